This is an optimization exercise on Yosys and OpenROAD, whose aim is small area, not a production implementation. Where RTL was checked, it was by simulation tests only, not by an equivalence proof against the original. Runs are listed by start time; runs that overlapped did not see each other's results, and the first one shown may already differ from the original design. Not every run is shown, and edits may drop behaviour that the tests do not exercise. Only the layout flow was run in run 2; the RTL was not checked for function there. In runs 6 to 14 the design's own scripts or RTL, not TritonCTS, make the clock network. The flow treats the clock pin as an ideal source. Dropping or thinning the clock tree relies on that and would not hold on a real chip. Power is estimated from default activity; no workload was simulated.

[flow/run.sh]
#!/bin/bash
# synth_recipe.tcl (not shown) runs the flow's synth.tcl, then flattens the netlist and writes it again
# the make line also repeats each setting of config.mk as NAME=value (left out here)
make -C /OpenROAD-flow-scripts/flow DESIGN_CONFIG=/design/flow/config.mk WORK_HOME=/design/flow/orfs CLKGATE_MAP_FILE= SYNTH_SCRIPT=/design/flow/synth_recipe.tcl finish
[flow/config.mk]
export PLATFORM = sky130hd
export DESIGN_NAME = frequence_divider
export DESIGN_NICKNAME = frequence_divider
export VERILOG_FILES = /design/flow/design.v
export SDC_FILE = /design/flow/constraint.sdc
export NUM_CORES = 4
export LEC_CHECK = 0
export CAP_MARGIN = 20
export CORE_MARGIN = 2
export CORE_UTILIZATION = 40
export CTS_BUF_LIST = sky130_fd_sc_hd__clkbuf_8
export SLEW_MARGIN = 20
[flow/constraint.sdc]
create_clock -name core_clock -period 20.0 [get_ports {iClk}]
set_input_delay 4.0000 -clock core_clock [delete_from_list [all_inputs] [get_ports {iClk}]]
set_output_delay 4.0000 -clock core_clock [all_outputs]
set_load 0.01 [all_outputs]
[flow/design.v]
module frequence_divider(input iClk, input rst, output reg oClk);
	integer count;
	parameter RATE =  50000000 ;
	always @(posedge iClk)
		begin 
			if(rst)
				begin
					count = 0;
					oClk = 0;
				end
			else
				begin
					if(count < RATE/2)
						oClk = 1;
					else
						oClk = 0;
					count = (count + 1) % RATE;
				end
		end 
endmodule 
==> implementation parameters, run 1 <==
Parameter                              Value

Synth
  Post-Synth Simple-Gate Area ... between 30% and 40%
  Fraction of registers with async set or reset after synthesis ... 0%
  Average size of a mapped cell ... 7.128 um^2
  Cell area after technology mapping ... ~8500 um^2
  Xor and xnor fraction of the mapped netlist area ... around 16%
  Combinational family with the most area after synthesis ... compound AO/OA/AOI/OAI gates
  Share of the synthesized area in the top cell type ... between 10% and 20%
  Number of enable flip-flop cells after synthesis ... 0
  Biggest area consumer among synthesized cells ... xnor2_1
  Share of synthesized cell area in full adder, half adder and majority cells ... 0.4123%
  Synthesis-stage register bit count ... 33
  Yosys warning total ... 1
  Proportion of synthesized chip area in sequential cells ... approximately 8%
  Main synth FF type ... dfxtp_1
  Fraction of the mapped netlist area in compound gates ... 35.49%
  Synth Instances ... around 1.2k
  Distinct cell type count of the synthesized netlist ... around 120
  Post-synthesis mux area share ... 2.356%
  Top cells by area in the synthesized netlist ... xnor2_1 (11%), dfxtp_1 (7.8%), nor2_1 (5.4%)
  Post-synthesis net count ... between 1k and 1.5k

Timing
  Final setup violation count ... 0
  Final count of hold timing violations ... 0
  Max-slew violation count ... 0
  Final period demand of the worst path ... about 13 ns
  Setup repair after global routing missed its margin ... false
  Fmax ... roughly 77 MHz
  Final TNS setup ... 0 ns
  Part of the cycle the worst path needs ... about two thirds
  Final worst clock skew ... slightly below 0.007 ns
  Slew at the pin closest to its max-slew limit ... between 0.9 and 1 ns
  Relative max-transition margin ... approximately a third

Finish
  Final design area excluding fillers ... between 8000 and 9000 um^2
  Antenna cells ... 0
  Filler cells ... about 2.3k
  Post-layout nets ... between 1k and 1.5k
  Area overhead of the layout relative to synthesis ... 2.813%
  Layout cell share with drive strength beyond 1 ... under 10%

Detailed routing
  Number of nets still failing antenna checks after routing ... 0
  Vias ... between 9k and 10k
  Avg WL per Cell ... ~21 um
  Total length of routed wires ... around 29000 um
  DR DRC count ... 0
  Via count normalized by instance count ... between 6 and 7
  First-pass DRT Iterations ... 5
  Number of DRC markers in iteration 0 ... around 1.0k

Worst setup path
  WP data required ... 20.21 ns
  Library cell contributing the largest single delay on the critical path ... o21ai_1
  Critical path arrival ... roughly 13 ns
  Crit-path most repeated cell ... a31oi_1
  Critical path endpoint category ... flop
  Flop2flop setup slack ... between 6 and 7 ns
  Critical Path Max Stage Delay ... ~0.84 ns
  Worst Path Max Fanout ... 16
  Critical Setup Path Class ... reg -> reg
  Type of element launching the critical path ... flop

Clocking
  Clock insertion delay at the later pin of the skew report ... about 0.28 ns
  Setup bufs post-CTS ... 0
  H-tree levels ... 2
  Clock slew at the register clock pins of the worst setup and hold paths ... 0.07 ns
  Hold-fix buffers, CTS ... 0
  Maximum buffer depth of the clock tree ... 2
  Root buffer cell ... clkbuf_8
  Post-CTS sizing ... 0
  Total CTS buffers ... 5
  Clock tree from TritonCTS ... built
  Sink Count ... 33

Global route
  Wire length of the first global-routing pass ... around 47000 um
  Vias in the first global route ... 8699
  Total overflow reported by the global router ... 0
  Aggregate global-route resource usage ... 25.60%
  Initial antenna violation count ... 0
  Largest net degree at the start of global routing ... 50

Floorplan
  Number of top-level pins ... 3
  Chip width ... around 150 um
  # rows ... between 50 and 60
  Starting density of the core ... between 40% and 50%
  DIE HEIGHT ... about 150 um
  Die Area ... about 22000 um^2
  Core area ... around 21000 um^2

Pwr
  VDD IR max ... 0.00002529 V
  Power per standard cell area ... 18.81 nW/um^2
  Leak ... between 2 and 3 nW

Place
  Post-placement cell area ... about 8600 um^2
  Final RePlAce weighted congestion ... just under 1
  IO Port Bufs ... 2
  DPL Wire Length ... between 20000 and 25000 um

Run status
  Status ... no timing/DRC/antenna violations

Worst hold path
  Class of the most critical hold timing path ... reg -> reg

Run
  Max-capacitance violation count ... 0
registers in the layout (all words and copies together) (netlist names):
signal and cells:
count 32, oClk 1
area by class of cell:
cell class	instances	area (um^2)	area share, %
Clock buffer	6	82.58	0.9453
Sequential cell	33	660.6	7.562
Timing Repair Buffer	9	72.57	0.8307
Tap cell	275	344.1	3.939
Clock inverter	1	3.754	0.04297
Multi-Input combinational cell	1091	7516	86.04
Inverter	15	56.30	0.6445
through the flow:
step	util (%)	power, mW	worst slack, ns	std cells	hold slack (ns)
3_5_place_dp	41.24	0.1141	6.996	1422	0.5558
4_1_cts	41.65	0.1647	6.912	1429	0.5715
3_3_place_gp	41.24	0.1141	7.280	1422	0.5398
2_1_floorplan	-	0.1055	9.769	1192	0.4986
6_report	41.69	0.1643	6.943	1430	0.5694
5_1_grt	41.69	0.1723	6.012	1430	0.6401
cell families (layout without fill, tap and decap cells):
group / Yosys count / in the layout
XOR/XNOR: 154 / 154
AO/OA/AOI/OAI: 393 / 393
adder cells (fa/ha/maj): 3 / 3
flip-flops: 33 / 33
AND/OR/NAND/NOR: 522 / 522
buffers and inverters: 68 / 31
multiplexers: 19 / 19
layout by cell type, fill, tap and decap left out, types with 11 or more instances in the layout:
master and count:
xor2_1 47, or3_1 11, o211ai_1 15, nor3_1 53, o21ai_1 16, dfxtp_1 33, and4_1 15, o21a_1 12
a21o_1 12, nor4_1 15, a211oi_1 20, or2_2 14, nand3_1 51, mux2i_1 11, and2_1 24, a21oi_1 70
o31ai_1 14, nand4_1 24, and3_1 23, nand2_1 99, nor2_1 122, a211o_1 11, o21ai_0 49, xnor2_1 101
inv_1 16, a31oi_1 29
routing by layer:
| metal | vias up | global-route usage [%] | share of wire (%) |
|---|---|---|---|
| met5 | - | 0 | 0 |
| met4 | 0 | 7.972 | 3.2 |
| met3 | 71 | 1.982 | 6.3 |
| met2 | 417 | 42.27 | 45 |
| met1 | 4500 | 35.45 | 45 |
| li1 | 4506 | - | - |
critical path, delay by kind of cell, from the launching register on:
kind            cells  cell delay (ns)
buf+inv             1             0.28
simple gates       13             5.11
xor+xnor            3             1.32
flops               1             0.50
compound gates     17             5.37
fa+ha+maj           1             0.38
report_power, final:
group          internal [mW]  total, mW  switching, mW
clock                 0.0268     0.0502         0.0235
combinational         0.0148     0.0433         0.0284
sequential            0.0672     0.0708        0.00368
path summary, 6_finish.rpt:
kind                            cells past startpoint         to  startpoint
worst max-delay path                               35  count[23]    count[0]
worst min-delay path                                1   count[0]    count[0]
worst max register to register                     35  count[23]    count[0]
worst min register to register                      1   count[0]    count[0]
cells in the mapped netlist, types with 6 or more instances:
cell type and count:
nor3_2 7, a31oi_1 29, or4_1 8, mux2i_1 11, nand4_1 24, a311oi_1 6
or3_1 11, o31ai_1 14, buf_2 12, o22ai_1 10, nor4_1 15, buf_4 7
a211oi_1 20, nor3_1 53, o21a_1 12, o211ai_1 15, and2_1 24, a41oi_1 10
a21oi_1 70, o21ai_1 16, and3_1 23, nand2_1 99, a211o_1 11, a21o_1 12
or2_2 14, xnor2_1 102, o2111ai_1 6, clkbuf_1 25, o211a_1 9, mux2_2 6
xor2_1 48, nand2b_1 8, dfxtp_1 33, and4_1 15, o21ai_0 49, nand3_1 51
inv_1 15, nor2_1 122
==> inputs of run 2 (changes only) <==
==> flow/design.v (replaced) <==
module frequence_divider(input iClk, input rst, output reg oClk);
	localparam [24:0] T = 25'h170b9c5;
	reg  [24:0] s;
	wire [24:0] d;
	wire rstn, x, tcn, oclk_x;
	fd_inv   u_rstn (.a(rst), .y(rstn));
	fd_nor2  u_d1 (.a(rst), .b(s[0]), .y(d[1]));
	fd_nand2 u_d2 (.a(rstn), .b(s[1]), .y(d[2]));
	fd_nor2  u_d3 (.a(rst), .b(s[2]), .y(d[3]));
	fd_nor2  u_d4 (.a(rst), .b(s[3]), .y(d[4]));
	fd_nor2  u_d5 (.a(rst), .b(s[4]), .y(d[5]));
	fd_nand2 u_d6 (.a(rstn), .b(s[5]), .y(d[6]));
	fd_nand2 u_d7 (.a(rstn), .b(s[6]), .y(d[7]));
	fd_nand2 u_d8 (.a(rstn), .b(s[7]), .y(d[8]));
	fd_nor2  u_d9 (.a(rst), .b(s[8]), .y(d[9]));
	fd_nor2  u_d10 (.a(rst), .b(s[9]), .y(d[10]));
	fd_nand2 u_d11 (.a(rstn), .b(s[10]), .y(d[11]));
	fd_nand2 u_d12 (.a(rstn), .b(s[11]), .y(d[12]));
	fd_nand2 u_d13 (.a(rstn), .b(s[12]), .y(d[13]));
	fd_nor2  u_d14 (.a(rst), .b(s[13]), .y(d[14]));
	fd_nand2 u_d15 (.a(rstn), .b(s[14]), .y(d[15]));
	fd_nor2  u_d16 (.a(rst), .b(s[15]), .y(d[16]));
	fd_nor2  u_d17 (.a(rst), .b(s[16]), .y(d[17]));
	fd_nor2  u_d18 (.a(rst), .b(s[17]), .y(d[18]));
	fd_nor2  u_d19 (.a(rst), .b(s[18]), .y(d[19]));
	fd_nand2 u_d20 (.a(rstn), .b(s[19]), .y(d[20]));
	fd_nand2 u_d21 (.a(rstn), .b(s[20]), .y(d[21]));
	fd_nand2 u_d22 (.a(rstn), .b(s[21]), .y(d[22]));
	fd_nor2  u_d23 (.a(rst), .b(s[22]), .y(d[23]));
	fd_nand2 u_d24 (.a(rstn), .b(s[23]), .y(d[24]));
	fd_xnor2 u_fb (.a(s[24]), .b(s[6]), .y(x));
	fd_nand3 u_d0 (.a(rstn), .b(tcn), .c(x), .y(d[0]));
	wire [5:0] m;
	fd_nand4 u_m0 (.a(s[0]), .b(d[2]), .c(s[2]), .d(d[4]), .y(m[0]));
	fd_nand4 u_m1 (.a(d[5]), .b(d[6]), .c(s[6]), .d(s[7]), .y(m[1]));
	fd_nand4 u_m2 (.a(s[8]), .b(d[11]), .c(s[11]), .d(s[12]), .y(m[2]));
	fd_nand4 u_m3 (.a(s[13]), .b(d[15]), .c(d[17]), .d(d[18]), .y(m[3]));
	fd_nand4 u_m4 (.a(d[20]), .b(s[20]), .c(s[21]), .d(s[22]), .y(m[4]));
	fd_nand2 u_m5 (.a(d[24]), .b(s[24]), .y(m[5]));
	wire g0, g1;
	fd_nor4  u_g0 (.a(m[0]), .b(m[1]), .c(m[2]), .d(m[3]), .y(g0));
	fd_nor2  u_g1 (.a(m[4]), .b(m[5]), .y(g1));
	fd_nand2 u_tc (.a(g0), .b(g1), .y(tcn));
	wire oclk_d;
	fd_xor2  u_ox (.a(oClk), .b(tcn), .y(oclk_x));
	fd_nor2  u_od (.a(rst), .b(oclk_x), .y(oclk_d));
	always @(posedge iClk) begin
		s    <= d;
		oClk <= oclk_d;
	end
endmodule
module fd_inv(input a, output y);
	assign y = ~a;
endmodule
module fd_nand2(input a, b, output y);
	assign y = ~(a & b);
endmodule
module fd_nor2(input a, b, output y);
	assign y = ~(a | b);
endmodule
module fd_nand3(input a, b, c, output y);
	assign y = ~(a & b & c);
endmodule
module fd_nor3(input a, b, c, output y);
	assign y = ~(a | b | c);
endmodule
module fd_nand4(input a, b, c, d, output y);
	assign y = ~(a & b & c & d);
endmodule
module fd_nor4(input a, b, c, d, output y);
	assign y = ~(a | b | c | d);
endmodule
module fd_xor2(input a, b, output y);
	assign y = a ^ b;
endmodule
module fd_xnor2(input a, b, output y);
	assign y = ~(a ^ b);
endmodule
--- a/flow/config.mk
+++ b/flow/config.mk
@@ -10,3 +10,4 @@
 export CORE_UTILIZATION = 40
 export CTS_BUF_LIST = sky130_fd_sc_hd__clkbuf_8
 export SLEW_MARGIN = 20
+export SYNTH_HIERARCHICAL = 1
==> run 2 against run 1 <==
  * Still clean on timing, DRC and antenna
  * Clock-buffer cell count is 3 lower
  * Worst setup slack better by 7.2 ns
  * Clock power is 46% lower
  * Critical path depth is 27 lower
  * Hold slack worse by 0.19 ns
  * Final cell count is 94% lower
  * Utilization is 4.4 points higher
  * First-iteration DRC count is 99% lower
  * Die area is 91% lower
  * Critical path type is now in -> reg
  * Largest power group unchanged
==> implementation parameters, run 2 <==
Parameter                              Value

Finish
  Area overhead of the layout relative to synthesis ... 11.87%
  Post-layout utilization of the core ... between 40% and 50%
  Most frequent standard cell in the layout excluding fill and tap cells ... dfxtp_1
  Number of flip-flops in the largest register ... 25
  Antenna cells ... 0
  Final design area excluding fillers ... approximately 780 um^2
  Most frequent cells in the layout ... dfxtp_1 (26), nor2_1 (14), nand2_1 (14), nand4_1 (5), clkbuf_8 (3)
  Post-layout nets ... between 70 and 80
  Layout cell share with drive strength beyond 1 ... approximately 5.8%

Clocking
  Maximum buffer depth of the clock tree ... 2
  Sink Count ... 26
  Total CTS buffers ... 3
  Hold-fix buffers, CTS ... 0
  Setup bufs post-CTS ... 0
  Post-CTS sizing ... 0
  H-tree levels ... 1
  Clock slew at the register clock pins of the worst setup and hold paths ... around 0.080 ns
  Clock insertion delay at the later pin of the skew report ... around 0.26 ns
  Clock tree from TritonCTS ... built
  Root buffer cell ... clkbuf_8

Worst setup path
  Worst Path Max Fanout ... 14
  Library cell contributing the largest single delay on the critical path ... clkdlybuf4s50_1
  Critical Path Max Stage Delay ... between 0.7 and 0.8 ns
  Critical path arrival ... approximately 6 ns
  Type of element launching the critical path ... input port
  Critical path endpoint category ... flop
  WP data required ... slightly above 20 ns
  CP Cell Sequence ... clkdlybuf4s50_1, inv_1, nand2_1, nand4_1, nor4_2, nand2_1, xor2_1, nor2_1
  Critical Setup Path Class ... in -> reg
  Crit-path most repeated cell ... nand2_1

Worst hold path
  Class of the most critical hold timing path ... reg -> reg

Synth
  Synth Instances ... 64
  Fraction of registers with async set or reset after synthesis ... 0%
  Distinct cell type count of the synthesized netlist ... 9
  Share of the synthesized area in the top cell type ... between 70% and 80%
  Synthesis-stage register bit count ... 26
  Biggest area consumer among synthesized cells ... dfxtp_1
  Cell area after technology mapping ... around 700 um^2
  Main synth FF type ... dfxtp_1
  Post-synthesis net count ... 66
  Proportion of synthesized chip area in sequential cells ... between 70% and 80%
  Yosys warning total ... 7
  Number of enable flip-flop cells after synthesis ... 0
  Count leader, synth ... dfxtp_1
  Average size of a mapped cell ... 10.87 um^2
  Top cells by area in the synthesized netlist ... dfxtp_1 (75%), nand2_1 (7.6%), nor2_1 (7.6%)
  Commonest cells in the netlist ... dfxtp_1 (26), nand2_1 (14), nor2_1 (14), nand4_1 (5)

Detailed routing
  Vias ... around 390
  First-pass DRT Iterations ... 2
  DR DRC count ... 0
  Routed length on met3 ... roughly 42 um
  Uppermost signal routing layer after detailed routing ... met4
  Number of DRC markers in iteration 0 ... 7
  Number of nets still failing antenna checks after routing ... 0
  Via count normalized by instance count ... between 4 and 5
  Metal1 wirelength ... 540 um
  Wire length on met2 ... 344 um
  Total length of routed wires ... ~940 um
  Avg WL per Cell ... ~11 um

Timing
  Final period demand of the worst path ... ~5.8 ns
  Slew at the pin closest to its max-slew limit ... between 0.4 and 0.5 ns
  Fmax ... between 150 and 200 MHz
  Part of the cycle the worst path needs ... 29.06%
  Setup repair after global routing missed its margin ... false
  Final TNS setup ... 0 ns
  Final worst clock skew ... between 0.003 and 0.004 ns
  Relative max-transition margin ... approximately 68%
  Final setup violation count ... 0
  Final count of hold timing violations ... 0
  Max-slew violation count ... 0

Place
  Final RePlAce weighted congestion ... roughly 0.70
  DPL Wire Length ... roughly 650 um
  Post-placement cell area ... ~740 um^2
  IO Port Bufs ... 2

Floorplan
  Core area ... between 1500 and 2000 um^2
  DIE HEIGHT ... around 46 um
  Chip width ... around 46 um
  Starting density of the core ... 41.19%
  Number of top-level pins ... 3
  Die Area ... ~2100 um^2
  # rows ... 15

Run
  Max-capacitance violation count ... 0

Pwr
  VDD IR max ... 0.00007283 V
  Power per standard cell area ... roughly 110 nW/um^2
  Leak ... between 0.3 and 0.4 nW

Global route
  Wire length of the first global-routing pass ... 1449 um
  Initial antenna violation count ... 0
  Largest net degree at the start of global routing ... 15
  Aggregate global-route resource usage ... 10.82%
  Vias in the first global route ... between 300 and 400
  Total overflow reported by the global router ... 0

Run status
  Status ... no timing/DRC/antenna violations
[run 2: cell types whose count changed in the layout (fill, tap and decap cells not counted), sizes merged, moves of 33 or more]
| cell | delta |
|---|---|
| o21ai | -70 |
| xor2 | -49 |
| nor2 | -108 |
| a31oi | -33 |
| nor3 | -60 |
| nand2 | -88 |
| a21oi | -75 |
| nand3 | -51 |
| xnor2 | -103 |
[run 2: per-module statistics from Yosys, one instance, submodules excluded]
module	area [um^2]	cells	flip-flops and latches	copies in the design
frequence_divider	520.5	26	26	1
fd_xnor2	8.758	1	0	1
fd_xor2	8.758	1	0	1
fd_nor4	12.51	1	0	1
fd_nand2	3.754	1	0	14
fd_nand4	6.256	1	0	5
fd_nand3	5.005	1	0	1
fd_inv	3.754	1	0	1
fd_nor2	3.754	1	0	14
[run 2: worst paths after layout]
kind | start | end | slack, ns | cells past startpoint
max | rst | oClk | 14.19 | 8
min | s[21] | s[22] | 0.38 | 1
max reg2reg | s[4] | oClk | 18.70 | 6
min reg2reg | s[21] | s[22] | 0.38 | 1
[run 2: power breakdown]
part           switching [mW]  leakage (nW)  internal (mW)  total [mW]
clock                  0.0138        0.0216         0.0134      0.0273
sequential            0.00110         0.216         0.0545      0.0556
combinational         0.00200        0.0873        0.00119     0.00319
total                  0.0169         0.325         0.0692      0.0861
[run 2: final cells by class]
type | count | area (um^2)
clock buffer | 3 | 41.29
tap | 17 | 21.27
multi-input combinational | 37 | 171.4
sequential | 26 | 520.5
timing repair buffer | 2 | 20.02
inverter | 1 | 3.754
fill | 159 | 910.9
[run 2: worst max-delay path, delay by kind of cell]
family | cells | cell delay (ns)
buffers and inverters | 2 | 1.08
AND/OR/NAND/NOR | 5 | 0.70
XOR/XNOR | 1 | 0.16
[run 2: stage by stage]
step,worst slack [ns],power [mW],hold WS (ns),instances
2_1_floorplan,15.03,0.05872,0.3578,64
3_3_place_gp,13.87,0.06008,0.3587,83
3_5_place_dp,13.86,0.06014,0.3653,83
4_1_cts,14.14,0.08737,0.3832,86
5_1_grt,13.98,0.08965,0.3911,86
6_report,14.19,0.08610,0.3814,86
[run 2: logic make-up (layout without fill, tap and decap cells)]
group,count (synthesis),in the layout,share of synthesized area [%]
AND/OR/NAND/NOR,35,35,22.12
flip-flops,26,26,74.82
XOR/XNOR,2,2,2.518
buffers and inverters,1,6,0.5391
[run 2: layer usage]
layer | vias up | GRT usage, %
met5 | - | 0
met4 | 0 | 5.143
met3 | 2 | 7.143
met2 | 4 | 11.55
met1 | 162 | 15.88
li1 | 217 | -
==> inputs of run 3 (changes only) <==
--- a/flow/design.v
+++ b/flow/design.v
@@ -35,12 +35,13 @@
 	fd_nand4 u_m1 (.a(d[5]), .b(d[6]), .c(s[6]), .d(s[7]), .y(m[1]));
 	fd_nand4 u_m2 (.a(s[8]), .b(d[11]), .c(s[11]), .d(s[12]), .y(m[2]));
 	fd_nand4 u_m3 (.a(s[13]), .b(d[15]), .c(d[17]), .d(d[18]), .y(m[3]));
-	fd_nand4 u_m4 (.a(d[20]), .b(s[20]), .c(s[21]), .d(s[22]), .y(m[4]));
-	fd_nand2 u_m5 (.a(d[24]), .b(s[24]), .y(m[5]));
-	wire g0, g1;
-	fd_nor4  u_g0 (.a(m[0]), .b(m[1]), .c(m[2]), .d(m[3]), .y(g0));
-	fd_nor2  u_g1 (.a(m[4]), .b(m[5]), .y(g1));
-	fd_nand2 u_tc (.a(g0), .b(g1), .y(tcn));
+	fd_nand3 u_m4 (.a(d[20]), .b(s[20]), .c(s[21]), .y(m[4]));
+	fd_nand3 u_m5 (.a(s[22]), .b(d[24]), .c(s[24]), .y(m[5]));
+	wire g0, g1, g2;
+	fd_nor2  u_g0 (.a(m[0]), .b(m[1]), .y(g0));
+	fd_nor2  u_g1 (.a(m[2]), .b(m[3]), .y(g1));
+	fd_nor2  u_g2 (.a(m[4]), .b(m[5]), .y(g2));
+	fd_nand3 u_tc (.a(g0), .b(g1), .c(g2), .y(tcn));
 	wire oclk_d;
 	fd_xor2  u_ox (.a(oClk), .b(tcn), .y(oclk_x));
 	fd_nor2  u_od (.a(rst), .b(oclk_x), .y(oclk_d));
==> flow/flow/run.sh (new file) <==
#!/bin/bash
# Standard layout, with the port buffers made of buf_1 cells.
export BUFFER_PORTS_ARGS="-buffer_cell sky130_fd_sc_hd__buf_1"
bash standard.sh > standard.log 2>&1
==> flow/standard.sh (new file) <==
#!/bin/bash
# synth_recipe.tcl (not shown) runs the flow's synth.tcl, then flattens the netlist and writes it again
# the make line also repeats each setting of config.mk as NAME=value (left out here)
make -C /OpenROAD-flow-scripts/flow DESIGN_CONFIG=/design/flow/config.mk WORK_HOME=/design/flow/orfs CLKGATE_MAP_FILE= SYNTH_SCRIPT=/design/flow/synth_recipe.tcl "${@:-finish}"
removed: flow/run.sh
==> run 3 against run 2 <==
  * Still clean on timing, DRC and antenna
  * Power about the same
  * Critical path depth stayed put
  * Hold slack better by 0.0017 ns
  * Sequential share of layout area is 1.4 points higher
  * Wire length rose by 3.9%
  * Cell area fell by 2.1%
  * Largest cell class unchanged
  * Clock-buffer cell count unchanged
==> implementation parameters, run 3 <==
Parameter                              Value

Detailed routing
  Number of nets still failing antenna checks after routing ... 0
  Total length of routed wires ... 976 um
  DR DRC count ... 0
  Vias ... about 420
  Via count normalized by instance count ... 4.793
  First-pass DRT Iterations ... 4
  Number of DRC markers in iteration 0 ... 8
  Avg WL per Cell ... about 11 um

Timing
  Fmax ... 186.2 MHz
  Final worst clock skew ... ~0.0022 ns
  Max-slew violation count ... 0
  Part of the cycle the worst path needs ... ~27%
  Final count of hold timing violations ... 0
  Final setup margin ... approximately 15 ns
  Final period demand of the worst path ... about 5.4 ns
  Final setup violation count ... 0
  Slew at the pin closest to its max-slew limit ... around 0.56 ns
  Setup repair after global routing missed its margin ... false
  Relative max-transition margin ... ~63%
  Final TNS setup ... 0 ns

Synth
  Post-synthesis net count ... 67
  Main synth FF type ... dfxtp_1
  Top cells by area in the synthesized netlist ... dfxtp_1 (75%), nor2_1 (8.7%), nand2_1 (6.5%)
  Biggest area consumer among synthesized cells ... dfxtp_1
  Fraction of registers with async set or reset after synthesis ... 0%
  Cell area after technology mapping ... slightly below 700 um^2
  Yosys warning total ... 7
  Synthesis-stage register bit count ... 26
  Distinct cell type count of the synthesized netlist ... 8
  Share of the synthesized area in the top cell type ... between 70% and 80%
  Post-synthesis mux area share ... 0%
  Post-Synth Simple-Gate Area ... between 20% and 30%
  Xor and xnor fraction of the mapped netlist area ... 2.532%
  Number of enable flip-flop cells after synthesis ... 0
  Proportion of synthesized chip area in sequential cells ... between 70% and 80%
  Count leader, synth ... dfxtp_1
  Synth Instances ... 65
  Fraction of the mapped netlist area in compound gates ... 0%
  Combinational family with the most area after synthesis ... simple AND/OR/NAND/NOR gates
  Commonest cells in the netlist ... dfxtp_1 (26), nor2_1 (16), nand2_1 (12), nand3_1 (4), nand4_1 (4)
  Average size of a mapped cell ... ~11 um^2
  Share of synthesized cell area in full adder, half adder and majority cells ... 0%

Floorplan
  Core area ... roughly 1700 um^2
  Number of top-level pins ... 3
  # rows ... 15
  Starting density of the core ... between 40% and 50%
  DIE HEIGHT ... approximately 46 um
  Chip width ... roughly 46 um
  Die Area ... 2078 um^2

Pwr
  Leak ... ~0.32 nW
  Gate power share ... 3.5%
  Clock power share ... about a third
  Internal portion of total power ... roughly 0.069 mW
  Net Sw Frac ... 19.83%
  Power per standard cell area ... 113.1 nW/um^2
  VDD IR max ... between 0.00006 and 0.00007 V
  Switching power summed over all nets ... between 0.015 and 0.02 mW
  Sequential group share of total power ... 64.6%

Run status
  Status ... no timing/DRC/antenna violations

Clocking
  Root buffer cell ... clkbuf_8
  Total CTS buffers ... 3
  Post-CTS sizing ... 0
  Setup bufs post-CTS ... 0
  Clock slew at the register clock pins of the worst setup and hold paths ... ~0.08 ns
  H-tree levels ... 1
  Hold-fix buffers, CTS ... 0
  Clock tree from TritonCTS ... built
  Clock insertion delay at the later pin of the skew report ... 0.26 ns
  Sink Count ... 26
  Maximum buffer depth of the clock tree ... 2

Global route
  Aggregate global-route resource usage ... around an eighth
  Wire length of the first global-routing pass ... between 1500 and 2000 um
  Vias in the first global route ... 339
  Total overflow reported by the global router ... 0
  Initial antenna violation count ... 0
  Largest net degree at the start of global routing ... 15

Finish
  Number of flip-flops in the largest register ... 25
  Most frequent cells in the layout ... dfxtp_1 (26), nor2_1 (16), nand2_1 (12), nand3_1 (4), nand4_1 (4)
  Most frequent standard cell in the layout excluding fill and tap cells ... dfxtp_1
  Final design area excluding fillers ... 762.0 um^2
  Antenna cells ... 0
  Layout cell share with drive strength beyond 1 ... 4.286%
  Post-layout nets ... 74
  Area overhead of the layout relative to synthesis ... 10.13%
  Filler cells ... 154

Worst setup path
  WP data required ... between 20 and 25 ns
  Worst Path Max Fanout ... 14
  Crit-path most repeated cell ... nor2_1
  Critical Path Max Stage Delay ... about 0.42 ns
  Critical path arrival ... around 5.5 ns
  Critical path endpoint category ... flop
  CP Cell Sequence ... buf_1, inv_1, nand2_1, nand4_1, nor2_1, nand3_1, xor2_1, nor2_1
  Type of element launching the critical path ... input port
  Library cell contributing the largest single delay on the critical path ... buf_1
  Critical Setup Path Class ... in -> reg

Worst hold path
  Class of the most critical hold timing path ... reg -> reg

Place
  DPL Wire Length ... roughly 610 um
  Worst slack at placement ... approximately 14 ns
  IO Port Bufs ... 2
  Final RePlAce weighted congestion ... approximately 0.62
  Post-placement cell area ... 720.7 um^2

Run
  Max-capacitance violation count ... 0
==> run 3: cell count changes after synthesis <==
cell     change
nand4_1      -1
nor4_2       -1
nor2_1       +2
nand2_1      -2
nand3_1      +3
==> run 3: power groups by stage <==
| stage | Combinational [mW] | Clock [mW] | Sequential (mW) |
|---|---|---|---|
| floorplan | 0.00212 | 0 | 0.0566 |
| global placement | 0.00298 | 0 | 0.0568 |
| detailed placement | 0.00306 | 0 | 0.0568 |
| CTS | 0.00308 | 0.0288 | 0.0556 |
| global route | 0.00362 | 0.0302 | 0.0558 |
| finish | 0.00304 | 0.0275 | 0.0556 |
==> run 3: layer usage <==
metal / GRT usage, % / up-vias / wire [um] / share of wire [%]
li1: - / 221 / - / -
met1: 16.33 / 185 / 507 / 52
met2: 12.68 / 9 / 393 / 40
met3: 7.143 / 2 / 54 / 5.5
met4: 8.824 / 0 / 21 / 2.2
met5: 0 / - / 0 / 0
==> run 3: worst max-delay path: cells and delay by family <==
kind | cells | cell delay, ns
XOR/XNOR | 1 | 0.18
buffers and inverters | 2 | 0.76
AND/OR/NAND/NOR | 5 | 0.55
==> run 3: kinds of logic after synthesis <==
| group | Yosys count |
|---|---|
| simple gates | 36 |
| xor+xnor | 2 |
| buf+inv | 1 |
| flops | 26 |
==> run 3: layout make-up <==
cell class	instances	area, um^2	share of cell area, %
clock buffer	3	41.29	5.419
multi-input combinational	38	167.7	22.00
sequential	26	520.5	68.31
tap	17	21.27	2.791
timing repair buffer	2	7.507	0.9852
inverter	1	3.754	0.4926
==> run 3: per-stage QoR <==
| step | util [%] | hold slack [ns] | power, mW | cells |
|---|---|---|---|---|
| final | 45.62 | 0.3831 | 0.08617 | 87 |
| after CTS | 45.62 | 0.3831 | 0.08751 | 87 |
| after detailed placement | 43.15 | 0.3659 | 0.05987 | 84 |
| after global routing | 45.62 | 0.3898 | 0.08960 | 87 |
| after global placement | 43.15 | 0.3615 | 0.05980 | 84 |
| after floorplan | - | 0.3578 | 0.05870 | 65 |
==> run 3: per-module statistics from Yosys (local to each module, per instance), a selection <==
| module | flops+latches | cells | times used |
|---|---|---|---|
| frequence_divider | 26 | 26 | 1 |
| fd_xor2 | 0 | 1 | 1 |
| fd_xnor2 | 0 | 1 | 1 |
| fd_nand4 | 0 | 1 | 4 |
| fd_nor2 | 0 | 1 | 16 |
| fd_inv | 0 | 1 | 1 |
| fd_nand2 | 0 | 1 | 12 |
==> run 3: worst paths after layout <==
path / start / endpoint / slack (ns) / cells after the start
min: s[11] / s[12] / 0.38 / 1
max reg2reg: s[17] / oClk / 18.81 / 6
max: rst / oClk / 14.63 / 8
min reg2reg: s[11] / s[12] / 0.38 / 1
==> inputs of run 4 (changes only) <==
==> flow/flow/run.sh (replaced) <==
#!/bin/bash
# The standard layout with two changes:
#  - the port buffers are buf_1 cells (BUFFER_PORTS_ARGS);
#  - the clock tree is a single clock buffer placed at the centre of the
#    registers (flow/one_clkbuf.tcl, sourced before CTS).
# Each tool's output goes to standard.log in this folder.
set -euo pipefail
export BUFFER_PORTS_ARGS="-buffer_cell sky130_fd_sc_hd__buf_1"
export PRE_CTS_TCL="$PWD/flow/one_clkbuf.tcl"
export ONE_CLKBUF_CELL="${ONE_CLKBUF_CELL:-sky130_fd_sc_hd__clkbuf_8}"
bash standard.sh > standard.log 2>&1
==> flow/flow/one_clkbuf.tcl (new file) <==
# Sourced by ORFS's cts.tcl before it builds the clock tree. It replaces
# clock_tree_synthesis with a tree of one clock buffer: the clock port drives
# the buffer, the buffer drives every register's clock pin. The buffer sits at
# the centre of the registers; cts.tcl's detailed placement legalises it.
rename clock_tree_synthesis orfs_clock_tree_synthesis
proc clock_tree_synthesis { args } {
  set block [ord::get_db_block]
  set db [ord::get_db]
  set master [$db findMaster $::env(ONE_CLKBUF_CELL)]
  set clk_port [get_ports [get_property [lindex [all_clocks] 0] sources]]
  set clk_net [$block findNet [get_name $clk_port]]
  set sinks [$clk_net getITerms]
  set sx 0
  set sy 0
  foreach it $sinks {
    set bb [[$it getInst] getBBox]
    set sx [expr { $sx + ([$bb xMin] + [$bb xMax]) / 2 }]
    set sy [expr { $sy + ([$bb yMin] + [$bb yMax]) / 2 }]
  }
  set n [llength $sinks]
  set inst [odb::dbInst_create $block $master clkbuf_0_iClk]
  set net [odb::dbNet_create $block clknet_0_iClk]
  $net setSigType CLOCK
  foreach it $sinks {
    $it disconnect
    $it connect $net
  }
  [$inst findITerm A] connect $clk_net
  [$inst findITerm X] connect $net
  $inst setLocation [expr { $sx / $n }] [expr { $sy / $n }]
  $inst setPlacementStatus PLACED
  global_connect
  puts "one_clkbuf: [$master getName] drives $n clock pins"
  set_propagated_clock [all_clocks]
}
==> run 4 against run 3 <==
  * Synthesized cell count is the same
  * Synthesized area stayed put
  * The run now fails in clock tree synthesis
==> implementation parameters, run 4 <==
Parameter                              Value

Run status
  Status ... did not finish
  Step where the flow halted ... clock tree synthesis
  First error line in the log ... [ERROR STA-0333] object '_c2c61133227f0000_p_Pin' is not a port.

Place
  Worst slack at placement ... 14.34 ns
  Final RePlAce weighted congestion ... between 0.6 and 0.7
  DPL Wire Length ... about 610 um
  # placed instances ... between 80 and 90
  IO Port Bufs ... 2

Synth
  Post-synthesis mux area share ... 0%
  Synthesis-stage register bit count ... 26
  Post-Synth Simple-Gate Area ... a little over a fifth
  Post-synthesis net count ... 67
  Commonest cells in the netlist ... dfxtp_1 (26), nor2_1 (16), nand2_1 (12), nand3_1 (4), nand4_1 (4)
  Fraction of the mapped netlist area in compound gates ... 0%
  Biggest area consumer among synthesized cells ... dfxtp_1
  Top cells by area in the synthesized netlist ... dfxtp_1 (75%), nor2_1 (8.7%), nand2_1 (6.5%)
  Share of synthesized cell area in full adder, half adder and majority cells ... 0%
  Average size of a mapped cell ... roughly 11 um^2
  Count leader, synth ... dfxtp_1
  Main synth FF type ... dfxtp_1
  Proportion of synthesized chip area in sequential cells ... 75.23%
  Share of the synthesized area in the top cell type ... 75.23%
  Synth Instances ... between 60 and 70
  Cell area after technology mapping ... approximately 700 um^2
  Combinational family with the most area after synthesis ... simple AND/OR/NAND/NOR gates
  Yosys warning total ... 7
  Number of enable flip-flop cells after synthesis ... 0
  Xor and xnor fraction of the mapped netlist area ... about 2.5%
  Fraction of registers with async set or reset after synthesis ... 0%
  Distinct cell type count of the synthesized netlist ... 8

Floorplan
  # rows ... 15
  Number of top-level pins ... 3
  Starting density of the core ... between 40% and 50%
  DIE HEIGHT ... roughly 46 um
  Chip width ... about 46 um
==> run 4: cell counts after synthesis <==
No cell type changed its count.
==> run 4: worst max-delay path by stage <==
stage	from	endpoint	depth (start not counted)
3_5_place_dp	rst	oClk	8
3_3_place_gp	rst	oClk	8
2_1_floorplan	rst	oClk	7
==> run 4: cell families after synthesis <==
logic type	count (synthesis)
buf+inv	1
simple gates	36
flops	26
xor+xnor	2
==> run 4: per-stage QoR <==
stage               hold slack [ns]  instance area, um^2
floorplan                    0.3578                691.9
global placement             0.3615                720.7
detailed placement           0.3659                720.7
==> run 4: modules after synthesis, one instance, submodules excluded <==
module	times used	cells
fd_inv	1	1
fd_nand2	12	1
fd_nand3	4	1
fd_nand4	4	1
fd_nor2	16	1
fd_xnor2	1	1
fd_xor2	1	1
frequence_divider	1	26
==> run 4: power groups by stage <==
stage | clock [mW] | sequential [mW] | combinational [mW]
after detailed placement | 0 | 0.0568 | 0.00306
after global placement | 0 | 0.0568 | 0.00298
after floorplan | 0 | 0.0566 | 0.00212
==> inputs of run 5 (changes only) <==
--- a/flow/flow/one_clkbuf.tcl
+++ b/flow/flow/one_clkbuf.tcl
@@ -7,8 +7,8 @@
   set block [ord::get_db_block]
   set db [ord::get_db]
   set master [$db findMaster $::env(ONE_CLKBUF_CELL)]
-  set clk_port [get_ports [get_property [lindex [all_clocks] 0] sources]]
-  set clk_net [$block findNet [get_name $clk_port]]
+  set clk_src [lindex [get_property [lindex [all_clocks] 0] sources] 0]
+  set clk_net [$block findNet [get_full_name $clk_src]]
   set sinks [$clk_net getITerms]
   set sx 0
   set sy 0
--- a/flow/config.mk
+++ b/flow/config.mk
@@ -7,7 +7,8 @@
 export LEC_CHECK = 0
 export CAP_MARGIN = 20
 export CORE_MARGIN = 2
-export CORE_UTILIZATION = 40
+export CORE_UTILIZATION = 85
 export CTS_BUF_LIST = sky130_fd_sc_hd__clkbuf_8
+export PLACE_DENSITY = 0.95
 export SLEW_MARGIN = 20
 export SYNTH_HIERARCHICAL = 1
==> run 5 against run 4 <==
  * The run fails in power grid generation
  * Synthesized cell count is the same
  * Synthesized area stayed put
==> implementation parameters, run 5 <==
Parameter                              Value

Synth
  Post-Synth Simple-Gate Area ... between 20% and 30%
  Commonest cells in the netlist ... dfxtp_1 (26), nor2_1 (16), nand2_1 (12), nand3_1 (4), nand4_1 (4)
  Yosys warning total ... 7
  Distinct cell type count of the synthesized netlist ... 8
  Fraction of the mapped netlist area in compound gates ... 0%
  Synth Instances ... between 60 and 70
  Top cells by area in the synthesized netlist ... dfxtp_1 (75%), nor2_1 (8.7%), nand2_1 (6.5%)
  Post-synthesis net count ... 67
  Main synth FF type ... dfxtp_1
  Post-synthesis mux area share ... 0%
  Number of enable flip-flop cells after synthesis ... 0
  Synthesis-stage register bit count ... 26
  Share of synthesized cell area in full adder, half adder and majority cells ... 0%
  Proportion of synthesized chip area in sequential cells ... 75.23%
  Fraction of registers with async set or reset after synthesis ... 0%
  Biggest area consumer among synthesized cells ... dfxtp_1
  Cell area after technology mapping ... 691.9 um^2
  Count leader, synth ... dfxtp_1
  Average size of a mapped cell ... roughly 11 um^2
  Combinational family with the most area after synthesis ... simple AND/OR/NAND/NOR gates
  Xor and xnor fraction of the mapped netlist area ... between 2 and 3%
  Share of the synthesized area in the top cell type ... around 75%

Floorplan
  Chip width ... around 33 um
  # rows ... 10
  Starting density of the core ... between 90% and 100%
  DIE HEIGHT ... approximately 33 um

Run status
  Status ... did not finish
  Step where the flow halted ... power grid generation
  First error line in the log ... [ERROR PDN-0185] Insufficient width (28.06 um) to add straps on layer met4 in grid "grid" with total strap width 15.2 um and offset 13.6 um.
[run 5: cell counts after synthesis]
Identical to the previous run, type by type.
[run 5: cell families after synthesis]
| family | after synthesis |
|---|---|
| XOR/XNOR | 2 |
| buffers and inverters | 1 |
| flip-flops | 26 |
| AND/OR/NAND/NOR | 36 |
[run 5: per-module statistics from Yosys, one instance, submodules excluded]
module | copies in the design | cells inside | flops+latches | area (um^2)
fd_nand3 | 4 | 1 | 0 | 5.005
fd_inv | 1 | 1 | 0 | 3.754
fd_nor2 | 16 | 1 | 0 | 3.754
fd_xnor2 | 1 | 1 | 0 | 8.758
fd_nand2 | 12 | 1 | 0 | 3.754
fd_nand4 | 4 | 1 | 0 | 6.256
fd_xor2 | 1 | 1 | 0 | 8.758
frequence_divider | 1 | 26 | 26 | 520.5
==> inputs of run 6 (changes only) <==
==> flow/flow/run.sh (replaced) <==
#!/bin/bash
# The standard layout with two changes:
#  - the port buffers are buf_1 cells (BUFFER_PORTS_ARGS);
#  - the clock tree is a one-level tree of clock buffers, each at the centre of its
#    the registers it drives (flow/one_clkbuf.tcl, sourced before CTS).
# Each tool's output goes to standard.log in this folder.
set -euo pipefail
export BUFFER_PORTS_ARGS="-buffer_cell sky130_fd_sc_hd__buf_1"
export PRE_CTS_TCL="$PWD/flow/one_clkbuf.tcl"
export CLKBUF_GROUPS="${CLKBUF_GROUPS:-sky130_fd_sc_hd__clkbuf_2 5 sky130_fd_sc_hd__clkbuf_8 21}"
bash standard.sh > standard.log 2>&1
==> flow/flow/one_clkbuf.tcl (replaced) <==
# Sourced by ORFS's cts.tcl before it builds the clock tree. It replaces
# clock_tree_synthesis with a one-level tree: the clock port drives a few
# clock buffers, each driving a group of register clock pins directly.
# CLKBUF_GROUPS lists "cell count" pairs; the last group takes the remaining
# registers. Registers are grouped by x position (left to right) and each
# buffer sits at the centre of its group; cts.tcl's detailed placement
# legalises the buffers.
rename clock_tree_synthesis orfs_clock_tree_synthesis
proc clock_tree_synthesis { args } {
  set block [ord::get_db_block]
  set db [ord::get_db]
  set clk_src [lindex [get_property [lindex [all_clocks] 0] sources] 0]
  set clk_net [$block findNet [get_full_name $clk_src]]
  set sinks {}
  foreach it [$clk_net getITerms] {
    set bb [[$it getInst] getBBox]
    lappend sinks [list [expr { ([$bb xMin] + [$bb xMax]) / 2 }] \
      [expr { ([$bb yMin] + [$bb yMax]) / 2 }] $it]
  }
  set sinks [lsort -integer -index 0 $sinks]
  set groups $::env(CLKBUF_GROUPS)
  set ngroups [expr { [llength $groups] / 2 }]
  set start 0
  for { set g 0 } { $g < $ngroups } { incr g } {
    set cell [lindex $groups [expr { 2 * $g }]]
    set count [lindex $groups [expr { 2 * $g + 1 }]]
    if { $g == $ngroups - 1 } {
      set members [lrange $sinks $start end]
    } else {
      set members [lrange $sinks $start [expr { $start + $count - 1 }]]
    }
    incr start [llength $members]
    set inst [odb::dbInst_create $block [$db findMaster $cell] clkbuf_${g}_iClk]
    set net [odb::dbNet_create $block clknet_${g}_iClk]
    $net setSigType CLOCK
    set sx 0
    set sy 0
    foreach m $members {
      set it [lindex $m 2]
      $it disconnect
      $it connect $net
      set sx [expr { $sx + [lindex $m 0] }]
      set sy [expr { $sy + [lindex $m 1] }]
    }
    set n [llength $members]
    [$inst findITerm A] connect $clk_net
    [$inst findITerm X] connect $net
    $inst setLocation [expr { $sx / $n }] [expr { $sy / $n }]
    $inst setPlacementStatus PLACED
    puts "one_clkbuf: $cell drives $n clock pins"
  }
  global_connect
  set_propagated_clock [all_clocks]
}
--- a/flow/config.mk
+++ b/flow/config.mk
@@ -6,9 +6,9 @@
 export NUM_CORES = 4
 export LEC_CHECK = 0
 export CAP_MARGIN = 20
-export CORE_MARGIN = 2
-export CORE_UTILIZATION = 85
+export CORE_AREA = 2 2 64 64
 export CTS_BUF_LIST = sky130_fd_sc_hd__clkbuf_8
-export PLACE_DENSITY = 0.95
+export DIE_AREA = 0 0 66 66
+export PLACE_DENSITY = 0.9
 export SLEW_MARGIN = 20
 export SYNTH_HIERARCHICAL = 1
==> run 6 against run 5 <==
  * Now clean on timing, DRC and antenna
  * Synthesized area is the same
  * Synthesized cell count is the same
==> implementation parameters, run 6 <==
Parameter                              Value

Worst hold path
  Class of the most critical hold timing path ... reg -> reg
  Hold endpoint ... s[8]
  Worst hold stages ... 1
  Hold wc startpoint ... s[7]

Worst setup path
  Register-to-Register Path Depth ... 6
  Type of element launching the critical path ... input port
  Critical path arrival ... roughly 5.5 ns
  Worst Path Max Fanout ... 14
  Worst R2R Start ... s[17]
  Reg-to-reg endpoint ... oClk
  Flop2flop setup slack ... around 19 ns
  Critical path endpoint category ... flop
  Critical Setup Path Class ... in -> reg
  WP data required ... 20.05 ns

Place
  DPL Wire Length ... 657.3 um
  Worst slack at placement ... between 10 and 15 ns
  Final RePlAce weighted congestion ... just over 0.7
  IO Port Bufs ... 2

Finish
  Post-layout nets ... 73
  Layout cell share with drive strength beyond 1 ... roughly 2.9%
  Most frequent standard cell in the layout excluding fill and tap cells ... dfxtp_1
  Area overhead of the layout relative to synthesis ... 12.48%
  Most frequent cells in the layout ... dfxtp_1 (26), nor2_1 (16), nand2_1 (12), nand3_1 (4), nand4_1 (4)
  Number of flip-flops in the largest register ... 25
  Antenna cells ... 0

Run status
  Status ... no timing/DRC/antenna violations

Global route
  Vias in the first global route ... around 400
  Total overflow reported by the global router ... 0
  Largest net degree at the start of global routing ... 22
  Initial antenna violation count ... 0
  Wire length of the first global-routing pass ... about 1600 um
  Aggregate global-route resource usage ... between 4 and 5%

Clocking
  Clock slew at the register clock pins of the worst setup and hold paths ... between 0.1 and 0.15 ns
  Hold-fix buffers, CTS ... 0
  Clock insertion delay at the later pin of the skew report ... approximately 0.17 ns
  Post-CTS sizing ... 0
  Setup bufs post-CTS ... 0

Synth
  Share of the synthesized area in the top cell type ... about three quarters
  Yosys warning total ... 7
  Post-synthesis net count ... 67
  Average size of a mapped cell ... between 10 and 15 um^2
  Distinct cell type count of the synthesized netlist ... 8
  Number of enable flip-flop cells after synthesis ... 0
  Synthesis-stage register bit count ... 26
  Top cells by area in the synthesized netlist ... dfxtp_1 (75%), nor2_1 (8.7%), nand2_1 (6.5%)
  Proportion of synthesized chip area in sequential cells ... about three quarters
  Cell area after technology mapping ... between 600 and 700 um^2
  Synth Instances ... 65
  Commonest cells in the netlist ... dfxtp_1 (26), nor2_1 (16), nand2_1 (12), nand3_1 (4), nand4_1 (4)
  Count leader, synth ... dfxtp_1
  Biggest area consumer among synthesized cells ... dfxtp_1
  Main synth FF type ... dfxtp_1
  Fraction of registers with async set or reset after synthesis ... 0%

Pwr
  Net Sw Frac ... approximately a fifth
  Sequential group share of total power ... around 73%
  Gate power share ... 3.9%
  Power per standard cell area ... between 90 and 100 nW/um^2
  Leak ... a little over 0.3 nW
  Clock power share ... between 20% and 30%
  Internal portion of total power ... between 0.06 and 0.07 mW
  VDD IR max ... just under 0.00004 V
  Switching power summed over all nets ... between 0.015 and 0.02 mW

Detailed routing
  Vias ... roughly 420
  Number of DRC markers in iteration 0 ... 17
  Total length of routed wires ... 959 um
  Via count normalized by instance count ... approximately 3.6
  Avg WL per Cell ... 8.197 um
  Number of nets still failing antenna checks after routing ... 0
  First-pass DRT Iterations ... 4
  DR DRC count ... 0

Timing
  Final count of hold timing violations ... 0
  Final worst clock skew ... between 0.05 and 0.06 ns
  Part of the cycle the worst path needs ... 27.14%
  Setup repair after global routing missed its margin ... false
  Relative max-transition margin ... between 60% and 70%
  Slew at the pin closest to its max-slew limit ... ~0.56 ns
  Final TNS setup ... 0 ns
  Fmax ... ~180 MHz
  Final setup violation count ... 0
  Final period demand of the worst path ... ~5.4 ns
  Final setup margin ... between 10 and 15 ns
  Max-slew violation count ... 0

Run
  Max-capacitance violation count ... 0

Floorplan
  Core area ... 3689 um^2
  Starting density of the core ... between 10% and 20%
  Chip width ... 66 um
  # rows ... 22
  DIE HEIGHT ... around 66 um
  Number of top-level pins ... 3
  Die Area ... approximately 4400 um^2
## run 6: cell counts after synthesis
No cell type changed its count.
## run 6: area by class of cell
class                           count  area, um^2
Buffer                              2       18.77
Tap cell                           48       60.06
Inverter                            1       3.754
Timing Repair Buffer                2       7.507
Multi-Input combinational cell     38       167.7
Sequential cell                    26       520.5
Fill cell                         410        2910
## run 6: how the worst max path moves through the flow
| stage | start | to | slack [ns] |
|---|---|---|---|
| 2_1_floorplan | rst | oClk | 15.19 |
| 3_3_place_gp | rst | oClk | 14.38 |
| 3_5_place_dp | rst | oClk | 14.36 |
| 4_1_cts | rst | oClk | 14.55 |
| 5_1_grt | rst | oClk | 14.27 |
| 6_report | rst | oClk | 14.57 |
## run 6: kinds of logic (layout without fill, tap and decap cells)
group	Yosys count	after routing	share of synthesized area, %
and+or+nand+nor	36	36	21.70
DFF	26	26	75.23
xor gates and xnor gates	2	2	2.532
buffers and inverters	1	5	0.5420
## run 6: per-module statistics from Yosys (local to each module, per instance)
module	flops+latches	times used	cell area, um^2	cells
fd_inv	0	1	3.754	1
fd_nand2	0	12	3.754	1
fd_nand3	0	4	5.005	1
fd_nand4	0	4	6.256	1
fd_nor2	0	16	3.754	1
fd_xnor2	0	1	8.758	1
fd_xor2	0	1	8.758	1
frequence_divider	26	1	520.5	26
## run 6: critical path, stage by stage
cell	delay (ns)
buf_1	0.42
inv_1	0.34
nand2_1	0.18
nand4_1	0.10
nor2_1	0.11
nand3_1	0.11
xor2_1	0.16
nor2_1	0.06
## run 6: power by group through the flow
stage / Clock (mW) / Combinational (mW) / Sequential (mW)
after floorplan: 0 / 0.00212 / 0.0566
final: 0.0181 / 0.00303 / 0.0558
after global routing: 0.0200 / 0.00361 / 0.0560
after global placement: 0 / 0.00290 / 0.0568
after detailed placement: 0 / 0.00304 / 0.0569
after CTS: 0.0183 / 0.00309 / 0.0558
## run 6: stage by stage
stage | util (%) | instances | power (mW) | hold slack [ns] | area, um^2
detailed placement | 20.59 | 115 | 0.05996 | 0.3682 | 759.5
global route | 21.10 | 117 | 0.07963 | 0.3644 | 778.2
CTS | 21.10 | 117 | 0.07713 | 0.3508 | 778.2
floorplan | - | 65 | 0.05870 | 0.3578 | 691.9
global placement | 20.59 | 115 | 0.05968 | 0.3645 | 759.5
finish | 21.10 | 117 | 0.07685 | 0.3364 | 778.2
## run 6: layer usage
| metal | part of all wire (%) | GRT usage [%] |
|---|---|---|
| met3 | 4.2 | 0.5111 |
| met1 | 48 | 6.112 |
| met5 | 0 | 0 |
| met2 | 48 | 8.207 |
| met4 | 0 | 0.5102 |
==> inputs of run 7 (changes only) <==
--- a/flow/flow/run.sh
+++ b/flow/flow/run.sh
@@ -7,5 +7,5 @@
 set -euo pipefail
 export BUFFER_PORTS_ARGS="-buffer_cell sky130_fd_sc_hd__buf_1"
 export PRE_CTS_TCL="$PWD/flow/one_clkbuf.tcl"
-export CLKBUF_GROUPS="${CLKBUF_GROUPS:-sky130_fd_sc_hd__clkbuf_2 5 sky130_fd_sc_hd__clkbuf_8 21}"
+export CLKBUF_GROUPS="${CLKBUF_GROUPS:-sky130_fd_sc_hd__clkbuf_1 3 sky130_fd_sc_hd__clkbuf_8 23}"
 bash standard.sh > standard.log 2>&1
==> run 7 against run 6 <==
  * Still clean
  * Maximum frequency increased by 0.20%
  * Register-to-register slack about the same
  * Worst setup slack improved by 0.011 ns
  * Combinational power about the same
  * Wire length decreased by 4.1%
  * Critical path type unchanged
  * Critical endpoint unchanged
==> implementation parameters, run 7 <==
Parameter                              Value

Global route
  Met3 Track Usage GR ... less than 1%
  Global Route met1 Usage ... 6.211%
  Vias in the first global route ... 386
  Aggregate global-route resource usage ... ~4.4%
  Busiest grt layer ... met2
  Largest net degree at the start of global routing ... 24
  Total overflow reported by the global router ... 0
  GR Layer Usage met2 ... 7.449%
  Initial antenna violation count ... 0
  Wire length of the first global-routing pass ... 1600 um

Finish
  Area overhead of the layout relative to synthesis ... 12.30%
  Most frequent standard cell in the layout excluding fill and tap cells ... dfxtp_1
  Layout cell share with drive strength beyond 1 ... under 10%
  Filler cells ... between 400 and 500
  Antenna cells ... 0
  Post-layout nets ... 73
  Final design area excluding fillers ... between 700 and 800 um^2
  Number of flip-flops in the largest register ... 25
  Most frequent cells in the layout ... dfxtp_1 (26), nor2_1 (16), nand2_1 (12), nand3_1 (4), nand4_1 (4)
  Post-layout utilization of the core ... a little over a fifth
  Final instance count without filler cells ... between 100 and 150

Timing
  Setup repair after global routing missed its margin ... false
  Slew at the pin closest to its max-slew limit ... approximately 0.57 ns
  Final count of hold timing violations ... 0
  Final period demand of the worst path ... about 5.4 ns
  Fmax ... 184.6 MHz
  Part of the cycle the worst path needs ... 27.08%
  Final TNS setup ... 0 ns
  Final worst clock skew ... around 0.073 ns
  Fin Hold WS ... roughly 0.31 ns
  Relative max-transition margin ... 62.33%
  Final setup margin ... between 10 and 15 ns
  Final setup violation count ... 0
  Max-slew violation count ... 0

Worst setup path
  Critical Setup Path Class ... in -> reg
  Worst Path Max Fanout ... 14
  Worst R2R Start ... s[4]
  Critical path endpoint category ... flop
  Critical Path Source ... rst
  Register-to-Register Path Depth ... 6
  WP data required ... 20.06 ns
  Type of element launching the critical path ... input port
  Flop2flop setup slack ... 18.86 ns
  Critical path arrival ... ~5.5 ns
  Worst setup path endpoint ... oClk
  Reg-to-reg endpoint ... oClk

Synth
  Distinct cell type count of the synthesized netlist ... 8
  Cell area after technology mapping ... about 690 um^2
  Share of the synthesized area in the top cell type ... approximately three quarters
  Synthesis-stage register bit count ... 26
  Proportion of synthesized chip area in sequential cells ... between 70% and 80%
  Biggest area consumer among synthesized cells ... dfxtp_1
  Post-synthesis net count ... 67
  Average size of a mapped cell ... about 11 um^2
  Count leader, synth ... dfxtp_1
  Fraction of registers with async set or reset after synthesis ... 0%
  Top cells by area in the synthesized netlist ... dfxtp_1 (75%), nor2_1 (8.7%), nand2_1 (6.5%)
  Commonest cells in the netlist ... dfxtp_1 (26), nor2_1 (16), nand2_1 (12), nand3_1 (4), nand4_1 (4)
  Number of enable flip-flop cells after synthesis ... 0
  Main synth FF type ... dfxtp_1
  Synth Instances ... 65
  Yosys warning total ... 7

Clocking
  Clock slew at the register clock pins of the worst setup and hold paths ... about 0.12 ns
  Setup bufs post-CTS ... 0
  Post-CTS sizing ... 0
  Hold-fix buffers, CTS ... 0
  Clock insertion delay at the later pin of the skew report ... about 0.17 ns

Detailed routing
  Avg WL per Cell ... a little under 8 um
  Vias ... 417
  Number of nets still failing antenna checks after routing ... 0
  First-pass DRT Iterations ... 2
  DR DRC count ... 0
  Number of DRC markers in iteration 0 ... 26
  Via count normalized by instance count ... 3.564
  Total length of routed wires ... approximately 920 um

Floorplan
  DIE HEIGHT ... around 66 um
  Core area ... between 3000 and 4000 um^2
  Chip width ... around 66 um
  Die Area ... ~4400 um^2
  Starting density of the core ... a little under a fifth
  Number of top-level pins ... 3
  # rows ... 22

Place
  Worst slack at placement ... 14.36 ns
  DPL Wire Length ... roughly 660 um
  IO Port Bufs ... 2
  Post-placement cell area ... 759.5 um^2
  Final RePlAce weighted congestion ... between 0.7 and 0.8
  # placed instances ... between 100 and 150

Run
  Max-capacitance violation count ... 0

Pwr
  Power per standard cell area ... about 98 nW/um^2
  Leak ... just over 0.3 nW
  VDD IR max ... 0.00004822 V
  Final Power ... 0.07607 mW

Run status
  Status ... no timing/DRC/antenna violations

Worst hold path
  Class of the most critical hold timing path ... reg -> reg
-- run 7: cell counts after synthesis --
Identical to the previous run, type by type.
-- run 7: worst min path at each step --
stage	start	to	cells after the start
6_report	s[7]	s[8]	1
5_1_grt	s[7]	s[8]	1
4_1_cts	s[7]	s[8]	1
3_5_place_dp	s[21]	s[22]	1
3_3_place_gp	s[12]	s[13]	1
2_1_floorplan	s[11]	s[12]	1
-- run 7: Yosys stat by module (local to each module, per instance) --
module / flip-flops and latches / area, um^2 / times used / cells inside
frequence_divider: 26 / 520.5 / 1 / 26
fd_xnor2: 0 / 8.758 / 1 / 1
fd_xor2: 0 / 8.758 / 1 / 1
fd_nand4: 0 / 6.256 / 4 / 1
fd_nand3: 0 / 5.005 / 4 / 1
fd_inv: 0 / 3.754 / 1 / 1
fd_nand2: 0 / 3.754 / 12 / 1
fd_nor2: 0 / 3.754 / 16 / 1
-- run 7: power breakdown --
part / switching [mW] / total [mW] / internal (mW)
Clock: 0.0118 / 0.0173 / 0.00558
Combinational: 0.00190 / 0.00300 / 0.00109
Sequential: 0.00115 / 0.0557 / 0.0546
-- run 7: cell type report --
type / instances / area, um^2 / share of cell area [%]
sequential: 26 / 520.5 / 66.99
multi-input combinational: 38 / 167.7 / 21.58
buffer: 2 / 17.52 / 2.254
tap: 48 / 60.06 / 7.729
inverter: 1 / 3.754 / 0.4831
timing repair buffer: 2 / 7.507 / 0.9662
-- run 7: kinds of logic after synthesis --
logic type	synth area share, %
XOR/XNOR	2.532
buffers and inverters	0.5420
flip-flops	75.23
AND/OR/NAND/NOR	21.70
-- run 7: critical path, stage by stage --
cell and delay [ns]:
buf_1 0.43, inv_1 0.34, nand2_1 0.16, nand4_1 0.09, nor2_1 0.12, nand3_1 0.11
xor2_1 0.17, nor2_1 0.06
-- run 7: layer usage --
layer / wire length, um / vias up
met2: 416 / 3
met3: 24 / 2
li1: - / 215
met4: 15 / 0
met1: 463 / 197
met5: 0 / -
==> inputs of run 8 (changes only) <==
==> flow/flow/run.sh (replaced) <==
#!/bin/bash
# The standard layout with two changes:
#  - the port buffers are buf_1 cells (BUFFER_PORTS_ARGS);
#  - the clock tree is one level of clock buffers, each at the centre of the
#    registers it drives (flow/one_clkbuf.tcl, sourced before CTS).
# Each tool's output goes to standard.log in this folder.
set -euo pipefail
export BUFFER_PORTS_ARGS="-buffer_cell sky130_fd_sc_hd__buf_1"
export PRE_CTS_TCL="$PWD/flow/one_clkbuf.tcl"
export CLKBUF_GROUPS="${CLKBUF_GROUPS:-sky130_fd_sc_hd__clkbuf_1 3 sky130_fd_sc_hd__clkbuf_8 23}"
bash standard.sh > standard.log 2>&1
==> run 8 against run 7 <==
  * Global-route usage stayed put
  * Clock skew stayed put
  * Highest routed layer unchanged
  * Worst setup slack did not move
  * First-iteration DRC count unchanged
  * Largest power group unchanged
  * Final cell count stayed put
  * Via count is the same
  * Cell area stayed put
  * Hold slack stayed put
  * Critical endpoint unchanged
==> implementation parameters, run 8 <==
Parameter                              Value

Detailed routing
  Total length of routed wires ... 920 um
  Avg WL per Cell ... roughly 7.9 um
  Vias ... between 400 and 500
  Number of DRC markers in iteration 0 ... 26
  DR DRC count ... 0
  Via count normalized by instance count ... ~3.6
  First-pass DRT Iterations ... 2
  Number of nets still failing antenna checks after routing ... 0

Global route
  Wire length of the first global-routing pass ... between 1500 and 2000 um
  Aggregate global-route resource usage ... under 10%
  Largest net degree at the start of global routing ... 24
  Total overflow reported by the global router ... 0
  Initial antenna violation count ... 0
  Vias in the first global route ... roughly 390

Timing
  Part of the cycle the worst path needs ... roughly 27%
  Final setup violation count ... 0
  Final period demand of the worst path ... 5.416 ns
  Setup repair after global routing missed its margin ... false
  Final count of hold timing violations ... 0
  Relative max-transition margin ... between 60% and 70%
  Fmax ... approximately 180 MHz
  Slew at the pin closest to its max-slew limit ... approximately 0.57 ns
  Max-slew violation count ... 0
  Final worst clock skew ... approximately 0.073 ns
  Final TNS setup ... 0 ns

Clocking
  Clock insertion delay at the later pin of the skew report ... ~0.17 ns
  Clock slew at the register clock pins of the worst setup and hold paths ... 0.12 ns
  Setup bufs post-CTS ... 0
  Hold-fix buffers, CTS ... 0
  Post-CTS sizing ... 0

Synth
  Post-Synth Simple-Gate Area ... a little over a fifth
  Cell area after technology mapping ... between 600 and 700 um^2
  Share of synthesized cell area in full adder, half adder and majority cells ... 0%
  Top cells by area in the synthesized netlist ... dfxtp_1 (75%), nor2_1 (8.7%), nand2_1 (6.5%)
  Fraction of the mapped netlist area in compound gates ... 0%
  Distinct cell type count of the synthesized netlist ... 8
  Commonest cells in the netlist ... dfxtp_1 (26), nor2_1 (16), nand2_1 (12), nand3_1 (4), nand4_1 (4)
  Average size of a mapped cell ... 10.64 um^2
  Proportion of synthesized chip area in sequential cells ... approximately three quarters
  Number of enable flip-flop cells after synthesis ... 0
  Post-synthesis net count ... 67
  Share of the synthesized area in the top cell type ... around 75%
  Combinational family with the most area after synthesis ... simple AND/OR/NAND/NOR gates
  Main synth FF type ... dfxtp_1
  Xor and xnor fraction of the mapped netlist area ... roughly 2.5%
  Biggest area consumer among synthesized cells ... dfxtp_1
  Post-synthesis mux area share ... 0%
  Synth Instances ... 65
  Fraction of registers with async set or reset after synthesis ... 0%
  Count leader, synth ... dfxtp_1
  Synthesis-stage register bit count ... 26
  Yosys warning total ... 7

Finish
  Most frequent cells in the layout ... dfxtp_1 (26), nor2_1 (16), nand2_1 (12), nand3_1 (4), nand4_1 (4)
  Antenna cells ... 0
  Area used by multi-input combinational logic ... around 170 um^2
  Most frequent standard cell in the layout excluding fill and tap cells ... dfxtp_1
  Post-layout nets ... 73
  Filler cells ... approximately 410
  Seq. cell area ... about 520 um^2
  Post-layout utilization of the core ... between 20% and 30%
  Number of flip-flops in the largest register ... 25
  Area overhead of the layout relative to synthesis ... 12.30%
  Layout cell share with drive strength beyond 1 ... around 1.4%

Worst setup path
  Type of element launching the critical path ... input port
  WP data required ... around 20 ns
  Critical Setup Path Class ... in -> reg
  Worst Path Max Fanout ... 14
  Worst R2R Start ... s[4]
  Critical path endpoint category ... flop
  Critical Path Max Stage Delay ... roughly 0.43 ns
  Library cell contributing the largest single delay on the critical path ... buf_1
  Crit path buf inv count ... 2
  CP Cell Sequence ... buf_1, inv_1, nand2_1, nand4_1, nor2_1, nand3_1, xor2_1, nor2_1
  Top cell family by delay on the critical path ... buffers and inverters
  Crit-path most repeated cell ... nor2_1
  Critical Path Source ... rst
  Critical path arrival ... ~5.5 ns

Place
  IO Port Bufs ... 2
  DPL Wire Length ... ~660 um
  Final RePlAce weighted congestion ... 0.7233

Floorplan
  Number of top-level pins ... 3
  Core area ... 3689 um^2
  DIE HEIGHT ... about 66 um
  Starting density of the core ... about a fifth
  Die Area ... roughly 4400 um^2
  # rows ... 22
  Chip width ... ~66 um

Pwr
  Power per standard cell area ... approximately 100 nW/um^2
  Leak ... around 0.31 nW
  VDD IR max ... 0.00004822 V

Worst hold path
  Class of the most critical hold timing path ... reg -> reg
  Hold wc startpoint ... s[7]

Run
  Max-capacitance violation count ... 0

Run status
  Status ... no timing/DRC/antenna violations
-- run 8: cell type report --
type	instances	share of cell area, %
inverter	1	0.4831
tap	48	7.729
buffer	2	2.254
sequential	26	66.99
timing repair buffer	2	0.9662
multi-input combinational	38	21.58
-- run 8: worst paths after layout --
path / end / slack [ns] / depth (start not counted)
hold reg to reg: s[8] / 0.31 / 1
setup reg to reg: oClk / 18.86 / 6
hold / removal: s[8] / 0.31 / 1
setup / recovery: oClk / 14.58 / 8
-- run 8: logic make-up (layout without fill, tap and decap cells) --
kind of cell           count (synthesis)  after routing
buffers and inverters                  1              5
AND/OR/NAND/NOR                       36             36
XOR/XNOR                               2              2
flip-flops                            26             26
-- run 8: metrics by stage --
| stage | instance area [um^2] | power (mW) | hold slack [ns] | setup WS (ns) | std cells |
|---|---|---|---|---|---|
| after floorplan | 691.9 | 0.05870 | 0.3578 | 15.19 | 65 |
| after global placement | 759.5 | 0.05968 | 0.3645 | 14.38 | 115 |
| after detailed placement | 759.5 | 0.05996 | 0.3682 | 14.36 | 115 |
| after CTS | 777.0 | 0.07647 | 0.3239 | 14.56 | 117 |
| after global routing | 777.0 | 0.07891 | 0.3385 | 14.28 | 117 |
| final | 777.0 | 0.07607 | 0.3107 | 14.58 | 117 |
-- run 8: worst register-to-register path, stage by stage, from the launching register on --
cell and delay (ns):
dfxtp_1 0.32, nor2_1 0.14, nand4_1 0.11, nor2_1 0.12
nand3_1 0.11, xor2_1 0.17, nor2_1 0.06
-- run 8: Yosys stat by module (local to each module, per instance) --
module	area [um^2]	flip-flops and latches
frequence_divider	520.5	26
fd_xnor2	8.758	0
fd_xor2	8.758	0
fd_nand4	6.256	0
fd_nand3	5.005	0
fd_inv	3.754	0
fd_nand2	3.754	0
fd_nor2	3.754	0
-- run 8: per-layer routing --
| metal | share of wire, % | wire length [um] | track usage (%) | up-vias |
|---|---|---|---|---|
| met5 | 0 | 0 | 0 | - |
| met4 | 1.6 | 15 | 0.5102 | 0 |
| met3 | 2.6 | 24 | 0.5111 | 2 |
| met2 | 45 | 416 | 7.449 | 3 |
| met1 | 50 | 463 | 6.211 | 197 |
| li1 | - | - | - | 215 |
-- run 8: report_power, final --
part           internal, mW  switching [mW]  leakage [nW]  total, mW
Clock               0.00558          0.0118       0.00837     0.0173
Sequential           0.0546         0.00115         0.216     0.0557
Combinational       0.00109         0.00190        0.0824    0.00300
Total                0.0613          0.0148         0.307     0.0761
==> inputs of run 9 (changes only) <==
==> flow/design.v (replaced) <==
module frequence_divider(input iClk, input rst, output reg oClk);
	localparam [24:0] T = 25'h0a367b8;
	reg  [24:0] s;
	wire [24:0] d;
	wire rstn, x, tcn, oclk_x;
	fd_inv   u_rstn (.a(rst), .y(rstn));
	fd_nor2  u_d1 (.a(rst), .b(s[0]), .y(d[1]));
	fd_nor2  u_d2 (.a(rst), .b(s[1]), .y(d[2]));
	fd_nand2 u_d3 (.a(rstn), .b(s[2]), .y(d[3]));
	fd_nand2 u_d4 (.a(rstn), .b(s[3]), .y(d[4]));
	fd_nand2 u_d5 (.a(rstn), .b(s[4]), .y(d[5]));
	fd_nor2  u_d6 (.a(rst), .b(s[5]), .y(d[6]));
	fd_nand2 u_d7 (.a(rstn), .b(s[6]), .y(d[7]));
	fd_nand2 u_d8 (.a(rstn), .b(s[7]), .y(d[8]));
	fd_nand2 u_d9 (.a(rstn), .b(s[8]), .y(d[9]));
	fd_nand2 u_d10 (.a(rstn), .b(s[9]), .y(d[10]));
	fd_nor2  u_d11 (.a(rst), .b(s[10]), .y(d[11]));
	fd_nor2  u_d12 (.a(rst), .b(s[11]), .y(d[12]));
	fd_nand2 u_d13 (.a(rstn), .b(s[12]), .y(d[13]));
	fd_nand2 u_d14 (.a(rstn), .b(s[13]), .y(d[14]));
	fd_nor2  u_d15 (.a(rst), .b(s[14]), .y(d[15]));
	fd_nand2 u_d16 (.a(rstn), .b(s[15]), .y(d[16]));
	fd_nand2 u_d17 (.a(rstn), .b(s[16]), .y(d[17]));
	fd_nor2  u_d18 (.a(rst), .b(s[17]), .y(d[18]));
	fd_nor2  u_d19 (.a(rst), .b(s[18]), .y(d[19]));
	fd_nor2  u_d20 (.a(rst), .b(s[19]), .y(d[20]));
	fd_nand2 u_d21 (.a(rstn), .b(s[20]), .y(d[21]));
	fd_nor2  u_d22 (.a(rst), .b(s[21]), .y(d[22]));
	fd_nand2 u_d23 (.a(rstn), .b(s[22]), .y(d[23]));
	assign d[24] = s[23];
	fd_xnor2 u_fb (.a(s[24]), .b(s[2]), .y(x));
	fd_a21oi u_d0 (.a1(tcn), .a2(x), .b1(rst), .y(d[0]));
	wire [5:0] m;
	fd_nand4 u_m0 (.a(d[1]), .b(d[2]), .c(d[3]), .d(s[3]), .y(m[0]));
	fd_nand4 u_m1 (.a(s[4]), .b(s[5]), .c(d[7]), .d(s[7]), .y(m[1]));
	fd_nand4 u_m2 (.a(s[8]), .b(s[9]), .c(s[10]), .d(d[12]), .y(m[2]));
	fd_nand4 u_m3 (.a(d[13]), .b(s[13]), .c(s[14]), .d(d[16]), .y(m[3]));
	fd_nand4 u_m4 (.a(s[16]), .b(s[17]), .c(d[19]), .d(d[20]), .y(m[4]));
	fd_nand3 u_m5 (.a(s[21]), .b(d[23]), .c(s[23]), .y(m[5]));
	wire g0, g1;
	fd_nor3  u_g0 (.a(m[0]), .b(m[1]), .c(m[2]), .y(g0));
	fd_nor3  u_g1 (.a(m[3]), .b(m[4]), .c(m[5]), .y(g1));
	fd_nand2 u_tc (.a(g0), .b(g1), .y(tcn));
	wire oclk_d;
	fd_xor2  u_ox (.a(oClk), .b(tcn), .y(oclk_x));
	fd_nor2  u_od (.a(rst), .b(oclk_x), .y(oclk_d));
	always @(posedge iClk) begin
		s    <= d;
		oClk <= oclk_d;
	end
endmodule
module fd_inv(input a, output y);
	assign y = ~a;
endmodule
module fd_nand2(input a, b, output y);
	assign y = ~(a & b);
endmodule
module fd_nor2(input a, b, output y);
	assign y = ~(a | b);
endmodule
module fd_nand3(input a, b, c, output y);
	assign y = ~(a & b & c);
endmodule
module fd_nor3(input a, b, c, output y);
	assign y = ~(a | b | c);
endmodule
module fd_nand4(input a, b, c, d, output y);
	assign y = ~(a & b & c & d);
endmodule
module fd_xor2(input a, b, output y);
	assign y = a ^ b;
endmodule
module fd_xnor2(input a, b, output y);
	assign y = ~(a ^ b);
endmodule
module fd_a21oi(input a1, a2, b1, output y);
	assign y = ~((a1 & a2) | b1);
endmodule
==> flow/flow/run.sh (replaced) <==
#!/bin/bash
# The standard layout with three changes:
#  - after floorplan, every combinational gate gets the smallest drive
#    strength of its function (flow/downsize.tcl);
#  - the port buffers are buf_1 cells (BUFFER_PORTS_ARGS);
#  - the clock tree is one level of clock buffers, each at the centre of the
#    registers it drives (flow/one_clkbuf.tcl, sourced before CTS).
# Each tool's output goes to standard.log in this folder.
set -euo pipefail
export BUFFER_PORTS_ARGS="-buffer_cell sky130_fd_sc_hd__buf_1"
export POST_FLOORPLAN_TCL="$PWD/flow/downsize.tcl"
export PRE_CTS_TCL="$PWD/flow/one_clkbuf.tcl"
export CLKBUF_GROUPS="${CLKBUF_GROUPS:-sky130_fd_sc_hd__clkbuf_1 3 sky130_fd_sc_hd__clkbuf_8 23}"
bash standard.sh > standard.log 2>&1
==> flow/flow/downsize.tcl (new file) <==
# Sourced by ORFS's floorplan.tcl after its own steps (POST_FLOORPLAN_TCL).
# Synthesis maps each gate module of the design on its own and its ABC script
# sizes some gates up (nor3_2, a21oi_2) to drive an unknown load. Give every
# combinational gate the smallest drive strength of its function; registers,
# buffers and the clock tree are left alone. Later repair steps still size up
# any gate that needs it.
set db [ord::get_db]
set lib_masters {}
foreach lib [$db getLibs] {
  foreach m [$lib getMasters] {
    dict set lib_masters [$m getName] $m
  }
}
set dont_use [expr { [info exists ::env(DONT_USE_CELLS)] ? $::env(DONT_USE_CELLS) : {} }]
foreach inst [[ord::get_db_block] getInsts] {
  set name [[$inst getMaster] getName]
  if { ![regexp {^(sky130_fd_sc_hd__)(a\w+|o\w+|nand\w+|nor\w+|xor\w+|xnor\w+|inv|and\w+|or\w+|mux\w+)_(\d+)$} $name -> pfx base drive] } {
    continue
  }
  if { $base eq "inv" && [string match "*clk*" [$inst getName]] } {
    continue
  }
  foreach d {0 1} {
    set cand ${pfx}${base}_$d
    if { $d >= $drive } {
      break
    }
    if { [dict exists $lib_masters $cand] && [lsearch -exact $dont_use $cand] < 0 } {
      puts "downsize: [$inst getName] $name -> $cand"
      replace_cell [$inst getName] $cand
      break
    }
  }
}
==> run 9 against run 8 <==
  * Still clean
  * Worst setup slack lost 0.061 ns
  * Cell area down 0.64%
  * Maximum frequency down 1.1%
  * Sequential power about the same
  * Largest power group unchanged
  * Highest routed layer is now met3
==> implementation parameters, run 9 <==
Parameter                              Value

Worst setup path
  Type of element launching the critical path ... input port
  Library cell contributing the largest single delay on the critical path ... buf_1
  Critical Path Max Stage Delay ... approximately 0.40 ns
  WP data required ... 20.06 ns
  Logic depth of the worst path, buffers included ... 8
  Critical Setup Path Class ... in -> reg
  Critical path endpoint category ... flop
  Critical path arrival ... approximately 5.5 ns
  Register-to-Register Path Depth ... 6
  Crit path buf inv count ... 2
  Worst Path Max Fanout ... 13
  CP Cell Sequence ... buf_1, inv_1, nand2_1, nand4_1, nor3_1, nand2_1, xor2_1, nor2_1
  Top cell family by delay on the critical path ... buffers and inverters
  Crit-path most repeated cell ... nand2_1

Pwr
  Internal portion of total power ... 0.06131 mW
  Net Sw Frac ... 19.42%
  Sequential group share of total power ... around three quarters
  Clock power share ... a little under a quarter
  Power per standard cell area ... a little under 100 nW/um^2
  VDD IR max ... 0.00006055 V
  Gate power share ... around 3.8%
  Switching power summed over all nets ... about 0.015 mW
  Leak ... 0.3018 nW
  Final Power ... 0.07609 mW

Timing
  Final count of hold timing violations ... 0
  Fmax ... between 150 and 200 MHz
  Final period demand of the worst path ... around 5.5 ns
  Slew at the pin closest to its max-slew limit ... 0.5226 ns
  Final TNS setup ... 0 ns
  Setup repair after global routing missed its margin ... false
  Final worst clock skew ... a little under 0.07 ns
  Part of the cycle the worst path needs ... 27.39%
  Final setup violation count ... 0
  Relative max-transition margin ... 65.16%
  Max-slew violation count ... 0

Clocking
  Hold-fix buffers, CTS ... 0
  Post-CTS sizing ... 0
  Clock slew at the register clock pins of the worst setup and hold paths ... 0.12 ns
  Setup bufs post-CTS ... 0
  Clock insertion delay at the later pin of the skew report ... between 0.15 and 0.2 ns

Global route
  Vias in the first global route ... ~400
  GR Layer Usage met2 ... under 10%
  Wire length of the first global-routing pass ... about 1700 um
  Busiest grt layer ... met2
  Aggregate global-route resource usage ... 4.508%
  Largest net degree at the start of global routing ... 24
  Initial antenna violation count ... 0
  Met3 Track Usage GR ... less than 1%
  Total overflow reported by the global router ... 0
  Global Route met1 Usage ... approximately 6%

Detailed routing
  Via count normalized by instance count ... about 3.5
  Number of nets still failing antenna checks after routing ... 0
  First-pass DRT Iterations ... 4
  Avg WL per Cell ... 7.983 um
  Number of DRC markers in iteration 0 ... 11
  Vias ... 407
  DR DRC count ... 0
  Total length of routed wires ... 918 um

Synth
  Average size of a mapped cell ... 11.12 um^2
  Combinational family with the most area after synthesis ... simple AND/OR/NAND/NOR gates
  Xor and xnor fraction of the mapped netlist area ... roughly 2.5%
  Number of enable flip-flop cells after synthesis ... 0
  Post-Synth Simple-Gate Area ... between 20% and 30%
  Synthesis-stage register bit count ... 26
  Share of the synthesized area in the top cell type ... 74.29%
  Proportion of synthesized chip area in sequential cells ... 74.29%
  Post-synthesis net count ... 65
  Fraction of the mapped netlist area in compound gates ... 1.250%
  Fraction of registers with async set or reset after synthesis ... 0%
  Post-synthesis mux area share ... 0%
  Distinct cell type count of the synthesized netlist ... 10
  Count leader, synth ... dfxtp_1
  Biggest area consumer among synthesized cells ... dfxtp_1
  Top cells by area in the synthesized netlist ... dfxtp_1 (74%), nand2_1 (7.5%), nor2_1 (5.9%)
  Main synth FF type ... dfxtp_1
  Cell area after technology mapping ... about 700 um^2
  Share of synthesized cell area in full adder, half adder and majority cells ... 0%
  Yosys warning total ... 7
  Synth Instances ... 63
  Commonest cells in the netlist ... dfxtp_1 (26), nand2_1 (14), nor2_1 (11), nand4_1 (5), nor3_2 (2)

Run
  Max-capacitance violation count ... 0

Worst hold path
  Worst hold stages ... 1
  Class of the most critical hold timing path ... reg -> reg

Finish
  Area overhead of the layout relative to synthesis ... 10.18%
  Post-layout nets ... just over 70
  Most frequent cells in the layout ... dfxtp_1 (26), nand2_1 (14), nor2_1 (11), nand4_1 (5)
  Most frequent standard cell in the layout excluding fill and tap cells ... dfxtp_1
  Antenna cells ... 0
  Number of flip-flops in the largest register ... 25
  Filler cells ... roughly 420
  Layout cell share with drive strength beyond 1 ... 1.493%

Floorplan
  # rows ... 22
  Core area ... 3689 um^2
  Chip width ... ~66 um
  Number of top-level pins ... 3
  DIE HEIGHT ... approximately 66 um
  Starting density of the core ... about a fifth
  Die Area ... ~4400 um^2

Place
  IO Port Bufs ... 2
  Final RePlAce weighted congestion ... approximately 0.76

Run status
  Status ... no timing/DRC/antenna violations
run 9: cell types whose count changed after synthesis, sizes merged:
cell	before	now
nand2	12	14
nor3	0	2
nand3	4	1
nand4	4	5
nor2	16	11
a21oi	0	1
run 9: stage by stage:
| step | hold slack, ns | util (%) | instance area (um^2) | setup slack, ns | instances |
|---|---|---|---|---|---|
| after global routing | 0.3778 | 20.93 | 772.0 | 14.25 | 115 |
| after detailed placement | 0.3544 | 20.45 | 754.5 | 14.31 | 113 |
| after CTS | 0.3616 | 20.93 | 772.0 | 14.50 | 115 |
| final | 0.3514 | 20.93 | 772.0 | 14.52 | 115 |
| after global placement | 0.3445 | 20.45 | 754.5 | 14.38 | 113 |
| after floorplan | 0.3314 | - | 700.7 | 15.10 | 63 |
run 9: worst reg2reg max path, delay by kind of cell, from the launching register on:
| kind | cells | cell delay, ns |
|---|---|---|
| and+or+nand+nor | 5 | 0.63 |
| xor gates and xnor gates | 1 | 0.16 |
| DFF | 1 | 0.32 |
run 9: power by group through the flow:
stage	Sequential [mW]	Combinational, mW	Clock (mW)
finish	0.0558	0.00291	0.0174
global route	0.0561	0.00345	0.0202
CTS	0.0558	0.00298	0.0179
detailed placement	0.0570	0.00293	0
global placement	0.0569	0.00279	0
floorplan	0.0567	0.00228	0
run 9: layout make-up:
class                      count  area (um^2)  share of cell area [%]
timing repair buffer           2        7.507                  0.9724
tap                           48        60.06                   7.780
inverter                       1        3.754                  0.4862
sequential                    26        520.5                   67.42
multi-input combinational     36        162.7                   21.07
buffer                         2        17.52                   2.269
run 9: worst paths after layout:
kind               from  endpoint  slack, ns
setup / recovery    rst      oClk      14.52
hold / removal    s[14]     s[15]       0.35
setup reg to reg  s[19]      oClk      18.79
hold reg to reg   s[14]     s[15]       0.35
run 9: per-layer routing:
layer	wire length, um	part of all wire, %
met1	472	51
met2	430	47
met3	15	1.6
met4	0	0
met5	0	0
run 9: kinds of logic (layout without fill, tap and decap cells):
family / Yosys count / after routing
buf+inv: 1 / 5
simple gates: 33 / 33
xor+xnor: 2 / 2
flops: 26 / 26
compound gates: 1 / 1
run 9: modules after synthesis (local to each module, per instance):
module,flip-flops and latches,times used,cells inside
fd_a21oi,0,1,1
fd_inv,0,1,1
fd_nand2,0,14,1
fd_nand3,0,1,1
fd_nand4,0,5,1
fd_nor2,0,11,1
fd_nor3,0,2,1
fd_xnor2,0,1,1
fd_xor2,0,1,1
frequence_divider,26,1,26
==> inputs of run 10 (changes only) <==
--- a/flow/flow/run.sh
+++ b/flow/flow/run.sh
@@ -10,5 +10,5 @@
 export BUFFER_PORTS_ARGS="-buffer_cell sky130_fd_sc_hd__buf_1"
 export POST_FLOORPLAN_TCL="$PWD/flow/downsize.tcl"
 export PRE_CTS_TCL="$PWD/flow/one_clkbuf.tcl"
-export CLKBUF_GROUPS="${CLKBUF_GROUPS:-sky130_fd_sc_hd__clkbuf_1 3 sky130_fd_sc_hd__clkbuf_8 23}"
+export CLKBUF_GROUPS="${CLKBUF_GROUPS:-sky130_fd_sc_hd__clkbuf_2 4 sky130_fd_sc_hd__clkbuf_8 22}"
 bash standard.sh > standard.log 2>&1
==> run 10 against run 9 <==
  * Maximum frequency decreased by 0.31%
  * Hold slack got worse by 0.033 ns
  * Wire length increased by 0.87%
  * Power increased by 0.65%
  * Combinational power about the same
  * Synthesized area unchanged
  * Still clean
  * Worst setup slack got worse by 0.017 ns
  * Flip-flop and latch count unchanged
==> implementation parameters, run 10 <==
Parameter                              Value

Finish
  Area overhead of the layout relative to synthesis ... 10.36%
  Final design area excluding fillers ... between 700 and 800 um^2
  Post-layout utilization of the core ... a little over a fifth
  Area used by multi-input combinational logic ... between 150 and 200 um^2
  Post-layout nets ... 71
  Antenna cells ... 0
  Seq. cell area ... roughly 520 um^2
  Filler cells ... 417
  Layout cell share with drive strength beyond 1 ... 2.985%
  Most frequent standard cell in the layout excluding fill and tap cells ... dfxtp_1
  Most frequent cells in the layout ... dfxtp_1 (26), nand2_1 (14), nor2_1 (11), nand4_1 (5)
  Final instance count without filler cells ... 115
  Number of flip-flops in the largest register ... 25

Timing
  Setup repair after global routing missed its margin ... false
  Final period demand of the worst path ... 5.494 ns
  Max-slew violation count ... 0
  Slew at the pin closest to its max-slew limit ... around 0.53 ns
  Final setup violation count ... 0
  Final TNS setup ... 0 ns
  Final count of hold timing violations ... 0
  Final worst clock skew ... between 0.06 and 0.07 ns
  Fmax ... ~180 MHz
  Relative max-transition margin ... ~65%
  Part of the cycle the worst path needs ... between 20% and 30%

Worst setup path
  Worst Path Max Fanout ... 13
  Critical Setup Path Class ... in -> reg
  Type of element launching the critical path ... input port
  Critical path endpoint category ... flop
  Critical path arrival ... around 5.6 ns
  WP data required ... ~20 ns

Detailed routing
  Number of nets still failing antenna checks after routing ... 0
  Number of DRC markers in iteration 0 ... 2
  Via count normalized by instance count ... about 3.6
  Total length of routed wires ... ~930 um
  First-pass DRT Iterations ... 4
  DR DRC count ... 0
  Vias ... 412
  Avg WL per Cell ... 8.052 um

Synth
  Distinct cell type count of the synthesized netlist ... 10
  Yosys warning total ... 7
  Biggest area consumer among synthesized cells ... dfxtp_1
  Number of enable flip-flop cells after synthesis ... 0
  Share of the synthesized area in the top cell type ... 74.29%
  Proportion of synthesized chip area in sequential cells ... between 70% and 80%
  Top cells by area in the synthesized netlist ... dfxtp_1 (74%), nand2_1 (7.5%), nor2_1 (5.9%)
  Commonest cells in the netlist ... dfxtp_1 (26), nand2_1 (14), nor2_1 (11), nand4_1 (5), nor3_2 (2)
  Cell area after technology mapping ... roughly 700 um^2
  Average size of a mapped cell ... ~11 um^2
  Fraction of registers with async set or reset after synthesis ... 0%
  Synthesis-stage register bit count ... 26
  Count leader, synth ... dfxtp_1
  Main synth FF type ... dfxtp_1
  Post-synthesis net count ... between 60 and 70
  Synth Instances ... 63

Pwr
  Leak ... between 0.3 and 0.4 nW
  Power per standard cell area ... slightly below 100 nW/um^2
  VDD IR max ... roughly 0.000059 V

Global route
  Aggregate global-route resource usage ... under 10%
  Total overflow reported by the global router ... 0
  Initial antenna violation count ... 0
  Vias in the first global route ... a little over 400
  Wire length of the first global-routing pass ... about 1700 um
  Largest net degree at the start of global routing ... 23

Run status
  Status ... no timing/DRC/antenna violations

Floorplan
  Number of top-level pins ... 3
  Die Area ... approximately 4400 um^2
  Core area ... ~3700 um^2
  DIE HEIGHT ... 66 um
  Chip width ... around 66 um
  # rows ... 22
  Starting density of the core ... approximately a fifth

Place
  Final RePlAce weighted congestion ... roughly 0.76
  IO Port Bufs ... 2
  Post-placement cell area ... about 750 um^2
  # placed instances ... between 100 and 150

Clocking
  Setup bufs post-CTS ... 0
  Post-CTS sizing ... 0
  Clock slew at the register clock pins of the worst setup and hold paths ... between 0.1 and 0.15 ns
  Hold-fix buffers, CTS ... 0
  Clock insertion delay at the later pin of the skew report ... 0.17 ns

Run
  Max-capacitance violation count ... 0

Worst hold path
  Class of the most critical hold timing path ... reg -> reg
[run 10: worst paths after layout]
path                             from    end  slack [ns]  depth (start not counted)
worst min register to register  s[11]  s[12]        0.32                          1
worst max register to register  s[19]   oClk       18.78                          6
worst min-delay path            s[11]  s[12]        0.32                          1
worst max-delay path              rst   oClk       14.51                          8
[run 10: cell type report]
| cell class | instances | area share [%] |
|---|---|---|
| inverters | 1 | 0.4854 |
| well taps | 48 | 7.767 |
| plain buffers | 2 | 2.427 |
| flip-flops and latches | 26 | 67.31 |
| multi-input cells | 36 | 21.04 |
| repair buffers | 2 | 0.9709 |
[run 10: Yosys stat by module (local to each module, per instance)]
module | cells | cell area (um^2) | flops+latches | times used
fd_nand3 | 1 | 5.005 | 0 | 1
fd_nor2 | 1 | 3.754 | 0 | 11
fd_nand2 | 1 | 3.754 | 0 | 14
fd_a21oi | 1 | 8.758 | 0 | 1
fd_inv | 1 | 3.754 | 0 | 1
fd_xor2 | 1 | 8.758 | 0 | 1
fd_nand4 | 1 | 6.256 | 0 | 5
fd_xnor2 | 1 | 8.758 | 0 | 1
fd_nor3 | 1 | 10.01 | 0 | 2
frequence_divider | 26 | 520.5 | 26 | 1
[run 10: where the power goes]
group | switching (mW) | internal (mW)
combinational | 0.00187 | 0.00105
sequential | 0.00114 | 0.0547
clock | 0.0117 | 0.00610
[run 10: critical path, cell delays in order]
cell and delay, ns:
buf_1 0.40, inv_1 0.34, nand2_1 0.17, nand4_1 0.11, nor3_1 0.20, nand2_1 0.11, xor2_1 0.16, nor2_1 0.06
[run 10: kinds of logic (layout without fill, tap and decap cells)]
group / Yosys count / in the layout / synth area share [%]
XOR/XNOR: 2 / 2 / 2.500
buffers and inverters: 1 / 5 / 0.5352
flip-flops: 26 / 26 / 74.29
AO/OA/AOI/OAI: 1 / 1 / 1.250
AND/OR/NAND/NOR: 33 / 33 / 21.43
[run 10: layer usage]
layer	routed length [um]	up-vias	GRT usage (%)
met2	442	3	8.081
met3	10	0	0.3407
met1	473	197	6.197
li1	-	212	-
met5	0	-	0
met4	0	0	0.2551
[run 10: stage by stage]
| stage | worst slack [ns] | hold WS, ns | total power [mW] |
|---|---|---|---|
| floorplan | 15.10 | 0.3314 | 0.05898 |
| global placement | 14.38 | 0.3445 | 0.05974 |
| detailed placement | 14.31 | 0.3544 | 0.05998 |
| CTS | 14.51 | 0.3253 | 0.07739 |
| global route | 14.27 | 0.3377 | 0.08052 |
| finish | 14.51 | 0.3186 | 0.07658 |
==> inputs of run 11 (changes only) <==
--- a/flow/flow/run.sh
+++ b/flow/flow/run.sh
@@ -10,5 +10,5 @@
 export BUFFER_PORTS_ARGS="-buffer_cell sky130_fd_sc_hd__buf_1"
 export POST_FLOORPLAN_TCL="$PWD/flow/downsize.tcl"
 export PRE_CTS_TCL="$PWD/flow/one_clkbuf.tcl"
-export CLKBUF_GROUPS="${CLKBUF_GROUPS:-sky130_fd_sc_hd__clkbuf_2 4 sky130_fd_sc_hd__clkbuf_8 22}"
+export CLKBUF_GROUPS="${CLKBUF_GROUPS:-sky130_fd_sc_hd__clkbuf_4 13 sky130_fd_sc_hd__clkbuf_4 13}"
 bash standard.sh > standard.log 2>&1
==> run 11 against run 10 <==
  * Sequential share of layout area increased by 0.33 points
  * Register-to-register slack improved by 0.02 ns
  * Synthesized cell count is the same
  * Via count decreased by 2.7%
  * Wire length fell by 1.4%
  * Worst setup slack improved by 0.016 ns
  * Utilization fell by 0.10 points
  * Critical path depth unchanged
  * Combinational power barely moved
  * First-iteration DRC count grew 50%
  * Clock skew decreased by 0.060 ns
  * Global-route usage shrank 0.068 points
  * Critical path type unchanged
  * Critical endpoint unchanged
  * Largest cell class unchanged
==> implementation parameters, run 11 <==
Parameter                              Value

Synth
  Yosys warning total ... 7
  Synth Instances ... between 60 and 70
  Cell area after technology mapping ... about 700 um^2
  Average size of a mapped cell ... roughly 11 um^2
  Post-synthesis net count ... 65
  Top cells by area in the synthesized netlist ... dfxtp_1 (74%), nand2_1 (7.5%), nor2_1 (5.9%)
  Fraction of registers with async set or reset after synthesis ... 0%
  Proportion of synthesized chip area in sequential cells ... between 70% and 80%
  Biggest area consumer among synthesized cells ... dfxtp_1
  Commonest cells in the netlist ... dfxtp_1 (26), nand2_1 (14), nor2_1 (11), nand4_1 (5), nor3_2 (2)
  Synthesis-stage register bit count ... 26
  Main synth FF type ... dfxtp_1
  Share of the synthesized area in the top cell type ... about 74%
  Count leader, synth ... dfxtp_1
  Number of enable flip-flop cells after synthesis ... 0
  Distinct cell type count of the synthesized netlist ... 10

Global route
  Initial antenna violation count ... 0
  Wire length of the first global-routing pass ... 1662 um
  Largest net degree at the start of global routing ... 14
  Total overflow reported by the global router ... 0
  Aggregate global-route resource usage ... roughly 4.4%
  Vias in the first global route ... just over 400

Finish
  Number of flip-flops in the largest register ... 25
  Post-layout utilization of the core ... 20.86%
  Final design area excluding fillers ... between 700 and 800 um^2
  Layout cell share with drive strength beyond 1 ... about 3.0%
  Filler cells ... approximately 420
  Area overhead of the layout relative to synthesis ... 9.821%
  Post-layout nets ... 71
  Most frequent standard cell in the layout excluding fill and tap cells ... dfxtp_1
  Most frequent cells in the layout ... dfxtp_1 (26), nand2_1 (14), nor2_1 (11), nand4_1 (5)
  Antenna cells ... 0

Timing
  Relative max-transition margin ... ~64%
  Fmax ... between 150 and 200 MHz
  Final TNS setup ... 0 ns
  Final period demand of the worst path ... about 5.5 ns
  Final setup violation count ... 0
  Max-slew violation count ... 0
  Final count of hold timing violations ... 0
  Setup repair after global routing missed its margin ... false
  Final worst clock skew ... just under 0.006 ns
  Fin Hold WS ... between 0.3 and 0.4 ns
  Final setup margin ... between 10 and 15 ns
  Slew at the pin closest to its max-slew limit ... approximately 0.53 ns
  Part of the cycle the worst path needs ... between 20% and 30%

Worst setup path
  Type of element launching the critical path ... input port
  Top cell family by delay on the critical path ... buffers and inverters
  Critical Setup Path Class ... in -> reg
  Critical path arrival ... 5.54 ns
  Critical Path Max Stage Delay ... ~0.40 ns
  Crit path buf inv count ... 2
  Critical path endpoint category ... flop
  Flop2flop setup slack ... between 15 and 20 ns
  Worst R2R Start ... s[19]
  CP Cell Sequence ... buf_1, inv_1, nand2_1, nand4_1, nor3_1, nand2_1, xor2_1, nor2_1
  Register-to-Register Path Depth ... 6
  Reg-to-reg endpoint ... oClk
  Crit-path most repeated cell ... nand2_1
  Worst Path Max Fanout ... 13
  Library cell contributing the largest single delay on the critical path ... buf_1
  WP data required ... 20.06 ns

Detailed routing
  Number of nets still failing antenna checks after routing ... 0
  Via count normalized by instance count ... ~3.5
  DR DRC count ... 0
  Avg WL per Cell ... 7.939 um
  Total length of routed wires ... 913 um
  Number of DRC markers in iteration 0 ... 3
  Vias ... ~400
  First-pass DRT Iterations ... 2

Floorplan
  Die Area ... about 4400 um^2
  Number of top-level pins ... 3
  DIE HEIGHT ... 66 um
  Chip width ... 66 um
  Starting density of the core ... a little under a fifth
  Core area ... 3689 um^2
  # rows ... 22

Pwr
  Leak ... roughly 0.30 nW
  VDD IR max ... roughly 0.000070 V
  Power per standard cell area ... between 90 and 100 nW/um^2

Worst hold path
  Hold wc startpoint ... s[23]
  Hold endpoint ... s[24]
  Class of the most critical hold timing path ... reg -> reg
  Worst hold stages ... 0

Clocking
  Post-CTS sizing ... 0
  Clock slew at the register clock pins of the worst setup and hold paths ... around 0.12 ns
  Setup bufs post-CTS ... 0
  Clock insertion delay at the later pin of the skew report ... around 0.18 ns
  Hold-fix buffers, CTS ... 0

Place
  Post-placement cell area ... roughly 750 um^2
  IO Port Bufs ... 2
  Final RePlAce weighted congestion ... between 0.7 and 0.8
  Worst slack at placement ... approximately 14 ns

Run status
  Status ... no timing/DRC/antenna violations

Run
  Max-capacitance violation count ... 0
run 11: logic make-up (layout without fill, tap and decap cells):
family | count (synthesis) | after routing | synth area share (%)
xor gates and xnor gates | 2 | 2 | 2.500
and+or+nand+nor | 33 | 33 | 21.43
AOI/OAI and AO/OA | 1 | 1 | 1.250
buffers and inverters | 1 | 5 | 0.5352
DFF | 26 | 26 | 74.29
run 11: final cells by class:
type / instances / area (um^2) / area share (%)
Sequential cell: 26 / 520.5 / 67.64
Multi-Input combinational cell: 36 / 162.7 / 21.14
Tap cell: 48 / 60.06 / 7.805
Buffer: 2 / 15.01 / 1.951
Timing Repair Buffer: 2 / 7.507 / 0.9756
Inverter: 1 / 3.754 / 0.4878
run 11: per-layer routing:
| layer | GRT usage [%] | wire length (um) | up-vias |
|---|---|---|---|
| met5 | 0 | 0 | - |
| met4 | 0.2551 | 0 | 0 |
| met3 | 0.5111 | 14 | 0 |
| met2 | 8.207 | 431 | 3 |
| met1 | 5.789 | 468 | 186 |
| li1 | - | - | 212 |
run 11: through the flow:
step                      instances  power [mW]
after floorplan                  63     0.05898
after global placement          113     0.05974
after detailed placement        113     0.05998
after CTS                       115     0.07593
after global routing            115     0.07861
final                           115     0.07522
run 11: how the worst max path moves through the flow:
stage | start | end | slack, ns | cells after the start
floorplan | rst | oClk | 15.10 | 7
global placement | rst | oClk | 14.38 | 8
detailed placement | rst | oClk | 14.31 | 8
CTS | rst | oClk | 14.51 | 8
global route | rst | oClk | 14.27 | 8
finish | rst | oClk | 14.52 | 8
run 11: worst reg2reg max path: cells and delay by family (launching register included):
kind | cells | cell delay, ns
xor+xnor | 1 | 0.16
flops | 1 | 0.32
simple gates | 5 | 0.61
run 11: modules after synthesis, one instance, submodules excluded, a selection:
module	cell area, um^2	times used
fd_xor2	8.758	1
fd_nor3	10.01	2
fd_nand4	6.256	5
fd_inv	3.754	1
fd_a21oi	8.758	1
fd_nor2	3.754	11
frequence_divider	520.5	1
fd_nand3	5.005	1
fd_nand2	3.754	14
run 11: power by group:
group	switching, mW	total (mW)	internal [mW]
logic	0.00186	0.00292	0.00105
clock network	0.0117	0.0165	0.00482
registers	0.00113	0.0558	0.0547
==> inputs of run 12 (changes only) <==
==> flow/design.v (replaced) <==
module frequence_divider(input iClk, input rst, output reg oClk);
	localparam [24:0] T = 25'h1ca98db;
	reg  [24:0] s;
	wire [24:0] d;
	wire rstn, x, tcn, oclk_x, oclk_d;
	fd_inv   u_rstn (.a(rst), .y(rstn));
	fd_nand2 u_d1 (.a(rstn), .b(s[0]), .y(d[1]));
	fd_nor2  u_d2 (.a(rst), .b(s[1]), .y(d[2]));
	fd_nand2 u_d3 (.a(rstn), .b(s[2]), .y(d[3]));
	fd_nand2 u_d4 (.a(rstn), .b(s[3]), .y(d[4]));
	fd_nor2  u_d5 (.a(rst), .b(s[4]), .y(d[5]));
	fd_nand2 u_d6 (.a(rstn), .b(s[5]), .y(d[6]));
	fd_nand2 u_d7 (.a(rstn), .b(s[6]), .y(d[7]));
	fd_nor2  u_d8 (.a(rst), .b(s[7]), .y(d[8]));
	fd_nor2  u_d9 (.a(rst), .b(s[8]), .y(d[9]));
	fd_nor2  u_d10 (.a(rst), .b(s[9]), .y(d[10]));
	fd_nand2 u_d11 (.a(rstn), .b(s[10]), .y(d[11]));
	assign d[12] = s[11];
	fd_a21oi u_d13 (.a1(tcn), .a2(s[12]), .b1(rst), .y(d[13]));
	fd_nor2  u_d14 (.a(rst), .b(s[13]), .y(d[14]));
	fd_nand2 u_d15 (.a(rstn), .b(s[14]), .y(d[15]));
	fd_nor2  u_d16 (.a(rst), .b(s[15]), .y(d[16]));
	fd_nand2 u_d17 (.a(rstn), .b(s[16]), .y(d[17]));
	fd_nor2  u_d18 (.a(rst), .b(s[17]), .y(d[18]));
	fd_nand2 u_d19 (.a(rstn), .b(s[18]), .y(d[19]));
	fd_nor2  u_d20 (.a(rst), .b(s[19]), .y(d[20]));
	fd_nor2  u_d21 (.a(rst), .b(s[20]), .y(d[21]));
	fd_nand2 u_d22 (.a(rstn), .b(s[21]), .y(d[22]));
	fd_nand2 u_d23 (.a(rstn), .b(s[22]), .y(d[23]));
	assign d[24] = s[23];
	fd_xor2  u_fb (.a(s[24]), .b(s[2]), .y(x));
	fd_nand3 u_d0 (.a(rstn), .b(tcn), .c(x), .y(d[0]));
	wire [5:0] m;
	fd_nand4 u_m0 (.a(s[0]), .b(s[1]), .c(d[3]), .d(s[3]), .y(m[0]));
	fd_nand4 u_m1 (.a(s[4]), .b(d[6]), .c(s[6]), .d(s[7]), .y(m[1]));
	fd_nand4 u_m2 (.a(d[9]), .b(d[10]), .c(d[11]), .d(s[11]), .y(m[2]));
	fd_nand4 u_m3 (.a(d[14]), .b(d[15]), .c(s[15]), .d(d[17]), .y(m[3]));
	fd_nand3 u_m4 (.a(s[17]), .b(d[19]), .c(s[19]), .y(m[4]));
	fd_nand3 u_m5 (.a(d[21]), .b(s[22]), .c(s[23]), .y(m[5]));
	wire g0, g1;
	fd_nor3  u_g0 (.a(m[0]), .b(m[1]), .c(m[2]), .y(g0));
	fd_nor3  u_g1 (.a(m[3]), .b(m[4]), .c(m[5]), .y(g1));
	fd_nand2 u_tc (.a(g0), .b(g1), .y(tcn));
	fd_xor2  u_ox (.a(oClk), .b(tcn), .y(oclk_x));
	fd_nor2  u_od (.a(rst), .b(oclk_x), .y(oclk_d));
	always @(posedge iClk) begin
		s    <= d;
		oClk <= oclk_d;
	end
endmodule
module fd_inv(input a, output y);
	assign y = ~a;
endmodule
module fd_nand2(input a, b, output y);
	assign y = ~(a & b);
endmodule
module fd_nor2(input a, b, output y);
	assign y = ~(a | b);
endmodule
module fd_nand3(input a, b, c, output y);
	assign y = ~(a & b & c);
endmodule
module fd_nor3(input a, b, c, output y);
	assign y = ~(a | b | c);
endmodule
module fd_nand4(input a, b, c, d, output y);
	assign y = ~(a & b & c & d);
endmodule
module fd_xor2(input a, b, output y);
	assign y = a ^ b;
endmodule
module fd_a21oi(input a1, a2, b1, output y);
	assign y = ~((a1 & a2) | b1);
endmodule
==> run 12 against run 11 <==
  * Still clean
  * Register-to-register slack about the same
  * Cell area down 0.49%
  * Power down 1.1%
  * Maximum frequency up 0.52%
  * Critical path depth unchanged
  * Final cell count down 0.87%
  * Clock power down 3%
  * Hold slack worse by 0.0052 ns
  * Flip-flop and latch count unchanged
  * Sequential share of layout area up 0.33 points
  * Largest cell class unchanged
  * Largest power group unchanged
==> implementation parameters, run 12 <==
Parameter                              Value

Finish
  Most frequent cells in the layout ... dfxtp_1 (26), nand2_1 (12), nor2_1 (11), nand4_1 (4), nand3_1 (3)
  Number of flip-flops in the largest register ... 25
  Antenna cells ... 0
  Final instance count without filler cells ... roughly 110
  Most frequent standard cell in the layout excluding fill and tap cells ... dfxtp_1
  Area overhead of the layout relative to synthesis ... 9.874%
  Layout cell share with drive strength beyond 1 ... 3.030%
  Post-layout nets ... 70

Global route
  Largest net degree at the start of global routing ... 14
  Initial antenna violation count ... 0
  Wire length of the first global-routing pass ... between 1500 and 2000 um
  Vias in the first global route ... roughly 430
  Total overflow reported by the global router ... 0
  Aggregate global-route resource usage ... just under 5%

Worst setup path
  Library cell contributing the largest single delay on the critical path ... buf_1
  Worst Path Max Fanout ... 13
  Critical path arrival ... around 5.5 ns
  Critical Setup Path Class ... in -> reg
  Type of element launching the critical path ... input port
  Critical path endpoint category ... flop
  Critical Path Max Stage Delay ... slightly below 0.4 ns
  CP Cell Sequence ... buf_1, inv_1, nand2_1, nand4_1, nor3_1, nand2_1, xor2_1, nor2_1
  WP data required ... between 20 and 25 ns
  Crit-path most repeated cell ... nand2_1
  Flop2flop setup slack ... 18.80 ns

Synth
  Synth Instances ... 62
  Commonest cells in the netlist ... dfxtp_1 (26), nand2_1 (12), nor2_1 (11), nand4_1 (4), nand3_1 (3)
  Post-synthesis net count ... 64
  Yosys warning total ... 7
  Number of enable flip-flop cells after synthesis ... 0
  Top cells by area in the synthesized netlist ... dfxtp_1 (75%), nand2_1 (6.5%), nor2_1 (5.9%)
  Proportion of synthesized chip area in sequential cells ... between 70 and 80%
  Fraction of registers with async set or reset after synthesis ... 0%
  Average size of a mapped cell ... 11.24 um^2
  Synthesis-stage register bit count ... 26
  Count leader, synth ... dfxtp_1
  Share of the synthesized area in the top cell type ... about 75%
  Cell area after technology mapping ... between 600 and 700 um^2
  Biggest area consumer among synthesized cells ... dfxtp_1
  Distinct cell type count of the synthesized netlist ... 9
  Main synth FF type ... dfxtp_1

Timing
  Part of the cycle the worst path needs ... roughly 27%
  Fmax ... 183.5 MHz
  Slew at the pin closest to its max-slew limit ... about 0.52 ns
  Setup repair after global routing missed its margin ... false
  Relative max-transition margin ... roughly two thirds
  Final TNS setup ... 0 ns
  Final period demand of the worst path ... approximately 5.5 ns
  Max-slew violation count ... 0
  Fin Hold WS ... 0.3631 ns
  Final count of hold timing violations ... 0
  Final worst clock skew ... 0.005108 ns
  Final setup violation count ... 0

Place
  # placed instances ... about 110
  DPL Wire Length ... 723.3 um
  Final RePlAce weighted congestion ... about 0.65
  IO Port Bufs ... 2

Clocking
  Hold-fix buffers, CTS ... 0
  Setup bufs post-CTS ... 0
  Post-CTS sizing ... 0
  Clock slew at the register clock pins of the worst setup and hold paths ... 0.12 ns
  Clock insertion delay at the later pin of the skew report ... ~0.17 ns

Floorplan
  Starting density of the core ... between 10% and 20%
  Core area ... between 3000 and 4000 um^2
  # rows ... 22
  Chip width ... roughly 66 um
  DIE HEIGHT ... 66 um
  Number of top-level pins ... 3
  Die Area ... roughly 4400 um^2

Pwr
  Internal portion of total power ... approximately 0.06 mW
  Gate power share ... 3.7%
  Leak ... 0.3026 nW
  Clock power share ... 21.6%
  Power per standard cell area ... between 90 and 100 nW/um^2
  Switching power summed over all nets ... between 0.01 and 0.015 mW
  Net Sw Frac ... between 10% and 20%
  Sequential group share of total power ... approximately three quarters
  VDD IR max ... between 0.00004 and 0.00005 V

Detailed routing
  Via count normalized by instance count ... ~3.6
  First-pass DRT Iterations ... 4
  Number of nets still failing antenna checks after routing ... 0
  Avg WL per Cell ... a little over 8 um
  Number of DRC markers in iteration 0 ... 7
  Vias ... roughly 400
  Total length of routed wires ... 936 um
  DR DRC count ... 0

Run status
  Status ... no timing/DRC/antenna violations

Worst hold path
  Class of the most critical hold timing path ... reg -> reg

Run
  Max-capacitance violation count ... 0
-- run 12: critical path: cells and delay by family --
kind	cells	cell delay (ns)
XOR/XNOR	1	0.16
AND/OR/NAND/NOR	5	0.65
buffers and inverters	2	0.70
-- run 12: power by group through the flow --
stage          clock, mW  sequential, mW  combinational [mW]
2_1_floorplan          0          0.0564             0.00212
3_3_place_gp           0          0.0566             0.00271
3_5_place_dp           0          0.0568             0.00281
4_1_cts           0.0169          0.0556             0.00284
5_1_grt           0.0186          0.0558             0.00342
6_report          0.0160          0.0556             0.00277
-- run 12: cells by family (layout without fill, tap and decap cells) --
family | Yosys count | after routing | share of synthesized area [%]
AOI/OAI and AO/OA | 1 | 1 | 1.257
xor gates and xnor gates | 2 | 2 | 2.514
buffers and inverters | 1 | 5 | 0.5381
DFF | 26 | 26 | 74.69
and+or+nand+nor | 32 | 32 | 21.00
-- run 12: layout make-up --
cell class,instances,area [um^2]
buffer,2,15.01
fill,404,2923
inverter,1,3.754
multi-input combinational,35,158.9
sequential,26,520.5
tap,48,60.06
timing repair buffer,2,7.507
-- run 12: routing by layer --
layer  track usage, %  vias up  share of wire, %
li1                 -      211                 -
met1            6.485      186                46
met2            8.712       10                47
met3           0.5111        3               5.2
met4           0.5102        0               1.3
met5                0        -                 0
-- run 12: worst paths after layout --
| kind | startpoint | endpoint | cells past startpoint |
|---|---|---|---|
| worst max-delay path | rst | oClk | 8 |
| worst min-delay path | s[11] | s[12] | 0 |
| worst max register to register | s[13] | oClk | 6 |
| worst min register to register | s[11] | s[12] | 0 |
-- run 12: per-stage QoR --
step | total power [mW] | utilization [%] | setup slack (ns) | area, um^2
after floorplan | 0.05852 | - | 15.11 | 696.9
after global placement | 0.05931 | 20.35 | 14.38 | 750.7
after detailed placement | 0.05957 | 20.35 | 14.32 | 750.7
after CTS | 0.07535 | 20.76 | 14.52 | 765.7
after global routing | 0.07782 | 20.76 | 14.21 | 765.7
final | 0.07438 | 20.76 | 14.55 | 765.7
-- run 12: per-module statistics from Yosys, one instance, submodules excluded --
| module | flops+latches | cell area, um^2 |
|---|---|---|
| fd_xor2 | 0 | 8.758 |
| fd_nand4 | 0 | 6.256 |
| fd_nand3 | 0 | 5.005 |
| fd_nand2 | 0 | 3.754 |
| frequence_divider | 26 | 520.5 |
| fd_nor2 | 0 | 3.754 |
| fd_nor3 | 0 | 10.01 |
| fd_a21oi | 0 | 8.758 |
| fd_inv | 0 | 3.754 |
==> inputs of run 13 (changes only) <==
--- a/flow/design.v
+++ b/flow/design.v
@@ -30,17 +30,14 @@
 	assign d[24] = s[23];
 	fd_xor2  u_fb (.a(s[24]), .b(s[2]), .y(x));
 	fd_nand3 u_d0 (.a(rstn), .b(tcn), .c(x), .y(d[0]));
-	wire [5:0] m;
-	fd_nand4 u_m0 (.a(s[0]), .b(s[1]), .c(d[3]), .d(s[3]), .y(m[0]));
-	fd_nand4 u_m1 (.a(s[4]), .b(d[6]), .c(s[6]), .d(s[7]), .y(m[1]));
-	fd_nand4 u_m2 (.a(d[9]), .b(d[10]), .c(d[11]), .d(s[11]), .y(m[2]));
-	fd_nand4 u_m3 (.a(d[14]), .b(d[15]), .c(s[15]), .d(d[17]), .y(m[3]));
-	fd_nand3 u_m4 (.a(s[17]), .b(d[19]), .c(s[19]), .y(m[4]));
-	fd_nand3 u_m5 (.a(d[21]), .b(s[22]), .c(s[23]), .y(m[5]));
-	wire g0, g1;
-	fd_nor3  u_g0 (.a(m[0]), .b(m[1]), .c(m[2]), .y(g0));
-	fd_nor3  u_g1 (.a(m[3]), .b(m[4]), .c(m[5]), .y(g1));
-	fd_nand2 u_tc (.a(g0), .b(g1), .y(tcn));
+	wire [2:0] m, g;
+	fd_nand4 u_m0 (.a(s[11]), .b(s[23]), .c(s[0]), .d(s[1]), .y(m[0]));
+	fd_nand4 u_m1 (.a(d[3]), .b(s[3]), .c(s[4]), .d(d[6]), .y(m[1]));
+	fd_nand4 u_m2 (.a(s[6]), .b(s[7]), .c(d[9]), .d(d[10]), .y(m[2]));
+	fd_nor4  u_g0 (.a(m[0]), .b(s[13]), .c(s[14]), .d(d[16]), .y(g[0]));
+	fd_nor4  u_g1 (.a(m[1]), .b(s[16]), .c(d[18]), .d(s[18]), .y(g[1]));
+	fd_nor4  u_g2 (.a(m[2]), .b(d[20]), .c(s[20]), .d(d[23]), .y(g[2]));
+	fd_nand4 u_tc (.a(g[0]), .b(g[1]), .c(g[2]), .d(d[11]), .y(tcn));
 	fd_xor2  u_ox (.a(oClk), .b(tcn), .y(oclk_x));
 	fd_nor2  u_od (.a(rst), .b(oclk_x), .y(oclk_d));
 	always @(posedge iClk) begin
@@ -60,11 +57,11 @@
 module fd_nand3(input a, b, c, output y);
 	assign y = ~(a & b & c);
 endmodule
-module fd_nor3(input a, b, c, output y);
-	assign y = ~(a | b | c);
-endmodule
 module fd_nand4(input a, b, c, d, output y);
 	assign y = ~(a & b & c & d);
+endmodule
+module fd_nor4(input a, b, c, d, output y);
+	assign y = ~(a | b | c | d);
 endmodule
 module fd_xor2(input a, b, output y);
 	assign y = a ^ b;
==> run 13 against run 12 <==
  * Register-to-register slack worse by 0.26 ns
  * Final cell count shrank 1.8%
  * Worst setup slack worse by 0.29 ns
  * Flip-flop and latch count stayed put
  * Wire length rose by 0.21%
  * Largest power group unchanged
  * Still clean
  * First-iteration DRC count up 57%
==> implementation parameters, run 13 <==
Parameter                              Value

Global route
  Aggregate global-route resource usage ... 4.750%
  Total overflow reported by the global router ... 0
  Vias in the first global route ... between 400 and 500
  Largest net degree at the start of global routing ... 14
  Wire length of the first global-routing pass ... 1752 um
  Initial antenna violation count ... 0

Finish
  Most frequent cells in the layout ... dfxtp_1 (26), nand2_1 (11), nor2_1 (11), nand4_1 (4), nor4_1 (3)
  Area used by multi-input combinational logic ... 153.9 um^2
  Area overhead of the layout relative to synthesis ... 8.571%
  Most frequent standard cell in the layout excluding fill and tap cells ... dfxtp_1
  Post-layout nets ... 68
  Number of flip-flops in the largest register ... 25
  Filler cells ... ~420
  Layout cell share with drive strength beyond 1 ... under 10%
  Antenna cells ... 0
  Seq. cell area ... approximately 520 um^2

Pwr
  Switching power summed over all nets ... between 0.01 and 0.015 mW
  Clock power share ... ~22%
  VDD IR max ... 0.00003621 V
  Internal portion of total power ... between 0.06 and 0.07 mW
  Sequential group share of total power ... 74.6%
  Leak ... approximately 0.3 nW
  Final Power ... 0.07436 mW
  Net Sw Frac ... a little under a fifth
  Gate power share ... 3.7%
  Power per standard cell area ... approximately 98 nW/um^2

Detailed routing
  Avg WL per Cell ... 8.375 um
  Via count normalized by instance count ... 3.571
  First-pass DRT Iterations ... 3
  Number of nets still failing antenna checks after routing ... 0
  Total length of routed wires ... 938 um
  Number of DRC markers in iteration 0 ... 11
  Vias ... 400
  DR DRC count ... 0

Synth
  Top cells by area in the synthesized netlist ... dfxtp_1 (74%), nand2_1 (5.9%), nor2_1 (5.9%)
  Proportion of synthesized chip area in sequential cells ... approximately 74%
  Cell area after technology mapping ... 700.7 um^2
  Biggest area consumer among synthesized cells ... dfxtp_1
  Commonest cells in the netlist ... dfxtp_1 (26), nand2_1 (11), nor2_1 (11), nand4_1 (4), nor4_2 (3)
  Share of synthesized cell area in full adder, half adder and majority cells ... 0%
  Synthesis-stage register bit count ... 26
  Combinational family with the most area after synthesis ... simple AND/OR/NAND/NOR gates
  Post-synthesis net count ... just over 60
  Synth Instances ... 60
  Count leader, synth ... dfxtp_1
  Xor and xnor fraction of the mapped netlist area ... under 10%
  Number of enable flip-flop cells after synthesis ... 0
  Main synth FF type ... dfxtp_1
  Yosys warning total ... 7
  Fraction of the mapped netlist area in compound gates ... 1.250%
  Average size of a mapped cell ... around 12 um^2
  Post-synthesis mux area share ... 0%
  Distinct cell type count of the synthesized netlist ... 9
  Fraction of registers with async set or reset after synthesis ... 0%
  Post-Synth Simple-Gate Area ... 21.43%
  Share of the synthesized area in the top cell type ... about 74%

Timing
  Relative max-transition margin ... roughly 64%
  Final worst clock skew ... roughly 0.0039 ns
  Fin Hold WS ... approximately 0.36 ns
  Fmax ... 174.2 MHz
  Final TNS setup ... 0 ns
  Setup repair after global routing missed its margin ... false
  Final count of hold timing violations ... 0
  Final period demand of the worst path ... approximately 5.7 ns
  Part of the cycle the worst path needs ... 28.71%
  Slew at the pin closest to its max-slew limit ... between 0.5 and 0.6 ns
  Final setup violation count ... 0
  Max-slew violation count ... 0

Worst setup path
  Critical path arrival ... a little under 6 ns
  Crit path buf inv count ... 2
  Library cell contributing the largest single delay on the critical path ... buf_1
  Type of element launching the critical path ... input port
  WP data required ... 20.06 ns
  Critical path endpoint category ... flop
  Critical Setup Path Class ... in -> reg
  Critical Path Max Stage Delay ... between 0.4 and 0.5 ns
  Flop2flop setup slack ... approximately 19 ns
  Crit-path most repeated cell ... nand4_1
  Top cell family by delay on the critical path ... simple AND/OR/NAND/NOR gates
  CP Cell Sequence ... buf_1, inv_1, nand2_1, nand4_1, nor4_1, nand4_1, xor2_1, nor2_1
  Worst Path Max Fanout ... 13

Floorplan
  Starting density of the core ... between 10% and 20%
  Number of top-level pins ... 3
  Die Area ... 4356 um^2
  Core area ... approximately 3700 um^2
  Chip width ... between 60 and 70 um
  # rows ... 22
  DIE HEIGHT ... 66 um

Worst hold path
  Class of the most critical hold timing path ... reg -> reg

Place
  DPL Wire Length ... 702.6 um
  Final RePlAce weighted congestion ... 0.6939
  IO Port Bufs ... 2

Clocking
  Post-CTS sizing ... 0
  Setup bufs post-CTS ... 0
  Clock slew at the register clock pins of the worst setup and hold paths ... around 0.12 ns
  Hold-fix buffers, CTS ... 0
  Clock insertion delay at the later pin of the skew report ... between 0.15 and 0.2 ns

Run
  Max-capacitance violation count ... 0

Run status
  Status ... no timing/DRC/antenna violations
[run 13: final timing paths]
kind | start | to | cells past startpoint
min | s[23] | s[24] | 0
max reg2reg | s[9] | oClk | 6
min reg2reg | s[23] | s[24] | 0
max | rst | oClk | 8
[run 13: final cells by class]
cell class / instances / area share, %
plain buffers: 2 / 1.974
inverters: 1 / 0.4934
multi-input cells: 33 / 20.23
flip-flops and latches: 26 / 68.42
repair buffers: 2 / 0.9868
well taps: 48 / 7.895
[run 13: logic make-up (layout without fill, tap and decap cells)]
family / Yosys count / in the layout
AOI/OAI and AO/OA: 1 / 1
xor gates and xnor gates: 2 / 2
buffers and inverters: 1 / 5
and+or+nand+nor: 30 / 30
DFF: 26 / 26
[run 13: stage by stage]
stage                     cells  util [%]  area (um^2)  setup slack, ns
after global placement      110     20.22        745.7            14.14
after CTS                   112     20.62        760.7            14.23
after detailed placement    110     20.22        745.7            14.04
after global routing        112     20.62        760.7            13.99
final                       112     20.62        760.7            14.26
after floorplan              60         -        700.7            14.93
[run 13: power groups by stage]
stage / clock network, mW / logic (mW) / registers [mW]
finish: 0.0161 / 0.00276 / 0.0555
global route: 0.0184 / 0.00326 / 0.0559
CTS: 0.0166 / 0.00280 / 0.0555
detailed placement: 0 / 0.00279 / 0.0567
global placement: 0 / 0.00264 / 0.0566
floorplan: 0 / 0.00218 / 0.0565
[run 13: Yosys stat by module, one instance, submodules excluded, excerpt]
module             flops+latches  cell area, um^2
frequence_divider             26            520.5
fd_nor4                        0            12.51
fd_xor2                        0            8.758
fd_nand4                       0            6.256
fd_nand3                       0            5.005
fd_nor2                        0            3.754
fd_nand2                       0            3.754
[run 13: metal layers]
metal / vias to the layer above / global-route usage, % / part of all wire, % / wire length, um
li1: 205 / - / - / -
met1: 188 / 5.956 / 50 / 466
met2: 4 / 8.838 / 45 / 418
met3: 3 / 0.6814 / 4.6 / 43
met4: 0 / 0.5102 / 1.1 / 10
met5: - / 0 / 0 / 0
==> inputs of run 14 (changes only) <==
==> flow/design.v (replaced) <==
module frequence_divider(input iClk, input rst, output reg oClk);
	localparam [24:0] T = 25'h1ed8ca8;
	reg  [24:0] s;
	wire [24:0] d;
	wire rstn, x, tcn, oclk_x, oclk_d;
	fd_inv   u_rstn (.a(rst), .y(rstn));
	assign d[1] = s[0];
	fd_a21oi u_d2 (.a1(tcn), .a2(s[1]), .b1(rst), .y(d[2]));
	fd_nand2 u_d3 (.a(rstn), .b(s[2]), .y(d[3]));
	fd_nor2  u_d4 (.a(rst), .b(s[3]), .y(d[4]));
	fd_nand2 u_d5 (.a(rstn), .b(s[4]), .y(d[5]));
	fd_nor2  u_d6 (.a(rst), .b(s[5]), .y(d[6]));
	fd_nand2 u_d7 (.a(rstn), .b(s[6]), .y(d[7]));
	fd_nor2  u_d8 (.a(rst), .b(s[7]), .y(d[8]));
	fd_nor2  u_d9 (.a(rst), .b(s[8]), .y(d[9]));
	assign d[10] = s[9];
	fd_nand3 u_d11 (.a(rstn), .b(tcn), .c(s[10]), .y(d[11]));
	fd_nor2  u_d12 (.a(rst), .b(s[11]), .y(d[12]));
	fd_nor2  u_d13 (.a(rst), .b(s[12]), .y(d[13]));
	fd_nor2  u_d14 (.a(rst), .b(s[13]), .y(d[14]));
	fd_nand2 u_d15 (.a(rstn), .b(s[14]), .y(d[15]));
	fd_nand2 u_d16 (.a(rstn), .b(s[15]), .y(d[16]));
	fd_nor2  u_d17 (.a(rst), .b(s[16]), .y(d[17]));
	fd_nand2 u_d18 (.a(rstn), .b(s[17]), .y(d[18]));
	fd_nand2 u_d19 (.a(rstn), .b(s[18]), .y(d[19]));
	fd_nor2  u_d20 (.a(rst), .b(s[19]), .y(d[20]));
	fd_nand2 u_d21 (.a(rstn), .b(s[20]), .y(d[21]));
	fd_nand2 u_d22 (.a(rstn), .b(s[21]), .y(d[22]));
	assign d[23] = s[22];
	fd_nand3 u_d24 (.a(rstn), .b(tcn), .c(s[23]), .y(d[24]));
	fd_xor2  u_fb (.a(s[24]), .b(s[21]), .y(x));
	fd_nor2  u_d0 (.a(rst), .b(x), .y(d[0]));
	wire [2:0] m, g;
	fd_nand4 u_m0 (.a(s[22]), .b(s[24]), .c(d[3]), .d(s[3]), .y(m[0]));
	fd_nand4 u_m1 (.a(d[5]), .b(s[5]), .c(d[7]), .d(s[7]), .y(m[1]));
	fd_nand4 u_m2 (.a(d[9]), .b(s[11]), .c(d[13]), .d(d[14]), .y(m[2]));
	fd_nor4  u_g0 (.a(m[0]), .b(s[0]), .c(s[9]), .d(d[16]), .y(g[0]));
	fd_nor4  u_g1 (.a(m[1]), .b(d[17]), .c(s[17]), .d(d[19]), .y(g[1]));
	fd_nor4  u_g2 (.a(m[2]), .b(d[20]), .c(s[20]), .d(d[22]), .y(g[2]));
	fd_nand4 u_tc (.a(g[0]), .b(g[1]), .c(g[2]), .d(d[15]), .y(tcn));
	fd_xor2  u_ox (.a(oClk), .b(tcn), .y(oclk_x));
	fd_nor2  u_od (.a(rst), .b(oclk_x), .y(oclk_d));
	always @(posedge iClk) begin
		s    <= d;
		oClk <= oclk_d;
	end
endmodule
module fd_inv(input a, output y);
	assign y = ~a;
endmodule
module fd_nand2(input a, b, output y);
	assign y = ~(a & b);
endmodule
module fd_nor2(input a, b, output y);
	assign y = ~(a | b);
endmodule
module fd_nand3(input a, b, c, output y);
	assign y = ~(a & b & c);
endmodule
module fd_nand4(input a, b, c, d, output y);
	assign y = ~(a & b & c & d);
endmodule
module fd_nor4(input a, b, c, d, output y);
	assign y = ~(a | b | c | d);
endmodule
module fd_xor2(input a, b, output y);
	assign y = a ^ b;
endmodule
module fd_a21oi(input a1, a2, b1, output y);
	assign y = ~((a1 & a2) | b1);
endmodule
==> run 14 against run 13 <==
  * Highest routed layer is now met3
  * Largest power group unchanged
  * Critical path depth did not move
  * Synthesized area shrank 0.36%
  * Wire length up 5.9%
  * Sequential share of layout area increased by 0.23 points
  * Die area did not move
  * Utilization is 0.068 points lower
  * Still clean on timing, DRC and antenna
  * Cell area decreased by 0.33%
  * Worst setup slack better by 0.060 ns
  * Sequential power about the same
  * Flip-flop and latch count stayed put
  * Global-route usage rose by 0.26 points
==> implementation parameters, run 14 <==
Parameter                              Value

Synth
  Average size of a mapped cell ... between 10 and 15 um^2
  Synthesis-stage register bit count ... 26
  Top cells by area in the synthesized netlist ... dfxtp_1 (75%), nor2_1 (5.9%), nor4_2 (5.4%)
  Biggest area consumer among synthesized cells ... dfxtp_1
  Yosys warning total ... 7
  Commonest cells in the netlist ... dfxtp_1 (26), nor2_1 (11), nand2_1 (9), nand4_1 (4), nor4_2 (3)
  Proportion of synthesized chip area in sequential cells ... about three quarters
  Distinct cell type count of the synthesized netlist ... 9
  Post-synthesis net count ... 61
  Number of enable flip-flop cells after synthesis ... 0
  Fraction of registers with async set or reset after synthesis ... 0%
  Synth Instances ... slightly below 60
  Cell area after technology mapping ... 698.2 um^2
  Main synth FF type ... dfxtp_1
  Share of the synthesized area in the top cell type ... between 70% and 80%
  Count leader, synth ... dfxtp_1

Timing
  Final TNS setup ... 0 ns
  Final period demand of the worst path ... roughly 5.7 ns
  Fin Hold WS ... around 0.36 ns
  Part of the cycle the worst path needs ... between 20% and 30%
  Final count of hold timing violations ... 0
  Relative max-transition margin ... 65.87%
  Max-slew violation count ... 0
  Final setup violation count ... 0
  Final worst clock skew ... about 0.0010 ns
  Setup repair after global routing missed its margin ... false
  Fmax ... 176.0 MHz
  Slew at the pin closest to its max-slew limit ... between 0.5 and 0.6 ns

Detailed routing
  Avg WL per Cell ... 8.946 um
  First-pass DRT Iterations ... 1
  Via count normalized by instance count ... ~3.5
  Number of DRC markers in iteration 0 ... 0
  Vias ... slightly below 400
  Number of nets still failing antenna checks after routing ... 0
  DR DRC count ... 0
  Total length of routed wires ... 993 um

Floorplan
  Number of top-level pins ... 3
  Core area ... roughly 3700 um^2
  DIE HEIGHT ... about 66 um
  Chip width ... 66 um
  Die Area ... around 4400 um^2
  Starting density of the core ... roughly a fifth
  # rows ... 22

Worst setup path
  Library cell contributing the largest single delay on the critical path ... buf_1
  Crit-path most repeated cell ... nand4_1
  Critical path arrival ... around 5.7 ns
  CP Cell Sequence ... buf_1, inv_1, nand2_1, nand4_1, nor4_1, nand4_1, xor2_1, nor2_1
  WP data required ... between 20 and 25 ns
  Worst Path Max Fanout ... 13
  Type of element launching the critical path ... input port
  Critical Path Max Stage Delay ... between 0.3 and 0.4 ns
  Critical path endpoint category ... flop
  Critical Setup Path Class ... in -> reg

Finish
  Layout cell share with drive strength beyond 1 ... approximately 3.2%
  Antenna cells ... 0
  Most frequent standard cell in the layout excluding fill and tap cells ... dfxtp_1
  Area overhead of the layout relative to synthesis ... 8.602%
  Most frequent cells in the layout ... dfxtp_1 (26), nor2_1 (11), nand2_1 (9), nand4_1 (4), nor4_1 (3)
  Number of flip-flops in the largest register ... 25
  Post-layout nets ... 67

Global route
  Largest net degree at the start of global routing ... 14
  Initial antenna violation count ... 0
  Aggregate global-route resource usage ... between 5 and 6%
  Wire length of the first global-routing pass ... ~1800 um
  Total overflow reported by the global router ... 0
  Vias in the first global route ... about 430

Clocking
  Setup bufs post-CTS ... 0
  Clock slew at the register clock pins of the worst setup and hold paths ... roughly 0.12 ns
  Clock insertion delay at the later pin of the skew report ... between 0.15 and 0.2 ns
  Hold-fix buffers, CTS ... 0
  Post-CTS sizing ... 0

Run status
  Status ... no timing/DRC/antenna violations

Place
  IO Port Bufs ... 2
  Final RePlAce weighted congestion ... between 0.8 and 0.9

Pwr
  Power per standard cell area ... 98.04 nW/um^2
  VDD IR max ... approximately 0.000045 V
  Leak ... roughly 0.29 nW

Run
  Max-capacitance violation count ... 0

Worst hold path
  Class of the most critical hold timing path ... reg -> reg
[run 14: worst max-delay path, delay by kind of cell]
kind / cells / cell delay, ns
simple gates: 5 / 0.84
buf+inv: 2 / 0.68
xor+xnor: 1 / 0.21
[run 14: per-module statistics from Yosys (local to each module, per instance), a selection]
module / area, um^2 / flip-flops and latches
fd_nor4: 12.51 / 0
fd_xor2: 8.758 / 0
fd_a21oi: 8.758 / 0
fd_nand4: 6.256 / 0
fd_nand3: 5.005 / 0
fd_nand2: 3.754 / 0
fd_nor2: 3.754 / 0
fd_inv: 3.754 / 0
[run 14: cell families after synthesis]
family | Yosys count | share of synthesized area [%]
AOI/OAI and AO/OA | 1 | 1.255
xor gates and xnor gates | 2 | 2.509
DFF | 26 | 74.55
and+or+nand+nor | 29 | 21.15
buffers and inverters | 1 | 0.5371
[run 14: cell type report]
class                           instances  area [um^2]
Buffer                                  2        15.01
Fill cell                             422         2930
Inverter                                1        3.754
Multi-Input combinational cell         32        151.4
Sequential cell                        26        520.5
Tap cell                               48        60.06
Timing Repair Buffer                    2        7.507
[run 14: worst paths after layout]
kind                            start  depth (start not counted)  endpoint  slack [ns]
worst max register to register   s[8]                          6      oClk       18.47
worst min-delay path            s[22]                          0     s[23]        0.36
worst max-delay path              rst                          8      oClk       14.32
worst min register to register  s[22]                          0     s[23]        0.36
[run 14: per-layer routing]
layer | wire length [um] | track usage, % | up-vias
met3 | 26 | 0.5111 | 0
met2 | 495 | 9.848 | 4
met5 | 0 | 0 | -
met1 | 471 | 6.092 | 178
li1 | - | - | 205
met4 | 0 | 0.2551 | 0
[run 14: through the flow]
stage          instances  power (mW)  cell area [um^2]  setup slack, ns  util (%)
4_1_cts              111     0.07502             758.2            14.30     20.56
5_1_grt              111     0.07735             758.2            14.03     20.56
3_5_place_dp         109     0.05922             743.2            14.10     20.15
2_1_floorplan         59     0.05844             698.2            14.90         -
6_report             111     0.07434             758.2            14.32     20.56
3_3_place_gp         109     0.05903             743.2            14.17     20.15
[run 14: power breakdown]
group          switching, mW  total (mW)  internal (mW)  leakage (nW)
Combinational        0.00166     0.00251       0.000855        0.0649
Sequential           0.00103      0.0555         0.0544         0.216
Clock                 0.0116      0.0164        0.00482       0.00920

## what the ideal ports hide
The flow's constraints put no driver on any port. The routed layouts listed below were extracted and timed again, unchanged, in two steps. Step 1 sets driving cells, clkbuf_16 on the clock port and buf_2 on the other inputs (assumed; they add their load-dependent delay and slew). Step 2 times the ports against the registers' clock, not the clock port: input delays grow and output delays shrink by t, the midpoint of the rising clock arrivals with the driver on. Three values: ideal ports, drivers, drivers and shift; two values: the first two.
run | t, ns | slack for setup (ns) | slew at the worst register clock pin (ns) | cell pins on the clock port's net
run 1 | 0.304 | 6.943 / 6.943 / 6.943 | 0.07 / 0.07 | 1
run 2 | 0.280 | 14.188 / 14.188 / 13.908 | 0.08 / 0.08 | 1
run 3 | 0.282 | 14.628 / 14.629 / 14.346 | 0.08 / 0.08 | 1
run 6 | 0.167 | 14.573 / 14.576 / 14.409 | 0.12 / 0.12 | 2
run 7 | 0.164 | 14.584 / 14.588 / 14.424 | 0.12 / 0.12 | 2
run 8 | 0.164 | 14.584 / 14.588 / 14.424 | 0.12 / 0.12 | 2
run 9 | 0.163 | 14.523 / 14.522 / 14.360 | 0.12 / 0.12 | 2
run 10 | 0.162 | 14.506 / 14.507 / 14.345 | 0.12 / 0.12 | 2
run 11 | 0.195 | 14.522 / 14.520 / 14.325 | 0.12 / 0.12 | 2
run 12 | 0.195 | 14.550 / 14.551 / 14.356 | 0.12 / 0.12 | 2
run 13 | 0.195 | 14.258 / 14.260 / 14.065 | 0.12 / 0.12 | 2
run 14 | 0.196 | 14.318 / 14.319 / 14.123 | 0.12 / 0.12 | 2
After both steps setup and hold are still met in every run listed. The setup slack of run 3, which loses most, moves by +0.001 ns with the drivers and by -0.282 ns with both steps.
